What follows belongs to an exercise in optimizing a design on an open flow for small area; a production flow would make more cautious choices.
RTL that was checked went through simulation tests only; none was proved equivalent to the original.
Runs are listed by start time; runs that overlapped did not see each other's results, and the first one shown may already differ from the original design.
The series may have gaps, and a smaller design here may also do less where the tests do not look.
The RTL of runs 1 and 8 was laid out without a check of its function.
Power figures rest on the tool's default switching activity, not on a simulated workload.

$ cat design/flow/run.sh
#!/bin/bash
# synth_recipe.tcl (not shown) runs the flow's synth.tcl, then flattens the netlist and writes it again
# the make line also repeats each setting of config.mk as NAME=value (left out here)
make -C /OpenROAD-flow-scripts/flow DESIGN_CONFIG=/design/flow/config.mk WORK_HOME=/design/flow/orfs CLKGATE_MAP_FILE= SYNTH_SCRIPT=/design/flow/synth_recipe.tcl finish
$ cat design/flow/config.mk
export PLATFORM = sky130hd
export DESIGN_NAME = Calculadora_Top
export DESIGN_NICKNAME = Calculadora_Top
export VERILOG_FILES = /design/flow/design.v
export SDC_FILE = /design/flow/constraint.sdc
export NUM_CORES = 4
export LEC_CHECK = 0
export CAP_MARGIN = 20
export CORE_MARGIN = 2
export CORE_UTILIZATION = 40
export SLEW_MARGIN = 20
$ cat design/flow/constraint.sdc
create_clock -name core_clock -period 15.0 [get_ports {clock}]
set_input_delay 3.0000 -clock core_clock [delete_from_list [all_inputs] [get_ports {clock}]]
set_output_delay 3.0000 -clock core_clock [all_outputs]
set_load 0.01 [all_outputs]
$ cat design/flow/design.v
module display(
    input logic [3:0] data,
    output logic a, b, c, d, e, f, g, dp
);
    always_comb begin
        case (data)
            4'd0: {a, b, c, d, e, f, g, dp} = 8'b1111110_0;
            4'd1: {a, b, c, d, e, f, g, dp} = 8'b0110000_0;
            4'd2: {a, b, c, d, e, f, g, dp} = 8'b1101101_0;
            4'd3: {a, b, c, d, e, f, g, dp} = 8'b1111001_0;
            4'd4: {a, b, c, d, e, f, g, dp} = 8'b0110011_0;
            4'd5: {a, b, c, d, e, f, g, dp} = 8'b1011011_0;
            4'd6: {a, b, c, d, e, f, g, dp} = 8'b1011111_0;
            4'd7: {a, b, c, d, e, f, g, dp} = 8'b1110000_0;
            4'd8: {a, b, c, d, e, f, g, dp} = 8'b1111111_0;
            4'd9: {a, b, c, d, e, f, g, dp} = 8'b1110011_0;
            default: {a, b, c, d, e, f, g, dp} = 8'b0000000_0;
        endcase
    end
endmodule
module Display_Ctrl(
  input logic clock,        
  input logic reset,        
  input logic [3:0] dig,    
  input logic [3:0] pos,    
  output logic [7:0] a,
  output logic [7:0] b,
  output logic [7:0] c,
  output logic [7:0] d,
  output logic [7:0] e,
  output logic [7:0] f,
  output logic [7:0] g,
  output logic [7:0] dp
);
  logic [7:0][3:0] data;
  display d0 (.data(data[0]),.a(a[0]), .b(b[0]), .c(c[0]), .d(d[0]), .e(e[0]), .f(f[0]), .g(g[0]), .dp(dp[0]));
  display d1 (.data(data[1]),.a(a[1]), .b(b[1]), .c(c[1]), .d(d[1]), .e(e[1]), .f(f[1]), .g(g[1]), .dp(dp[1]));
  display d2 (.data(data[2]),.a(a[2]), .b(b[2]), .c(c[2]), .d(d[2]), .e(e[2]), .f(f[2]), .g(g[2]), .dp(dp[2]));
  display d3 (.data(data[3]),.a(a[3]), .b(b[3]), .c(c[3]), .d(d[3]), .e(e[3]), .f(f[3]), .g(g[3]), .dp(dp[3]));
  display d4 (.data(data[4]),.a(a[4]), .b(b[4]), .c(c[4]), .d(d[4]), .e(e[4]), .f(f[4]), .g(g[4]), .dp(dp[4]));
  display d5 (.data(data[5]),.a(a[5]), .b(b[5]), .c(c[5]), .d(d[5]), .e(e[5]), .f(f[5]), .g(g[5]), .dp(dp[5]));
  display d6 (.data(data[6]),.a(a[6]), .b(b[6]), .c(c[6]), .d(d[6]), .e(e[6]), .f(f[6]), .g(g[6]), .dp(dp[6]));
  display d7 (.data(data[7]),.a(a[7]), .b(b[7]), .c(c[7]), .d(d[7]), .e(e[7]), .f(f[7]), .g(g[7]), .dp(dp[7]));
  always @(posedge clock) begin
    if (reset) begin
      for (int i = 0; i < 8; i++) begin
        data[i] <= 4'b0;
      end
    end else begin
      if (pos < 8 && dig < 10) begin
        data[pos[2:0]] <= dig;
      end
    end
  end
endmodule
module Calculadora(
    input logic [3:0] cmd,   
    input logic reset,
    input logic clock,
    output logic [1:0] status,  
    output logic [3:0] pos,      
    output logic [3:0] dig       
);
    typedef enum logic [1:0] {ERRO, PRONTA, OCUPADA} statetype;
    statetype estados;
    reg [31:0] reg1, reg2, saida, contador;
    reg [3:0] op;
    reg set_op, flag;
    reg [31:0] resultado, temp;
    reg [3:0] dig_count;
    reg exibir_resultado;
    assign status = estados[1:0];
    always @(posedge clock) begin
        if (reset) begin
            estados         <= PRONTA;
            op              <= 4'b1010;
            dig             <= 0;
            pos             <= 0;
            set_op          <= 0;
            flag            <= 0;
            reg1            <= 32'd0;
            reg2            <= 32'd0;
            saida           <= 32'b0;
            contador        <= 32'd0;
            resultado       <= 0;
            temp            <= 0;
            dig_count       <= 0;
            exibir_resultado <= 0;
        end else begin
            case (estados)
                PRONTA: begin
                    if (exibir_resultado) begin
                        if (dig_count < 8) begin
                            dig <= temp % 10;
                            pos <= dig_count;
                            temp <= temp / 10;
                            dig_count <= dig_count + 1;
                        end else begin
                            exibir_resultado <= 0;
                        end
                    end else if (cmd < 10 && !set_op) begin
                        reg1 <= (reg1 * 10) + cmd;
                        dig  <= cmd;
                        if (flag) pos <= pos + 1;
                        flag <= 1;
                    end else if (cmd < 10 && set_op) begin
                        reg2 <= (reg2 * 10) + cmd;
                        dig  <= cmd;
                        if (flag) pos <= pos + 1;
                        flag <= 1;
                    end else if (cmd >= 10 && cmd != 4'b1110 && cmd != 4'b1111) begin
                        op     <= cmd;
                        set_op <= 1;
                    end else if (cmd == 4'b1110) begin
                        case (op)
                            4'b1010: begin   
                                resultado <= reg1 + reg2;
                                temp <= reg1 + reg2;
                                dig_count <= 0;
                                exibir_resultado <= 1;
                            end
                            4'b1011: begin   
                                resultado <= reg1 - reg2;
                                temp <= reg1 - reg2;
                                dig_count <= 0;
                                exibir_resultado <= 1;
                            end
                            4'b1100: begin   
                                if (reg1 == 0 || reg2 == 0) begin
                                    resultado <= 0;
                                    temp <= 0;
                                    dig_count <= 0;
                                    exibir_resultado <= 1;
                                end else begin
                                    saida <= 0;
                                    contador <= 0;
                                    estados <= OCUPADA;
                                end
                            end
                            default: estados <= ERRO;
                        endcase
                    end else if (cmd == 4'b1111) begin
                        if (set_op) begin
                            reg2 <= reg2 / 10;
                            pos  <= pos - 1;
                        end else begin
                            reg1 <= reg1 / 10;
                            pos  <= pos - 1;
                        end
                    end
                    if ((!set_op && reg1 > 32'd99999999) || (set_op && reg2 > 32'd99999999))
                        estados <= ERRO;
                end
                ERRO: begin
                    if (cmd == 4'b1111) begin
                        estados  <= PRONTA;
                        reg1     <= 0;
                        reg2     <= 0;
                        saida    <= 0;
                        op       <= 0;
                        set_op   <= 0;
                        contador <= 0;
                        dig      <= 0;
                        pos      <= 0;
                        exibir_resultado <= 0;
                    end
                end
                OCUPADA: begin
                    if (contador < reg2) begin
                        saida    <= saida + reg1;
                        contador <= contador + 1;
                    end else begin
                        contador <= 0;
                        if (saida > 32'd99999999)
                            estados <= ERRO;
                        else begin
                            estados <= PRONTA;
                            resultado <= saida;
                            temp <= saida;
                            dig_count <= 0;
                            exibir_resultado <= 1;
                        end
                    end
                end
            endcase
        end
    end
endmodule
module Calculadora_Top(
    input logic [3:0] cmd,
    input logic reset, clock,
    output logic [7:0] d0, d1, d2, d3, d4, d5, d6, d7    
);
    logic [3:0] dig, pos;   
    logic [1:0] status;      
    logic [7:0] a, b, c, d, e, f, g, dp;   
    Calculadora calculo (
        .clock(clock),
        .reset(reset),
        .cmd(cmd),
        .dig(dig),
        .pos(pos),
        .status(status)
    );
    Display_Ctrl controlador(
        .clock(clock),
        .reset(reset),
        .dig(dig),
        .pos(pos),
        .a(a),
        .b(b),
        .c(c),
        .d(d),
        .e(e),
        .f(f),
        .g(g),
        .dp(dp)
    );
    assign d0 = {a[0], b[0], c[0], d[0], e[0], f[0], g[0], dp[0]};
    assign d1 = {a[1], b[1], c[1], d[1], e[1], f[1], g[1], dp[1]};
    assign d2 = {a[2], b[2], c[2], d[2], e[2], f[2], g[2], dp[2]};
    assign d3 = {a[3], b[3], c[3], d[3], e[3], f[3], g[3], dp[3]};
    assign d4 = {a[4], b[4], c[4], d[4], e[4], f[4], g[4], dp[4]};
    assign d5 = {a[5], b[5], c[5], d[5], e[5], f[5], g[5], dp[5]};
    assign d6 = {a[6], b[6], c[6], d[6], e[6], f[6], g[6], dp[6]};
    assign d7 = {a[7], b[7], c[7], d[7], e[7], f[7], g[7], dp[7]};
endmodule
==> results.json, run 1 <==
{
  "cts_max_path_buffers": 3,
  "cts_buffers": 36,
  "synth_simple_gate_area_frac": 0.2371,
  "grt.total_usage": 0.2266,
  "grt_pass1_vias": 33490,
  "start_util": 0.4020,
  "antenna_violating_nets_post_route": 0,
  "nNetsFinal": 4996,
  "cts.sinks": 269,
  "yosysUniqueCellTypes": 150,
  "final-hold-violation-count": 0,
  "clk_pin_slew_ns": 0.06,
  "slew_headroom": 0.2594,
  "cts_setup_buffers": 0,
  "slew_viol_final": 0,
  "worst_pin_slew_ns": 1.109,
  "max-cap-violations": 0,
  "fin_setup_tns_ns": 0,
  "num_vias": 36870,
  "cts_resized": 0,
  "ctsHoldBuffers": 0,
  "vias_per_cell": 6.229,
  "synthCells": 4976,
  "ios": 70,
  "portBuffers": 61,
  "min_period_ns": 13.58,
  "synth_xor_area_frac": 0.07051,
  "wire_per_inst_um": 18.63,
  "dieHeight_um": 304.3,
  "worstHoldPathType": "reg2reg",
  "grt_max_degree": 81,
  "dieArea_um2": 92600,
  "synth_compound_area_frac": 0.3429,
  "seq_area_frac_synth": 0.1493,
  "synth_fa_ha_area_frac": 0.09864,
  "drc": 0,
  "synth_seq_cells": 269,
  "start_kind": "register",
  "synth_edf_count": 0,
  "critPathRequiredTime_ns": 15.40,
  "gp_congestion": 0.9198,
  "antenna_found_initial": 1,
  "core_area_um2": 89740,
  "diodes": 0,
  "crit_family": "compound AO/OA/AOI/OAI gates",
  "ys.warnings.count": 3,
  "die_width_um": 304.3,
  "rsz0062_at_grt": "no",
  "drt_wl_total_um": 110300,
  "clk_latency_ns": 0.56,
  "criticalPathCategory": "reg2reg",
  "setup_violations": 0,
  "finalClockSkew_ns": 0.01912,
  "synth_ff_type": "dfxtp_1",
  "drtPass1Iterations": 9,
  "run_status": "finished clean",
  "rows": 110,
  "htree_levels": 2,
  "cpPeakStageDelay_ns": 0.96,
  "synth_mux_area_frac": 0.02345,
  "grt_pass1_wl_um": 178900,
  "finalCritPeriodShare": 0.9051,
  "syn_to_final_growth_pct": 4.953,
  "fillers": 9257,
  "crit_path_end_kind": "register",
  "drt_iter0_drc": 4143,
  "root_buffer": "clkbuf_16",
  "synth_top_family_by_area": "compound AO/OA/AOI/OAI gates",
  "critPathBufInv": 0,
  "maxClockFrequency_mhz": 73.65,
  "synthArstFlopShare": 0,
  "cts_tree": "yes",
  "netlist_area_um2": 36070,
  "arrival_ns": 13.98,
  "drive_gt1_frac": 0.06706,
  "syn_avg_cell_area_um2": 7.250,
  "cp_max_fo": 24,
  "overflow": 0,
  "dp_hpwl_um": 79560,
  "crit_slowest_cell": "dfxtp_1"
}
[per-stage QoR]
stage	hold slack (ns)	setup slack, ns	std cells	utilization	area [µm²]
4_1_cts	0.4724	1.727	5918	0.4219	37860
5_1_grt	0.4886	0.4651	5918	0.4219	37860
6_report	0.4727	1.423	5918	0.4219	37860
3_3_place_gp	0.4476	1.915	5852	0.4079	36610
3_5_place_dp	0.4643	1.740	5852	0.4079	36610
2_1_floorplan	0.4403	4.583	4983	-	36100
[synthesized netlist by cell type, types with 47 or more instances]
| cell type | count | share of area |
|---|---|---|
| nand4_1 | 58 | 0.010 |
| nor2_1 | 557 | 0.058 |
| clkbuf_1 | 257 | 0.027 |
| nor3_1 | 171 | 0.024 |
| nor2b_1 | 52 | 0.0090 |
| o21ai_0 | 241 | 0.033 |
| o31ai_1 | 53 | 0.011 |
| and3_1 | 60 | 0.010 |
| a31oi_1 | 57 | 0.0099 |
| buf_2 | 65 | 0.0090 |
| a21oi_1 | 358 | 0.050 |
| nand2_1 | 359 | 0.037 |
| nand2b_1 | 47 | 0.0082 |
| a22oi_1 | 92 | 0.019 |
| ha_1 | 270 | 0.094 |
| mux2i_1 | 61 | 0.017 |
| inv_1 | 169 | 0.018 |
| o211ai_1 | 55 | 0.011 |
| dfxtp_1 | 269 | 0.15 |
| a211oi_1 | 51 | 0.011 |
| a21o_1 | 97 | 0.020 |
| nand3_1 | 169 | 0.023 |
| xnor2_1 | 192 | 0.047 |
| o21bai_1 | 66 | 0.014 |
| buf_4 | 79 | 0.016 |
| xor2_1 | 94 | 0.023 |
[worst paths after layout]
path	from	endpoint	slack, ns	cells past startpoint
setup reg to reg	calculo.reg1[27]$_SDFFE_PP0P_	calculo.reg1[0]$_SDFFE_PP0P_	1.42	37
hold reg to reg	controlador.data[0]$_SDFFE_PP0P_	controlador.data[0]$_SDFFE_PP0P_	0.47	2
hold / removal	controlador.data[0]$_SDFFE_PP0P_	controlador.data[0]$_SDFFE_PP0P_	0.47	2
setup / recovery	calculo.reg1[27]$_SDFFE_PP0P_	calculo.reg1[0]$_SDFFE_PP0P_	1.42	37
[layout make-up]
cell class,count,area [µm²],area share
Sequential cell,269,5385,0.1422
Clock inverter,17,274.0,0.007237
Multi-Input combinational cell,4085,27950,0.7381
Tap cell,1176,1471,0.03886
Timing Repair Buffer,118,1040,0.02746
Clock buffer,49,979.7,0.02588
Inverter,204,765.7,0.02022
[state kept, by name (all words and copies together) (netlist names), 2 cells and up]
register and flops:
calculo.saida 32, calculo.pos 4, calculo.dig 4, d3 7
calculo.temp 32, d1 7, d4 7, d2 7
calculo.dig_count 4, controlador.data 32, calculo.reg2 32, calculo.estados 2
calculo.contador 32, calculo.op 4, calculo.reg1 32, d6 7
d0 7, d7 7, d5 7
[cell usage in the layout, fill, tap and decap left out, drive strengths merged, types with 36 or more instances in the layout]
master,count
nand2b,48
a21oi,366
clkdlybuf4s50,60
xnor2,193
ha,270
mux2i,62
buf,58
nor2,569
nor2b,53
and3,60
o21ai,284
o21bai,66
a221oi,49
a222oi,43
o31ai,55
a211oi,57
nor3,180
o2111ai,43
a21o,97
nand2,361
dfxtp,269
clkbuf,49
o211ai,57
nor4,43
a22oi,95
nand4,59
nand3,174
a31oi,61
inv,181
and2,36
xor2,94
[logic make-up after synthesis]
group           after synthesis
compound gates             1684
xor+xnor                    288
fa+ha+maj                   282
buf+inv                     629
flops                       269
mux                          80
other cells                   1
simple gates               1743
[tightest hold or removal path: stages (launching register included)]
cell,delay [ns]
dfxtp_1,0.30
nand2_1,0.07
a21oi_1,0.06
[metal layers]
layer | wire length (µm) | share of wire | track usage | vias to the layer above
met2 | 49740 | 0.45 | 0.3671 | 1228
met3 | 6321 | 0.057 | 0.02437 | 170
met1 | 51670 | 0.47 | 0.3194 | 17380
li1 | - | - | - | 18080
met5 | 13 | 0.00012 | 0 | -
met4 | 2525 | 0.023 | 0.05722 | 2
Power of run 1 is left out: the tool's default activity adds up to more than one toggle a clock period on the data nets, which glitch-free logic cannot reach.
==> inputs of run 2 (changes only) <==
==> design/flow/design.v (replaced) <==
module display(
    input  logic [3:0] data,
    output logic a, b, c, d, e, f, g, dp
);
    wire cb = data[3], cd = data[2], cf = data[1], cx = data[0];
    assign b  = cb;
    assign d  = cd;
    assign f  = cf;
    assign a  = cd | !cx;
    assign c  = !(cd & !cf & cx);
    assign e  = cd & (cx | (cb & cf));
    assign g  = !((!cd & !cf) | (cb & cd & cf & cx));
    assign dp = 1'b0;
endmodule
module Display_Ctrl(
  input  logic clock,
  input  logic reset,
  input  logic [3:0] dig,    
  input  logic [3:0] pos,    
  output logic [7:0] a,
  output logic [7:0] b,
  output logic [7:0] c,
  output logic [7:0] d,
  output logic [7:0] e,
  output logic [7:0] f,
  output logic [7:0] g,
  output logic [7:0] dp
);
  logic [7:0][3:0] data;
  genvar k;
  generate
    for (k = 0; k < 8; k++) begin : disp
      display u (.data(data[k]), .a(a[k]), .b(b[k]), .c(c[k]), .d(d[k]), .e(e[k]), .f(f[k]), .g(g[k]), .dp(dp[k]));
    end
  endgenerate
  always_ff @(posedge clock) begin
    if (reset) begin
      for (int i = 0; i < 8; i++) data[i] <= 4'b1111;    
    end else if (!pos[3]) begin
      data[pos[2:0]] <= dig;
    end
  end
endmodule
module Calculadora(
    input  logic [3:0] cmd,
    input  logic       reset,
    input  logic       clock,
    output logic [3:0] dig,
    output logic [3:0] pos
);
    localparam logic [1:0] OP_ADD = 2'b10, OP_SUB = 2'b11, OP_MUL = 2'b00, OP_BAD = 2'b01;
    logic        err, busy, exib, set_op, flag, ovf, neg;
    logic [1:0]  op, cy;
    logic [3:0]  dcnt;
    logic [31:0] r1, r2, cnt, acc;
    logic [5:0]  acc_hi;
    function automatic logic [4:0] bcd_add(input logic [3:0] a, input logic [3:0] b, input logic c);
        logic [4:0] t;
        t = a + b + c;
        if (t >= 10) bcd_add = {1'b1, 4'(t - 10)};
        else         bcd_add = {1'b0, t[3:0]};
    endfunction
    function automatic logic [3:0] enc(input logic [3:0] v);
        case (v)
            4'd0: enc = 4'b1111;
            4'd1: enc = 4'b1001;
            4'd2: enc = 4'b1101;
            4'd3: enc = 4'b1100;
            4'd4: enc = 4'b1011;
            4'd5: enc = 4'b0110;
            4'd6: enc = 4'b0111;
            4'd7: enc = 4'b1000;
            4'd8: enc = 4'b1110;
            default: enc = 4'b1010;
        endcase
    endfunction
    wire rdy    = !err && !busy;
    wire act    = rdy && !exib;
    wire is_dig = !cmd[3] || (cmd[2:1] == 2'b00);
    wire is_opr = cmd[3] && (cmd[2] ^ cmd[1]);
    wire is_eq  = (cmd == 4'd14);
    wire is_bs  = (cmd == 4'd15);
    wire recov  = err && is_bs;
    wire clr    = reset || recov;
    wire disp   = rdy && exib && !dcnt[3];
    wire fin    = rdy && exib && dcnt[3];
    wire r1z = (r1 == 32'd0);
    wire cz  = (cnt == 32'd0);             
    wire eq_go   = act && is_eq;
    wire eq_show = eq_go && (op[1] || (op == OP_MUL && (r1z || cz)));
    wire eq_busy = eq_go && op == OP_MUL && !r1z && !cz;
    wire done    = busy && cz;
    wire [31:0] ed = set_op ? r2 : r1;
    wire big = (ed[31:28] != 4'd0);
    logic [31:0] r1_n, r2_n;
    always_comb begin
        r1_n = r1;
        r2_n = r2;
        if (clr) begin
            r1_n = 32'd0;
            r2_n = 32'd0;
        end else if (act && is_dig) begin
            if (set_op) r2_n = {r2[27:0], cmd};
            else        r1_n = {r1[27:0], cmd};
        end else if (act && is_bs) begin
            if (set_op) r2_n = {4'd0, r2[31:4]};
            else        r1_n = {4'd0, r1[31:4]};
        end else if (disp) begin
            r1_n = {r1[3:0], r1[31:4]};
            r2_n = {r2[3:0], r2[31:4]};
        end
    end
    logic [31:0] sum, sumw;
    logic [8:0]  c1, c2;
    logic [5:0]  hi_s;
    logic        wrap;
    localparam logic [31:0] T_LO = 32'h94967296;    
    localparam logic [31:0] T_NEG = 32'h05032704;   
    always_comb begin
        c1[0] = 1'b0;
        for (int i = 0; i < 8; i++)
            {c1[i+1], sum[4*i +: 4]} = bcd_add(acc[4*i +: 4], r1[4*i +: 4], c1[i]);
        hi_s = acc_hi + 6'(c1[8]);
        wrap = (hi_s > 6'd42) || (hi_s == 6'd42 && sum >= T_LO);
        c2[0] = 1'b0;
        for (int i = 0; i < 8; i++)
            {c2[i+1], sumw[4*i +: 4]} = bcd_add(sum[4*i +: 4], wrap ? T_NEG[4*i +: 4] : 4'd0, c2[i]);
    end
    logic [3:0] kd, bq, rd;
    logic [4:0] s5;
    always_comb begin
        case (dcnt[2:0])           
            3'd0: kd = 4'd6;
            3'd1: kd = 4'd9;
            3'd2: kd = 4'd2;
            3'd3: kd = 4'd7;
            3'd4: kd = 4'd6;
            3'd5: kd = 4'd9;
            3'd6: kd = 4'd4;
            default: kd = 4'd9;
        endcase
        if (!(op[0] && neg)) kd = 4'd0;
        bq = op[0] ? 4'd9 - r2[3:0] : r2[3:0];
        s5 = r1[3:0] + bq + kd + cy;
        if (op == OP_MUL) rd = acc[3:0];
        else if (s5 >= 20) rd = 4'(s5 - 20);
        else if (s5 >= 10) rd = 4'(s5 - 10);
        else rd = s5[3:0];
    end
    always_ff @(posedge clock) begin
        r1 <= r1_n;
        r2 <= r2_n;
        cnt <= (busy && !reset) ? cnt_dec(cnt) : r2_n;
        if (reset || err) begin
            acc <= 32'd0;
            acc_hi <= 6'd0;
        end else if (busy && !cz) begin
            acc <= sumw;
            acc_hi <= wrap ? 6'd0 : hi_s;
        end else if (disp) begin
            acc <= {4'd0, acc[31:4]};
        end
        if (reset) begin
            err <= 1'b0; busy <= 1'b0; exib <= 1'b0; set_op <= 1'b0; flag <= 1'b0;
            ovf <= 1'b0; op <= OP_ADD; dig <= enc(4'd0); pos <= 4'd0;
        end else begin
            ovf <= act && is_dig && big;
            if (recov) begin
                err <= 1'b0; exib <= 1'b0; set_op <= 1'b0; op <= OP_BAD;
                dig <= enc(4'd0); pos <= 4'd0;
            end else if (done) begin
                busy <= 1'b0;
                if (acc_hi != 6'd0) err <= 1'b1;
                else begin
                    exib <= 1'b1; dcnt <= 4'd0;
                end
            end else if (disp) begin
                dig <= enc(rd);
                pos <= {1'b0, dcnt[2:0]};
                dcnt <= dcnt + 4'd1;
                if (s5 >= 20) cy <= 2'd2;
                else if (s5 >= 10) cy <= 2'd1;
                else cy <= 2'd0;
            end else if (fin) begin
                exib <= 1'b0;
            end else if (act) begin
                if (is_dig) begin
                    dig <= enc(cmd);
                    if (flag) pos <= pos + 4'd1;
                    flag <= 1'b1;
                end else if (is_opr) begin
                    op <= cmd[1:0];
                    set_op <= 1'b1;
                end else if (is_bs) begin
                    pos <= pos - 4'd1;
                end
                if (eq_show) begin
                    exib <= 1'b1; dcnt <= 4'd0;
                    cy <= {1'b0, op[0]};
                    neg <= (r1 < r2);
                end
                if (eq_busy) busy <= 1'b1;
                if (eq_go && op == OP_BAD) err <= 1'b1;
            end
            if (rdy && ovf) begin
                err <= 1'b1;
                busy <= 1'b0;
            end
        end
    end
    function automatic logic [31:0] cnt_dec(input logic [31:0] v);
        logic b;
        b = 1'b1;
        for (int i = 0; i < 8; i++) begin
            if (b) begin
                if (v[4*i +: 4] == 4'd0) cnt_dec[4*i +: 4] = 4'd9;
                else begin
                    cnt_dec[4*i +: 4] = v[4*i +: 4] - 4'd1;
                    b = 1'b0;
                end
            end else cnt_dec[4*i +: 4] = v[4*i +: 4];
        end
    endfunction
endmodule
module Calculadora_Top(
    input logic [3:0] cmd,
    input logic reset, clock,
    output logic [7:0] d0, d1, d2, d3, d4, d5, d6, d7
);
    logic [3:0] dig, pos;
    logic [7:0] a, b, c, d, e, f, g, dp;
    Calculadora calculo (.clock(clock), .reset(reset), .cmd(cmd), .dig(dig), .pos(pos));
    Display_Ctrl controlador (.clock(clock), .reset(reset), .dig(dig), .pos(pos),
        .a(a), .b(b), .c(c), .d(d), .e(e), .f(f), .g(g), .dp(dp));
    assign d0 = {a[0], b[0], c[0], d[0], e[0], f[0], g[0], dp[0]};
    assign d1 = {a[1], b[1], c[1], d[1], e[1], f[1], g[1], dp[1]};
    assign d2 = {a[2], b[2], c[2], d[2], e[2], f[2], g[2], dp[2]};
    assign d3 = {a[3], b[3], c[3], d[3], e[3], f[3], g[3], dp[3]};
    assign d4 = {a[4], b[4], c[4], d[4], e[4], f[4], g[4], dp[4]};
    assign d5 = {a[5], b[5], c[5], d[5], e[5], f[5], g[5], dp[5]};
    assign d6 = {a[6], b[6], c[6], d[6], e[6], f[6], g[6], dp[6]};
    assign d7 = {a[7], b[7], c[7], d[7], e[7], f[7], g[7], dp[7]};
endmodule
==> run 2 against run 1 <==
The layout now fails its checks (negative setup slack). Maximum frequency decreased by 44%. Global-route usage decreased by 1.0 points. Die area decreased by 58%. Core utilization increased by 9.8 points. Critical endpoint is now calculo.acc[29]$_SDFFE_PP0P_.
==> results.json, run 2 <==
{
  "start_kind": "register",
  "yosysMostFrequentCell": "nor2_1",
  "die_width_um": 196.5,
  "reg2reg_from": "calculo.r1[0]$_SDFFE_PN0P_",
  "layout_commonest_cell": "buf_4",
  "ios": 70,
  "syn_avg_cell_area_um2": 7.992,
  "setup_slack_ns": -9.141,
  "placed_area_um2": 17690,
  "final-hold-violation-count": 0,
  "cp-startpoint": "calculo.r1[0]$_SDFFE_PN0P_",
  "total_power_mw": 2.256,
  "slew_viol_final": 0,
  "drt_iter0_drc": 1022,
  "mostFrequentLayoutCells": "263 x buf_4, 203 x nor2_1, 163 x nand2_1",
  "max-cap-violations": 0,
  "vdd_drop_max_v": 0.00009290,
  "htree_levels": 4,
  "rows": 70,
  "finalClockSkew_ns": 0.01872,
  "arrival_ns": 24.51,
  "synth_seq_cells": 189,
  "crit_slowest_cell": "fa_2",
  "core_area_um2": 36520,
  "cts_buffers": 17,
  "wire_per_inst_um": 16.74,
  "cpPeakStageDelay_ns": 0.61,
  "worst_pin_slew_ns": 1.039,
  "critPathCapture": "calculo.acc[29]$_SDFFE_PP0P_",
  "cts_tree": "yes",
  "run_status": "failed layout checks",
  "diodes": 0,
  "grt_pass1_wl_um": 67680,
  "reg2reg_to": "calculo.acc[29]$_SDFFE_PP0P_",
  "critPathRequiredTime_ns": 15.37,
  "antenna_found_initial": 0,
  "num_vias": 13960,
  "portBuffers": 61,
  "grt_max_degree": 65,
  "slew_headroom": 0.3073,
  "critPathMostFrequentCell": "ha_4",
  "p_leak_nw": 7.815,
  "drive_gt1_frac": 0.2394,
  "drt_wl_total_um": 42720,
  "synthCells": 1855,
  "clk_latency_ns": 0.45,
  "cp_max_fo": 4,
  "ys.warnings.count": 2,
  "worstHoldPathType": "reg2reg",
  "synthTopCellsByArea": "dfxtp_1 21%, ha_1 10%, edfxtp_1 7.1%",
  "grt.total_usage": 0.2163,
  "ys_top_cells_by_count": "211 x nor2_1, 165 x nand2_1, 154 x dfxtp_1",
  "ctsHoldBuffers": 0,
  "regToRegSetupSlack_ns": -9.14,
  "seq_area_frac_synth": 0.2788,
  "min_period_ns": 24.14,
  "cts.sinks": 189,
  "yosysUniqueCellTypes": 82,
  "synth_top_cell_by_area": "dfxtp_1",
  "root_buffer": "clkbuf_16",
  "drtPass1Iterations": 5,
  "r2r_cells": 131,
  "criticalPathCategory": "reg2reg",
  "synth_ff_type": "dfxtp_1",
  "cts_max_path_buffers": 2,
  "start_util": 0.4059,
  "dp_hpwl_um": 31480,
  "nNetsFinal": 2228,
  "dieArea_um2": 38620,
  "clk_pin_slew_ns": 0.08,
  "vias_per_cell": 5.471,
  "gp_congestion": 0.8881,
  "grt_pass1_vias": 13210,
  "netlist_area_um2": 14830,
  "crit_path_end_kind": "register",
  "antenna_violating_nets_post_route": 0,
  "design_area_um2": 18980,
  "dieHeight_um": 196.5,
  "synth_top_area_frac": 0.2080,
  "synthArstFlopShare": 0,
  "violations": "negative setup slack",
  "setup_violations": 31,
  "dpl_worst_slack_ns": -9.185,
  "overflow": 0,
  "pwr_density_cell_nw_per_um2": 118.9,
  "fillers": 3423,
  "finalCritPeriodShare": 1.609,
  "synth_edf_count": 35,
  "syn_to_final_growth_pct": 28.04,
  "rsz0062_at_grt": "yes",
  "maxClockFrequency_mhz": 41.42,
  "drc": 0
}
-- run 2: logic make-up (layout without fill, tap and decap cells) --
group,count (synthesis),after routing,synth area share
other,1,8,0.0002529
adder cells (fa/ha/maj),151,151,0.1421
flip-flops,189,189,0.2788
AO/OA/AOI/OAI,480,480,0.2187
AND/OR/NAND/NOR,657,657,0.2117
multiplexers,41,41,0.02827
buffers and inverters,286,508,0.09064
XOR/XNOR,50,50,0.02954
-- run 2: metrics by stage --
stage	setup TNS, ns	cells	util	hold WS (ns)
2_1_floorplan	-167.56	1862	-	0.4412
3_3_place_gp	-143.89	2486	0.4843	0.4499
3_5_place_dp	-161.17	2486	0.4843	0.4748
6_report	-164.71	2552	0.5197	0.4888
5_1_grt	-197.83	2552	0.5197	0.5216
4_1_cts	-158.18	2520	0.5011	0.4843
-- run 2: worst min path at each step --
stage / from / to / slack, ns / cells past startpoint
after floorplan: calculo.flag$_SDFFE_PP0P_ / calculo.flag$_SDFFE_PP0P_ / 0.44 / 2
after global placement: calculo.flag$_SDFFE_PP0P_ / calculo.flag$_SDFFE_PP0P_ / 0.45 / 2
after detailed placement: calculo.acc[24]$_SDFFE_PP0P_ / calculo.acc[24]$_SDFFE_PP0P_ / 0.47 / 2
after CTS: calculo.acc[24]$_SDFFE_PP0P_ / calculo.acc[24]$_SDFFE_PP0P_ / 0.48 / 2
after global routing: calculo.flag$_SDFFE_PP0P_ / calculo.flag$_SDFFE_PP0P_ / 0.52 / 2
final: calculo.acc[24]$_SDFFE_PP0P_ / calculo.acc[24]$_SDFFE_PP0P_ / 0.49 / 2
-- run 2: critical path: cells and delay by family, from the launching register on --
kind	cells	cell delay, ns
AOI/OAI and AO/OA	32	4.58
buffers and inverters	23	1.41
xor gates and xnor gates	12	2.31
and+or+nand+nor	16	2.00
adders and majority gates	47	13.15
muxes	1	0.17
DFF	1	0.36
-- run 2: repair_timing --
item / CTS / global route
gates resized for setup: 4 / 85
pin swaps: 7 / 99
setup endpoints to repair: 31 / 37
buffers inserted: 2 / 32
-- run 2: metal layers --
layer	GRT usage	vias to the layer above	routed length, µm
met2	0.3775	264	20900
met3	0.02413	36	1396
met1	0.2875	6679	19880
met5	0	-	0
li1	-	6982	-
met4	0.04882	0	549
-- run 2: final cells by class --
cell class | instances | area [µm²] | share of cell area
clock buffer | 19 | 434.2 | 0.02287
clock inverter | 13 | 150.1 | 0.007910
inverter | 141 | 534.3 | 0.02815
multi-input combinational | 1387 | 10430 | 0.5495
sequential | 189 | 4138 | 0.2180
tap | 468 | 585.6 | 0.03085
timing repair buffer | 335 | 2709 | 0.1427
-- run 2: power breakdown --
group / switching [mW] / leakage [nW] / internal [mW]
logic: 0.590 / 5.87 / 0.570
clock network: 0.230 / 0.285 / 0.237
registers: 0.0624 / 1.66 / 0.566
==> inputs of run 3 (changes only) <==
--- a/design/flow/design.v
+++ b/design/flow/design.v
@@ -51,4 +51,6 @@
     localparam logic [1:0] OP_ADD = 2'b10, OP_SUB = 2'b11, OP_MUL = 2'b00, OP_BAD = 2'b01;
-    logic        err, busy, exib, set_op, flag, ovf, neg;
-    logic [1:0]  op, cy;
+    localparam logic [31:0] T_LO  = 32'h94967296;    
+    localparam logic [31:0] T_NEG = 32'h05032704;    
+    logic        err, busy, exib, set_op, flag, ovf;
+    logic [1:0]  op;
     logic [3:0]  dcnt;
@@ -56,7 +58,30 @@
     logic [5:0]  acc_hi;
-    function automatic logic [4:0] bcd_add(input logic [3:0] a, input logic [3:0] b, input logic c);
-        logic [4:0] t;
-        t = a + b + c;
-        if (t >= 10) bcd_add = {1'b1, 4'(t - 10)};
-        else         bcd_add = {1'b0, t[3:0]};
+    function automatic logic [32:0] bcd_add8(input logic [31:0] a, input logic [31:0] b, input logic cin);
+        logic [4:0] t [8];
+        logic [8:0] c;
+        logic [4:0] v;
+        logic k;
+        for (int i = 0; i < 8; i++) begin
+            k = 1'b0;
+            for (int j = 0; j < 4; j++) begin
+                t[i][j] = a[4*i+j] ^ b[4*i+j] ^ k;
+                k = (a[4*i+j] & b[4*i+j]) | (k & (a[4*i+j] ^ b[4*i+j]));
+            end
+            t[i][4] = k;
+        end
+        c[0] = cin;
+        for (int i = 0; i < 8; i++)
+            c[i+1] = t[i][4] | (t[i][3] & (t[i][2] | t[i][1])) |
+                     (t[i][3] & !t[i][2] & !t[i][1] & t[i][0] & c[i]);
+        for (int i = 0; i < 8; i++) begin
+            v[0] = t[i][0] ^ c[i];
+            k    = t[i][0] & c[i];
+            v[1] = t[i][1] ^ k;
+            k    = t[i][1] & k;
+            v[2] = t[i][2] ^ k;
+            k    = t[i][2] & k;
+            v[3] = t[i][3] ^ k;
+            bcd_add8[4*i +: 4] = {v[3] ^ (c[i+1] & (v[2] | v[1])), v[2] ^ (c[i+1] & !v[1]), v[1] ^ c[i+1], v[0]};
+        end
+        bcd_add8[32] = c[8];
     endfunction
@@ -76,2 +101,25 @@
     endfunction
+    function automatic logic [31:0] cnt_dec(input logic [31:0] v);
+        logic b, z;
+        logic [3:0] d;
+        b = 1'b1;
+        for (int i = 0; i < 8; i++) begin
+            d = v[4*i +: 4];
+            z = (d == 4'd0);
+            if (b) cnt_dec[4*i +: 4] = {d[3] ^ (!d[0] & !d[1] & !d[2]),
+                                        !z & (d[2] ^ (!d[0] & !d[1])),
+                                        !z & (d[1] ^ !d[0]),
+                                        !d[0]};
+            else   cnt_dec[4*i +: 4] = d;
+            b = b & z;
+        end
+    endfunction
+    function automatic logic [5:0] inc6(input logic [5:0] v, input logic c);
+        logic k;
+        k = c;
+        for (int i = 0; i < 6; i++) begin
+            inc6[i] = v[i] ^ k;
+            k = k & v[i];
+        end
+    endfunction
     wire rdy    = !err && !busy;
@@ -89,4 +137,5 @@
     wire eq_go   = act && is_eq;
-    wire eq_show = eq_go && (op[1] || (op == OP_MUL && (r1z || cz)));
-    wire eq_busy = eq_go && op == OP_MUL && !r1z && !cz;
+    wire eq_mul  = eq_go && op == OP_MUL;
+    wire eq_show = eq_go && (op[1] || r1z || cz);
+    wire eq_busy = eq_mul && !r1z && !cz;
     wire done    = busy && cz;
@@ -107,43 +156,23 @@
             else        r1_n = {4'd0, r1[31:4]};
-        end else if (disp) begin
-            r1_n = {r1[3:0], r1[31:4]};
-            r2_n = {r2[3:0], r2[31:4]};
-        end
-    end
-    logic [31:0] sum, sumw;
-    logic [8:0]  c1, c2;
+        end
+    end
+    wire cpl = !busy && op[0];
+    logic [31:0] a_in, sum, sumw, kc;
+    logic        co1, co2;
     logic [5:0]  hi_s;
-    logic        wrap;
-    localparam logic [31:0] T_LO = 32'h94967296;    
-    localparam logic [31:0] T_NEG = 32'h05032704;   
+    logic        wrap, ge, sneg;
     always_comb begin
-        c1[0] = 1'b0;
-        for (int i = 0; i < 8; i++)
-            {c1[i+1], sum[4*i +: 4]} = bcd_add(acc[4*i +: 4], r1[4*i +: 4], c1[i]);
-        hi_s = acc_hi + 6'(c1[8]);
-        wrap = (hi_s > 6'd42) || (hi_s == 6'd42 && sum >= T_LO);
-        c2[0] = 1'b0;
-        for (int i = 0; i < 8; i++)
-            {c2[i+1], sumw[4*i +: 4]} = bcd_add(sum[4*i +: 4], wrap ? T_NEG[4*i +: 4] : 4'd0, c2[i]);
-    end
-    logic [3:0] kd, bq, rd;
-    logic [4:0] s5;
-    always_comb begin
-        case (dcnt[2:0])           
-            3'd0: kd = 4'd6;
-            3'd1: kd = 4'd9;
-            3'd2: kd = 4'd2;
-            3'd3: kd = 4'd7;
-            3'd4: kd = 4'd6;
-            3'd5: kd = 4'd9;
-            3'd6: kd = 4'd4;
-            default: kd = 4'd9;
-        endcase
-        if (!(op[0] && neg)) kd = 4'd0;
-        bq = op[0] ? 4'd9 - r2[3:0] : r2[3:0];
-        s5 = r1[3:0] + bq + kd + cy;
-        if (op == OP_MUL) rd = acc[3:0];
-        else if (s5 >= 20) rd = 4'(s5 - 20);
-        else if (s5 >= 10) rd = 4'(s5 - 10);
-        else rd = s5[3:0];
+        for (int i = 0; i < 8; i++) begin
+            logic [3:0] d;
+            d = acc[4*i +: 4];
+            a_in[4*i +: 4] = cpl ? {!(d[3] | d[2] | d[1]), d[2] ^ d[1], d[1], !d[0]} : d;
+        end
+        {co1, sum} = bcd_add8(a_in, r1, cpl);
+        hi_s = inc6(acc_hi, co1);
+        ge = (sum >= T_LO);
+        wrap = busy && ((hi_s == 6'd43) || (hi_s == 6'd42 && ge));
+        sneg = cpl && !co1;                           
+        for (int i = 0; i < 32; i++)
+            kc[i] = (wrap && T_NEG[i]) || (sneg && T_LO[i]);
+        {co2, sumw} = bcd_add8(sum, kc, 1'b0);
     end
@@ -153,10 +182,17 @@
         cnt <= (busy && !reset) ? cnt_dec(cnt) : r2_n;
-        if (reset || err) begin
+        if (busy) begin
+            if (!cz) begin
+                acc <= sumw;
+                acc_hi <= wrap ? 6'd0 : hi_s;
+            end
+        end else begin
+            acc_hi <= 6'd0;
+            if (disp)               acc <= {4'd0, acc[31:4]};
+            else if (eq_mul)        acc <= 32'd0;
+            else if (eq_go && op[1]) acc <= sumw;
+            else                    acc <= r2_n;
+        end
+        if (reset) begin
             acc <= 32'd0;
             acc_hi <= 6'd0;
-        end else if (busy && !cz) begin
-            acc <= sumw;
-            acc_hi <= wrap ? 6'd0 : hi_s;
-        end else if (disp) begin
-            acc <= {4'd0, acc[31:4]};
         end
@@ -177,8 +213,5 @@
             end else if (disp) begin
-                dig <= enc(rd);
+                dig <= enc(acc[3:0]);
                 pos <= {1'b0, dcnt[2:0]};
                 dcnt <= dcnt + 4'd1;
-                if (s5 >= 20) cy <= 2'd2;
-                else if (s5 >= 10) cy <= 2'd1;
-                else cy <= 2'd0;
             end else if (fin) begin
@@ -198,4 +231,2 @@
                     exib <= 1'b1; dcnt <= 4'd0;
-                    cy <= {1'b0, op[0]};
-                    neg <= (r1 < r2);
                 end
@@ -210,15 +241,2 @@
     end
-    function automatic logic [31:0] cnt_dec(input logic [31:0] v);
-        logic b;
-        b = 1'b1;
-        for (int i = 0; i < 8; i++) begin
-            if (b) begin
-                if (v[4*i +: 4] == 4'd0) cnt_dec[4*i +: 4] = 4'd9;
-                else begin
-                    cnt_dec[4*i +: 4] = v[4*i +: 4] - 4'd1;
-                    b = 1'b0;
-                end
-            end else cnt_dec[4*i +: 4] = v[4*i +: 4];
-        end
-    endfunction
 endmodule
==> run 3 against run 2 <==
The run now finishes clean. Worst hold slack lost 0.0035 ns. Setup slack improved by 13 ns. Non-clock buffer count shrank 260. Sequential share of layout area up 6.4 points. Cell count down 21%. Power is 10% lower. Clock-buffer cell count down 1. Register-to-register slack gained 13 ns. Cell area fell by 23%. Global-route usage shrank 1.7 points.
==> results.json, run 3 <==
{
  "run_status": "finished clean",
  "synth_edf_count": 32,
  "seqPwrFrac": 0.305,
  "start_kind": "register",
  "antenna_found_initial": 0,
  "power_frac_comb": 0.467,
  "vdd_drop_max_v": 0.0001356,
  "sw_frac_of_total": 0.4169,
  "regToRegSetupSlack_ns": 3.98,
  "pwr_density_cell_nw_per_um2": 138.8,
  "synth_ff_type": "dfxtp_1",
  "grt_pass1_wl_um": 56750,
  "diodes": 0,
  "multi_input_area_um2": 8133,
  "finalClockSkew_ns": 0.01693,
  "criticalPathCategory": "reg2reg",
  "ys.warnings.count": 4,
  "overflow": 0,
  "yosysUniqueCellTypes": 83,
  "nNetsFinal": 1715,
  "finalCritPeriodShare": 0.7348,
  "clk_latency_ns": 0.45,
  "antenna_violating_nets_post_route": 0,
  "p_sw_mw": 0.8466,
  "synthCells": 1590,
  "synth_seq_cells": 190,
  "critPathMostFrequentCell": "ha_1",
  "drc": 0,
  "gp_congestion": 0.8683,
  "netlist_area_um2": 13500,
  "final-hold-violation-count": 0,
  "clkPwrFrac": 0.229,
  "start_util": 0.4046,
  "dieArea_um2": 35240,
  "yosysMostFrequentCell": "nor2_1",
  "grt.total_usage": 0.1995,
  "rsz0062_at_grt": "no",
  "drtPass1Iterations": 6,
  "cts_buffers": 17,
  "crit_slowest_cell": "nand2_1",
  "synth_top_cell_by_area": "dfxtp_1",
  "cp_max_fo": 18,
  "grt_pass1_vias": 10600,
  "core_area_um2": 33360,
  "setup_violations": 0,
  "seq_area_frac_synth": 0.3055,
  "ys_top_cells_by_count": "184 x nor2_1, 158 x dfxtp_1, 136 x inv_1",
  "cts_max_path_buffers": 2,
  "power.internal_mw": 1.184,
  "slew_headroom": 0.2995,
  "fillers": 3343,
  "arrival_ns": 11.32,
  "grt_max_degree": 75,
  "min_period_ns": 11.02,
  "ios": 70,
  "portBuffers": 61,
  "clk_pin_slew_ns": 0.09,
  "synthTopCellsByArea": "dfxtp_1 23%, ha_1 11%, edfxtp_1 7.1%",
  "layout_commonest_cell": "nor2_1",
  "slew_viol_final": 0,
  "worstHoldPathType": "reg2reg",
  "drive_gt1_frac": 0.05099,
  "syn_to_final_growth_pct": 8.396,
  "p_leak_nw": 6.148,
  "synth_top_area_frac": 0.2343,
  "vias_per_cell": 5.567,
  "cpPeakStageDelay_ns": 0.74,
  "syn_avg_cell_area_um2": 8.491,
  "dieHeight_um": 187.7,
  "cts_setup_buffers": 0,
  "root_buffer": "clkbuf_16",
  "rows": 67,
  "synthArstFlopShare": 0,
  "drt_wl_total_um": 35360,
  "num_vias": 11230,
  "cts_resized": 0,
  "total_power_mw": 2.031,
  "die_width_um": 187.7,
  "wire_per_inst_um": 17.53,
  "fin_setup_tns_ns": 0,
  "worst_pin_slew_ns": 1.048,
  "max-cap-violations": 0,
  "htree_levels": 4,
  "cts_tree": "yes",
  "maxClockFrequency_mhz": 90.73,
  "regArea_um2": 4124,
  "mostFrequentLayoutCells": "183 x nor2_1, 158 x dfxtp_1, 136 x inv_1",
  "ctsHoldBuffers": 0,
  "dp_hpwl_um": 26890,
  "drt_iter0_drc": 815,
  "crit_path_end_kind": "register",
  "cts.sinks": 190,
  "critPathRequiredTime_ns": 15.30
}
==> run 3: changes by cell type after synthesis, sizes merged, moves of 21 or more <==
| cell | change |
|---|---|
| nand2b | -21 |
| a21o | -29 |
| a21oi | -34 |
| nand2 | -58 |
| nand3 | -33 |
| o22ai | +31 |
| nor2 | -26 |
==> run 3: power by group through the flow <==
stage	Sequential [mW]	Clock (mW)	Combinational [mW]
2_1_floorplan	0.606	0	0.720
3_3_place_gp	0.629	0	0.932
3_5_place_dp	0.629	0	0.940
4_1_cts	0.617	0.474	0.951
5_1_grt	0.625	0.492	1.07
6_report	0.619	0.464	0.948
==> run 3: final cells by class <==
type | instances | share of cell area
Sequential cell | 190 | 0.2818
Clock buffer | 18 | 0.02933
Tap cell | 448 | 0.03830
Clock inverter | 14 | 0.01111
Multi-Input combinational cell | 1135 | 0.5557
Timing Repair Buffer | 75 | 0.04856
Inverter | 137 | 0.03514
==> run 3: kinds of logic after synthesis <==
| family | count (synthesis) | synth area share |
|---|---|---|
| XOR/XNOR | 71 | 0.04717 |
| other | 1 | 0.0002778 |
| AO/OA/AOI/OAI | 395 | 0.1991 |
| adder cells (fa/ha/maj) | 153 | 0.1618 |
| buffers and inverters | 272 | 0.09509 |
| AND/OR/NAND/NOR | 490 | 0.1777 |
| multiplexers | 18 | 0.01344 |
| flip-flops | 190 | 0.3055 |
==> run 3: worst paths after layout <==
path / startpoint / endpoint / cells after the start
worst min-delay path: calculo.acc_hi[1]$_SDFFE_PP0P_ / calculo.acc_hi[1]$_SDFFE_PP0P_ / 2
worst max register to register: calculo.busy$_SDFFE_PP0P_ / calculo.acc[31]$_SDFFE_PP0N_ / 41
worst max-delay path: calculo.busy$_SDFFE_PP0P_ / calculo.acc[31]$_SDFFE_PP0N_ / 41
worst min register to register: calculo.acc_hi[1]$_SDFFE_PP0P_ / calculo.acc_hi[1]$_SDFFE_PP0P_ / 2
==> run 3: metrics by stage <==
stage / hold WS [ns] / instance area (µm²) / util / setup slack, ns / cells
floorplan: 0.4371 / 13530 / - / 4.657 / 1597
global placement: 0.4600 / 14040 / 0.4209 / 4.354 / 1985
detailed placement: 0.4743 / 14040 / 0.4209 / 4.035 / 1985
CTS: 0.4894 / 14630 / 0.4386 / 3.981 / 2017
global route: 0.5038 / 14630 / 0.4386 / 3.157 / 2017
finish: 0.4853 / 14630 / 0.4386 / 3.978 / 2017
==> run 3: metal layers <==
metal	up-vias	routed length, µm	track usage
met2	261	16990	0.3382
met5	-	0	0
li1	5552	-	-
met4	0	623	0.05179
met3	42	1343	0.02564
met1	5373	16390	0.2681
==> run 3: worst max-delay path: cells and delay by family (launching register included) <==
family                   cells  cell delay (ns)
AO/OA/AOI/OAI               17             3.88
XOR/XNOR                     1             0.09
adder cells (fa/ha/maj)     11             3.29
buffers and inverters        3             0.88
flip-flops                   1             0.59
AND/OR/NAND/NOR              9             2.12
==> inputs of run 4 (changes only) <==
--- a/design/flow/config.mk
+++ b/design/flow/config.mk
@@ -9,3 +9,4 @@
 export CORE_MARGIN = 2
-export CORE_UTILIZATION = 40
+export CORE_UTILIZATION = 60
+export CTS_BUF_LIST = sky130_fd_sc_hd__clkbuf_8
 export SLEW_MARGIN = 20
==> run 4 against run 3 <==
Global-route usage is 9.9 points higher. First-iteration DRC count increased by 13%. Still clean on timing, DRC and antenna. Flip-flop and latch count is the same. Wire length is 0.92% lower. Die area is 33% lower. Critical path depth increased by 1. Via count is 1.4% higher. Clock skew is essentially flat. Core utilization is 21 points higher. Critical path type unchanged. Clock power down 29%.
==> results.json, run 4 <==
{
  "synthTopCellsByArea": "dfxtp_1 23%, ha_1 11%, edfxtp_1 7.1%",
  "num_vias": 11380,
  "met3_length_um": 2023,
  "critPathBufInv": 4,
  "synth_top_area_frac": 0.2343,
  "syn_avg_cell_area_um2": 8.491,
  "vdd_drop_max_v": 0.0001172,
  "rows": 54,
  "ios": 70,
  "crit_path_end_kind": "register",
  "cts_setup_buffers": 0,
  "cpPeakStageDelay_ns": 0.75,
  "dieArea_um2": 23720,
  "worstHoldPathType": "reg2reg",
  "power.internal_mw": 1.077,
  "synth_ff_type": "dfxtp_1",
  "nNetsFinal": 1714,
  "overflow": 0,
  "crit_family": "compound AO/OA/AOI/OAI gates",
  "mostFrequentLayoutCells": "183 x nor2_1, 158 x dfxtp_1, 136 x inv_1",
  "grt.total_usage": 0.2980,
  "grt_pass1_vias": 10700,
  "grt_max_degree": 74,
  "wl_met2_um": 16840,
  "multi_input_area_um2": 8133,
  "drt-met1-wl_um": 15570,
  "worst_pin_slew_ns": 1.061,
  "netlist_area_um2": 13500,
  "portBuffers": 61,
  "finalCritPeriodShare": 0.7604,
  "fin_setup_tns_ns": 0,
  "final-hold-violation-count": 0,
  "layout_commonest_cell": "nor2_1",
  "die_width_um": 154,
  "design_area_um2": 14200,
  "maxClockFrequency_mhz": 87.67,
  "htree_levels": 4,
  "finalClockSkew_ns": 0.01711,
  "run_status": "finished clean",
  "cts_resized": 0,
  "seqPwrFrac": 0.327,
  "yosysMostFrequentCell": "nor2_1",
  "slew_viol_final": 0,
  "grt_pass1_wl_um": 56620,
  "drtPass1Iterations": 5,
  "placed_area_um2": 13820,
  "clk_latency_ns": 0.49,
  "dieHeight_um": 154,
  "regToRegSetupSlack_ns": 3.59,
  "critPathRequiredTime_ns": 15.35,
  "arrival_ns": 11.75,
  "cts_max_path_buffers": 2,
  "cp_max_fo": 31,
  "start_kind": "register",
  "drt_iter0_drc": 919,
  "p_sw_mw": 0.8200,
  "cts_buffers": 17,
  "slew_headroom": 0.2829,
  "drt_wl_total_um": 35030,
  "dp_hpwl_um": 26760,
  "whs_ns": 0.4845,
  "synth_edf_count": 32,
  "drive_gt1_frac": 0.04974,
  "antenna_found_initial": 1,
  "pwr_density_cell_nw_per_um2": 133.6,
  "min_period_ns": 11.41,
  "sw_frac_of_total": 0.4323,
  "yosysUniqueCellTypes": 83,
  "routed.top_layer": "met4",
  "seq_area_frac_synth": 0.3055,
  "ctsHoldBuffers": 0,
  "fillers": 1874,
  "wire_per_inst_um": 18.95,
  "synthArstFlopShare": 0,
  "criticalPathCategory": "reg2reg",
  "start_util": 0.6148,
  "synth_seq_cells": 190,
  "vias_per_cell": 6.156,
  "rsz0062_at_grt": "no",
  "p_leak_nw": 6.039,
  "core_area_um2": 21960,
  "ys_top_cells_by_count": "184 x nor2_1, 158 x dfxtp_1, 136 x inv_1",
  "drc": 0,
  "antenna_violating_nets_post_route": 0,
  "root_buffer": "clkbuf_8",
  "syn_to_final_growth_pct": 5.162,
  "clkPwrFrac": 0.173,
  "max-cap-violations": 0,
  "power_frac_comb": 0.500,
  "synthCells": 1590,
  "crit_slowest_cell": "nand2_1",
  "setup_violations": 0,
  "regArea_um2": 4124,
  "gp_congestion": 0.9228,
  "cts_tree": "yes",
  "ys.warnings.count": 4,
  "clk_pin_slew_ns": 0.10,
  "cts.sinks": 190,
  "critPathMostFrequentCell": "ha_1",
  "synth_top_cell_by_area": "dfxtp_1"
}
[run 4: cell counts after synthesis]
Identical to the previous run, type by type.
[run 4: area by class of cell]
class | instances | share of cell area
timing repair buffer | 74 | 0.04953
clock buffer | 17 | 0.01648
sequential | 190 | 0.2905
multi-input combinational | 1135 | 0.5728
antenna | 1 | 0.0001763
inverter | 137 | 0.03622
tap | 280 | 0.02468
clock inverter | 15 | 0.009606
[run 4: power by group through the flow]
stage | logic [mW] | clock network (mW) | registers, mW
final | 0.948 | 0.328 | 0.620
after detailed placement | 0.939 | 0 | 0.630
after global placement | 0.924 | 0 | 0.629
after global routing | 1.07 | 0.351 | 0.626
after floorplan | 0.720 | 0 | 0.606
after CTS | 0.946 | 0.330 | 0.619
[run 4: logic make-up after synthesis]
logic type                 share of synthesized area
other                                      0.0002778
buffers and inverters                        0.09509
adders and majority gates                     0.1618
muxes                                        0.01344
and+or+nand+nor                               0.1777
AOI/OAI and AO/OA                             0.1991
xor gates and xnor gates                     0.04717
DFF                                           0.3055
[run 4: final timing paths]
path / startpoint / to / cells after the start
max: calculo.busy$_SDFFE_PP0P_ / calculo.acc[31]$_SDFFE_PP0N_ / 42
min: calculo.acc_hi[1]$_SDFFE_PP0P_ / calculo.acc_hi[1]$_SDFFE_PP0P_ / 2
max reg2reg: calculo.busy$_SDFFE_PP0P_ / calculo.acc[31]$_SDFFE_PP0N_ / 42
min reg2reg: calculo.acc_hi[1]$_SDFFE_PP0P_ / calculo.acc_hi[1]$_SDFFE_PP0P_ / 2
[run 4: tightest hold or removal path, cell delays in order, from the launching register on]
cell     delay [ns]
dfxtp_1        0.34
nand2_1        0.06
a21oi_1        0.05
[run 4: stage by stage]
stage | total power, mW | setup slack [ns] | cells | utilization
6_report | 1.897 | 3.594 | 1849 | 0.6466
5_1_grt | 2.044 | 2.824 | 1848 | 0.6464
4_1_cts | 1.895 | 3.723 | 1848 | 0.6464
3_5_place_dp | 1.569 | 3.786 | 1816 | 0.6296
3_3_place_gp | 1.553 | 4.097 | 1816 | 0.6296
2_1_floorplan | 1.326 | 4.657 | 1597 | -
[run 4: per-layer routing]
| metal | up-vias | track usage |
|---|---|---|
| met2 | 351 | 0.5025 |
| met3 | 40 | 0.04425 |
| met5 | - | 0 |
| met4 | 0 | 0.07477 |
| li1 | 5554 | - |
| met1 | 5438 | 0.4029 |
==> inputs of run 5 (changes only) <==
==> design/flow/flow/run.sh (new file) <==
#!/bin/bash
# Standard synthesis, then an area-oriented re-mapping of its combinational
# cells (flip-flops and full adders untouched, so the registers are exactly the
# standard synthesis's), then the standard ORFS layout steps.
set -euo pipefail
HERE=$(pwd)
LIB=$FLOW_HOME/platforms/sky130hd/lib/sky130_fd_sc_hd__tt_025C_1v80.lib
R=$HERE/orfs/results/sky130hd/Calculadora_Top/base
YOSYS=$(command -v yosys || echo /OpenROAD-flow-scripts/tools/install/yosys/bin/yosys)
PY=$(command -v python3 || command -v python)

bash standard.sh synth > synth.log 2>&1
cp $R/1_2_yosys.v $R/1_2_yosys_std.v

$YOSYS -q -p "read_liberty -ignore_miss_func $LIB; write_verilog -noattr cells_all.v" > cells.log 2>&1
$PY flow/comb_models.py cells_all.v comb_models.v > models.log 2>&1
sed -e "s#@LIB@#$LIB#g; s#@IN@#$R/1_2_yosys_std.v#; s#@OUT@#$R/1_2_yosys.v#; s#@TOP@#$FLOW_TOP#; s#@DIR@#$HERE/flow#" flow/remap.ys > remap_run.ys
$YOSYS -s remap_run.ys > remap.log 2>&1

rm -f $R/1_synth.odb $R/1_synth.sdc
bash standard.sh finish BUFFER_PORTS_ARGS="-buffer_cell sky130_fd_sc_hd__buf_1" > finish.log 2>&1
==> design/flow/flow/area.abc (new file) <==
&get -n
&st
&syn2
&syn2
&dch -f
&nf -R 1000
&put
&get -n
&st
&dch -f
&nf -R 1000
&put
==> design/flow/flow/comb_models.py (new file) <==
#!/usr/bin/env python3
# Keep the combinational cell models (no flip-flops, latches, full adders,
# tie cells or special cells) from a write_verilog of the liberty file.
import re, sys
t = open(sys.argv[1]).read()
out = []
for body, name in re.findall(r'(module (\S+)\(.*?endmodule)', t, re.S):
    if 'always' in body or 'reg ' in body:
        continue
    if re.search(r'__(fa|fah|conb|tap|fill|decap|diode|lpflow|probe|macro)', name):
        continue
    out.append(body)
open(sys.argv[2], 'w').write('\n'.join(out) + '\n')
print(len(out), 'combinational cell models')
==> design/flow/flow/remap.ys (new file) <==
# Re-map the combinational logic of the standard synthesis for area.
# Flip-flops and full adders stay as the standard synthesis made them.
read_liberty -lib @LIB@
read_verilog -noblackbox @IN@
hierarchy -top @TOP@
techmap -map comb_models.v
techmap
opt -purge
abc -script @DIR@/area.abc -liberty @LIB@ -dont_use sky130_fd_sc_hd__probe_p_8 -dont_use sky130_fd_sc_hd__probec_p_8 -dont_use sky130_fd_sc_hd__lpflow_*
opt_clean -purge
hilomap -singleton -hicell sky130_fd_sc_hd__conb_1 HI -locell sky130_fd_sc_hd__conb_1 LO
splitnets
opt_clean -purge
tee -o remap_stat.txt stat -liberty @LIB@
write_verilog -noattr -noexpr -nohex -nodec @OUT@
==> design/flow/standard.sh (new file) <==
#!/bin/bash
# synth_recipe.tcl (not shown) runs the flow's synth.tcl, then flattens the netlist and writes it again
# the make line also repeats each setting of config.mk as NAME=value (left out here)
make -C /OpenROAD-flow-scripts/flow DESIGN_CONFIG=/design/flow/config.mk WORK_HOME=/design/flow/orfs CLKGATE_MAP_FILE= SYNTH_SCRIPT=/design/flow/synth_recipe.tcl "${@:-finish}"
removed: design/flow/run.sh
==> run 5 against run 4 <==
First-iteration DRC count increased by 14%. Clock-buffer cell count unchanged. Area after synthesis shrank 14%. Cell area fell by 9.7%. Critical endpoint is now calculo.acc[29]$_SDFFE_PP0N_. Largest cell class unchanged.
==> results.json, run 5 <==
{
  "rows": 50,
  "crit_slowest_cell": "fa_1",
  "core_area_um2": 18890,
  "finalClockSkew_ns": 0.01616,
  "syn_avg_cell_area_um2": 7.612,
  "worstHoldPathType": "reg2reg",
  "clk_pin_slew_ns": 0.10,
  "gp_congestion": 0.9568,
  "reg2reg_from": "calculo.op[0]$_SDFFE_PP0P_",
  "drtPass1Iterations": 5,
  "antenna_violating_nets_post_route": 0,
  "slew_viol_final": 0,
  "grt_use_met2": 0.4960,
  "run_status": "finished clean",
  "overflow": 0,
  "total_power_mw": 1.734,
  "start_kind": "register",
  "ios": 70,
  "grtUsageMet1": 0.4707,
  "finalCritPeriodShare": 0.9093,
  "ctsHoldBuffers": 0,
  "portBuffers": 61,
  "root_buffer": "clkbuf_8",
  "rsz0062_at_grt": "no",
  "grt.total_usage": 0.3221,
  "min_period_ns": 13.64,
  "pwr_density_cell_nw_per_um2": 135.3,
  "drc": 0,
  "vdd_drop_max_v": 0.00007532,
  "htree_levels": 4,
  "drive_gt1_frac": 0.03630,
  "critPathMostFrequentCell": "o21ai_0",
  "dieArea_um2": 20550,
  "grt_pass1_vias": 10220,
  "wire_per_inst_um": 17.27,
  "dieHeight_um": 143.4,
  "netlist_area_um2": 11650,
  "cp_max_fo": 17,
  "antenna_found_initial": 0,
  "slew_headroom": 0.3113,
  "r2r_cells": 56,
  "drt_wl_total_um": 33040,
  "synthCells": 1531,
  "die_width_um": 143.4,
  "layout_commonest_cell": "nand2_1",
  "reg2reg_to": "calculo.acc[29]$_SDFFE_PP0N_",
  "whs_ns": 0.4626,
  "maxClockFrequency_mhz": 73.32,
  "max-cap-violations": 0,
  "critPathRequiredTime_ns": 15.35,
  "arrival_ns": 13.99,
  "num_vias": 11570,
  "setup_violations": 0,
  "drt_iter0_drc": 1051,
  "cpPeakStageDelay_ns": 0.63,
  "start_util": 0.6168,
  "mostFrequentLayoutCells": "239 x nand2_1, 204 x nor2_1, 173 x a21oi_1",
  "min-delay-start": "controlador.data[4]$_SDFFE_PP1N_",
  "cts.sinks": 190,
  "fin_setup_tns_ns": 0,
  "criticalPathCategory": "reg2reg",
  "dp_hpwl_um": 24450,
  "grtUsageMet3": 0.04765,
  "hold_end": "controlador.data[4]$_SDFFE_PP1N_",
  "regToRegSetupSlack_ns": 1.36,
  "crit_path_end_kind": "register",
  "hold-path-cell-count": 2,
  "final-hold-violation-count": 0,
  "cts_setup_buffers": 0,
  "ys.warnings.count": 4,
  "worst_pin_slew_ns": 1.031,
  "top_usage_layer": "met2",
  "cts_max_path_buffers": 2,
  "clk_latency_ns": 0.50,
  "syn_to_final_growth_pct": 9.952,
  "p_leak_nw": 4.790,
  "cts_buffers": 17,
  "cts_resized": 0,
  "cts_tree": "yes",
  "nNetsFinal": 1683,
  "grt_max_degree": 61,
  "diodes": 0,
  "vias_per_cell": 6.050,
  "grt_pass1_wl_um": 52520
}
-- run 5: cell type report --
| cell class | count | area (µm²) |
|---|---|---|
| multi-input combinational | 1280 | 7328 |
| fill | 1730 | 6080 |
| sequential | 190 | 4124 |
| timing repair buffer | 84 | 402.9 |
| tap | 260 | 325.3 |
| inverter | 68 | 255.2 |
| clock buffer | 17 | 234.0 |
| clock inverter | 14 | 143.9 |
-- run 5: critical path, delay by kind of cell, from the launching register on --
kind	cells	cell delay, ns
AO/OA/AOI/OAI	21	4.51
XOR/XNOR	1	0.15
adder cells (fa/ha/maj)	5	2.40
buffers and inverters	4	0.91
flip-flops	1	0.42
AND/OR/NAND/NOR	25	5.07
-- run 5: report_power, final --
group | total (mW) | internal [mW] | leakage [nW] | switching [mW]
logic | 0.762 | 0.297 | 2.92 | 0.465
registers | 0.626 | 0.565 | 1.67 | 0.0611
clock network | 0.345 | 0.148 | 0.204 | 0.197
-- run 5: per-stage QoR --
step | instance area [µm²] | setup WS [ns] | instances | util
floorplan | 11680 | 1.853 | 1538 | -
global placement | 12420 | 1.898 | 1882 | 0.6574
detailed placement | 12420 | 1.156 | 1882 | 0.6574
CTS | 12800 | 1.073 | 1913 | 0.6774
global route | 12810 | 0.02660 | 1913 | 0.6782
finish | 12810 | 1.361 | 1913 | 0.6782
-- run 5: routing by layer --
metal | vias to the layer above | part of all wire
met5 | - | 0
met3 | 60 | 0.075
met2 | 502 | 0.44
li1 | 5679 | -
met4 | 0 | 0.023
met1 | 5332 | 0.46
-- run 5: how the worst max path moves through the flow --
| stage | from | to | slack [ns] | cells after the start |
|---|---|---|---|---|
| detailed placement | calculo.op[0]$_SDFFE_PP0P_ | calculo.acc[29]$_SDFFE_PP0N_ | 1.16 | 56 |
| floorplan | calculo.busy$_SDFFE_PP0P_ | calculo.acc[29]$_SDFFE_PP0N_ | 1.85 | 53 |
| global route | calculo.op[0]$_SDFFE_PP0P_ | calculo.acc[30]$_SDFFE_PP0N_ | 0.03 | 56 |
| CTS | calculo.op[0]$_SDFFE_PP0P_ | calculo.acc[29]$_SDFFE_PP0N_ | 1.07 | 56 |
| global placement | calculo.op[0]$_SDFFE_PP0P_ | calculo.acc[29]$_SDFFE_PP0N_ | 1.90 | 56 |
| finish | calculo.op[0]$_SDFFE_PP0P_ | calculo.acc[29]$_SDFFE_PP0N_ | 1.36 | 56 |
==> inputs of run 6 (changes only) <==
--- a/design/flow/design.v
+++ b/design/flow/design.v
@@ -56,3 +56,6 @@
     logic [3:0]  dcnt;
-    logic [31:0] r1, r2, cnt, acc;
+    logic [31:0] r1, r2, acc;
+    logic [3:0]  cu;                
+    logic [27:0] ch;                
+    logic        pend, pb;          
     logic [5:0]  acc_hi;
@@ -101,16 +104,6 @@
     endfunction
-    function automatic logic [31:0] cnt_dec(input logic [31:0] v);
-        logic b, z;
-        logic [3:0] d;
-        b = 1'b1;
-        for (int i = 0; i < 8; i++) begin
-            d = v[4*i +: 4];
-            z = (d == 4'd0);
-            if (b) cnt_dec[4*i +: 4] = {d[3] ^ (!d[0] & !d[1] & !d[2]),
-                                        !z & (d[2] ^ (!d[0] & !d[1])),
-                                        !z & (d[1] ^ !d[0]),
-                                        !d[0]};
-            else   cnt_dec[4*i +: 4] = d;
-            b = b & z;
-        end
+    function automatic logic [3:0] dec_d(input logic [3:0] d);
+        logic z;
+        z = (d == 4'd0);
+        dec_d = {d[3] ^ (!d[0] & !d[1] & !d[2]), !z & (d[2] ^ (!d[0] & !d[1])), !z & (d[1] ^ !d[0]), !d[0]};
     endfunction
@@ -135,3 +128,3 @@
     wire r1z = (r1 == 32'd0);
-    wire cz  = (cnt == 32'd0);             
+    wire cz  = (cu == 4'd0) && (ch == 28'd0);   
     wire eq_go   = act && is_eq;
@@ -141,2 +134,4 @@
     wire done    = busy && cz;
+    wire ph0 = (dcnt[2:0] == 3'd0);
+    wire bin = ph0 ? (pend || (cu == 4'd0)) : pb;
     wire [31:0] ed = set_op ? r2 : r1;
@@ -181,3 +176,18 @@
         r2 <= r2_n;
-        cnt <= (busy && !reset) ? cnt_dec(cnt) : r2_n;
+        if (busy && !reset) begin
+            cu <= dec_d(cu);
+            ch <= {bin ? dec_d(ch[3:0]) : ch[3:0], ch[27:4]};
+            if (ph0) begin
+                pend <= 1'b0;
+                pb <= bin && (ch[3:0] == 4'd0);
+            end else begin
+                pend <= pend || (cu == 4'd0);
+                pb <= pb && (ch[3:0] == 4'd0);
+            end
+        end else begin
+            cu <= r2_n[3:0];
+            ch <= r2_n[31:4];
+            pend <= 1'b0;
+            pb <= 1'b0;
+        end
         if (busy) begin
@@ -212,2 +222,4 @@
                 end
+            end else if (busy) begin
+                dcnt <= (dcnt[2:0] == 3'd6) ? 4'd0 : dcnt + 4'd1;
             end else if (disp) begin
@@ -232,3 +244,5 @@
                 end
-                if (eq_busy) busy <= 1'b1;
+                if (eq_busy) begin
+                    busy <= 1'b1; dcnt <= 4'd0;
+                end
                 if (eq_go && op == OP_BAD) err <= 1'b1;
==> run 6 against run 5 <==
Critical path type unchanged. Via count fell by 0.53%. Global-route usage rose by 1.2 points. Clock power rose by 6%. Area after synthesis fell by 1.0%. Worst hold slack got worse by 0.0084 ns. First-iteration DRC count fell by 6.8%. Critical endpoint unchanged.
==> results.json, run 6 <==
{
  "run_status": "finished clean",
  "wire_per_inst_um": 17.94,
  "antenna_found_initial": 0,
  "final-hold-violation-count": 0,
  "vdd_drop_max_v": 0.00009119,
  "arrival_ns": 13.95,
  "ctsHoldBuffers": 0,
  "clk_latency_ns": 0.49,
  "dieHeight_um": 142.7,
  "grt_pass1_wl_um": 53850,
  "grt_pass1_vias": 10160,
  "die_width_um": 142.7,
  "antenna_violating_nets_post_route": 0,
  "placed_area_um2": 12220,
  "layout_commonest_cell": "nand2_1",
  "whs_ns": 0.4542,
  "root_buffer": "clkbuf_8",
  "p_leak_nw": 4.692,
  "r2r_cells": 50,
  "drt_wl_total_um": 33590,
  "fin_util": 0.6743,
  "worst_pin_slew_ns": 0.9277,
  "finalCritPeriodShare": 0.9063,
  "synthCells": 1522,
  "critPathCapture": "calculo.acc[29]$_SDFFE_PP0N_",
  "cts_resized": 0,
  "drtPass1Iterations": 5,
  "crit_path_end_kind": "register",
  "portBuffers": 61,
  "start_kind": "register",
  "drive_gt1_frac": 0.03297,
  "worstHoldPathType": "reg2reg",
  "mostFrequentLayoutCells": "258 x nand2_1, 188 x dfxtp_1, 178 x a21oi_1",
  "ios": 70,
  "overflow": 0,
  "finalClockSkew_ns": 0.02008,
  "cts_max_path_buffers": 2,
  "diodes": 0,
  "power.internal_mw": 0.9667,
  "nNetsFinal": 1667,
  "cp_max_fo": 19,
  "slew_headroom": 0.3734,
  "gp_congestion": 0.9567,
  "max-cap-violations": 0,
  "regToRegSetupSlack_ns": 1.40,
  "start_util": 0.6147,
  "cts_buffers": 17,
  "p_sw_mw": 0.7660,
  "maxClockFrequency_mhz": 73.56,
  "sw_frac_of_total": 0.4421,
  "critPathRequiredTime_ns": 15.36,
  "core_area_um2": 18770,
  "pwr_density_cell_nw_per_um2": 136.9,
  "clk_pin_slew_ns": 0.12,
  "cts_tree": "yes",
  "netlist_area_um2": 11540,
  "syn_to_final_growth_pct": 9.695,
  "dieArea_um2": 20350,
  "design_area_um2": 12660,
  "htree_levels": 4,
  "crit_slowest_cell": "fa_1",
  "reg2reg_from": "calculo.busy$_SDFFE_PP0N_",
  "vias_per_cell": 6.150,
  "min_period_ns": 13.60,
  "slew_viol_final": 0,
  "drc": 0,
  "grt_max_degree": 62,
  "rows": 50,
  "reg2reg_to": "calculo.acc[29]$_SDFFE_PP0N_",
  "dp_hpwl_um": 25250,
  "seqPwrFrac": 0.359,
  "cts_setup_buffers": 0,
  "total_power_mw": 1.733,
  "criticalPathCategory": "reg2reg",
  "cts.sinks": 192,
  "power_frac_comb": 0.430,
  "clkPwrFrac": 0.210,
  "cp-startpoint": "calculo.busy$_SDFFE_PP0N_",
  "grt.total_usage": 0.3339,
  "ys.warnings.count": 4,
  "drt_iter0_drc": 980,
  "rsz0062_at_grt": "no",
  "cpPeakStageDelay_ns": 0.58,
  "setup_violations": 0,
  "fin_setup_tns_ns": 0,
  "syn_avg_cell_area_um2": 7.580,
  "num_vias": 11510
}
-- run 6: cell types whose count changed in the layout (fill, tap and decap cells not counted), sizes merged, moves of 9 or more --
| cell | previous run | this run |
|---|---|---|
| o21ai | 126 | 138 |
| clkinv | 71 | 80 |
| nand3 | 29 | 20 |
| nor3 | 81 | 36 |
| o221ai | 1 | 18 |
| a221oi | 23 | 11 |
| edfxtp | 32 | 4 |
| dfxtp | 158 | 188 |
| nand2 | 241 | 258 |
| nor2 | 207 | 173 |
| nor4 | 18 | 38 |
| o22ai | 45 | 20 |
-- run 6: critical path: cells and delay by family, from the launching register on --
| kind | cells | cell delay (ns) |
|---|---|---|
| AO/OA/AOI/OAI | 13 | 3.85 |
| XOR/XNOR | 3 | 0.53 |
| adder cells (fa/ha/maj) | 4 | 1.93 |
| buffers and inverters | 3 | 0.76 |
| flip-flops | 1 | 0.35 |
| AND/OR/NAND/NOR | 27 | 6.05 |
-- run 6: final cells by class --
class,count,area [µm²]
Clock buffer,17,234.0
Clock inverter,15,197.7
Inverter,74,277.8
Fill cell,1670,6112
Sequential cell,192,3884
Multi-Input combinational cell,1263,7420
Timing Repair Buffer,77,350.3
Tap cell,234,292.8
-- run 6: worst min-delay path by stage --
stage | startpoint | to | slack (ns) | cells past startpoint
final | calculo.ch[14]$_DFF_P_ | calculo.ch[10]$_DFF_P_ | 0.45 | 2
after global routing | register | calculo.dig[0]$_SDFFE_PP1P_ | 0.47 | 2
after CTS | calculo.ch[10]$_DFF_P_ | calculo.ch[6]$_DFF_P_ | 0.46 | 2
after detailed placement | register | calculo.dig[2]$_SDFFE_PP1P_ | 0.44 | 2
after floorplan | register | calculo.dig[1]$_SDFFE_PP1P_ | 0.41 | 2
after global placement | register | calculo.dig[2]$_SDFFE_PP1P_ | 0.42 | 2
-- run 6: power groups by stage --
stage / Sequential, mW / Clock [mW] / Combinational (mW)
floorplan: 0.613 / 0 / 0.558
global placement: 0.632 / 0 / 0.713
detailed placement: 0.633 / 0 / 0.726
CTS: 0.621 / 0.367 / 0.730
global route: 0.629 / 0.388 / 0.824
finish: 0.623 / 0.364 / 0.746
-- run 6: per-layer routing --
metal,track usage,up-vias,part of all wire
met5,0,-,0
met4,0.1126,0,0.029
met3,0.04326,56,0.075
met2,0.5142,480,0.45
met1,0.4850,5354,0.45
li1,-,5622,-
-- run 6: per-stage QoR --
| step | cells | setup WS (ns) |
|---|---|---|
| final | 1872 | 1.405 |
| after global routing | 1872 | 0.02817 |
| after CTS | 1872 | 1.510 |
| after detailed placement | 1840 | 1.620 |
| after global placement | 1840 | 2.247 |
| after floorplan | 1529 | 2.327 |
==> inputs of run 7 (changes only) <==
--- a/design/flow/flow/run.sh
+++ b/design/flow/flow/run.sh
@@ -3,3 +3,4 @@
 # cells (flip-flops and full adders untouched, so the registers are exactly the
-# standard synthesis's), then the standard ORFS layout steps.
+# standard synthesis's), proven equal to the standard netlist, then the
+# standard ORFS layout steps. Every tool's output goes to a log file here.
 set -euo pipefail
@@ -9,2 +10,3 @@
 YOSYS=$(command -v yosys || echo /OpenROAD-flow-scripts/tools/install/yosys/bin/yosys)
+STA=$(command -v sta || echo /OpenROAD-flow-scripts/tools/install/OpenROAD/bin/sta)
 PY=$(command -v python3 || command -v python)
@@ -16,4 +18,27 @@
 $PY flow/comb_models.py cells_all.v comb_models.v > models.log 2>&1
-sed -e "s#@LIB@#$LIB#g; s#@IN@#$R/1_2_yosys_std.v#; s#@OUT@#$R/1_2_yosys.v#; s#@TOP@#$FLOW_TOP#; s#@DIR@#$HERE/flow#" flow/remap.ys > remap_run.ys
-$YOSYS -s remap_run.ys > remap.log 2>&1
+
+# candidates: a plain area script and deep synthesis with a few seeds
+remap() {  # name abc-script
+  sed -e "s#@SEED@#${3:-1}#" $2 > abc_$1.script
+  sed -e "s#@LIB@#$LIB#g; s#@IN@#$R/1_2_yosys_std.v#; s#@OUT@#net_$1.v#; s#@TOP@#$FLOW_TOP#; s#@ABC@#$HERE/abc_$1.script#; s#@STAT@#stat_$1.txt#" flow/remap.ys > remap_$1.ys
+  $YOSYS -s remap_$1.ys > remap_$1.log 2>&1 || return 0
+  sed -e "s#@STD@#$R/1_2_yosys_std.v#; s#@NEW@#net_$1.v#; s#@TOP@#$FLOW_TOP#" flow/equiv.ys > equiv_$1.ys
+  if $YOSYS -s equiv_$1.ys > equiv_$1.log 2>&1; then
+    sed -e "s#@LIB@#$LIB#; s#@NET@#net_$1.v#; s#@TOP@#$FLOW_TOP#; s#@SDC@#$FLOW_SDC#" flow/sta.tcl > sta_$1.tcl
+    $STA -no_init -exit sta_$1.tcl > sta_$1.log 2>&1 || true
+    echo "$1 $(awk "/Chip area/{print \$NF}" stat_$1.txt) $(awk "/worst slack/{print \$NF}" sta_$1.log)" >> candidates.txt
+  fi
+}
+: > candidates.txt
+remap std flow/area_std.abc &
+remap d7 flow/area_deep.abc 7 &
+remap d1 flow/area_deep.abc 1 &
+remap d13 flow/area_deep.abc 13 &
+wait
+# smallest area among proven candidates with unplaced slack >= -0.6 ns, else the
+# plain script's, else the standard netlist
+BEST=$(awk '$3 != "" && $3 >= -0.6 {print $2, $1}' candidates.txt | sort -n | head -1 | awk '{print $2}')
+[ -z "$BEST" ] && BEST=$(awk '$1 == "std" {print $1}' candidates.txt)
+echo "chosen: ${BEST:-standard}" >> candidates.txt
+if [ -n "$BEST" ]; then cp net_$BEST.v $R/1_2_yosys.v; fi
 
==> design/flow/flow/area_deep.abc (new file) <==
&get -n
&st
&deepsyn -T 60 -S @SEED@
&dch -f
&nf -R 1000
&put
&get -n
&st
&dch -f
&nf -R 1000
&put
==> design/flow/flow/area_std.abc (new file) <==
&get -n
&st
&syn2
&syn2
&dch -f
&nf -R 1000
&put
&get -n
&st
&dch -f
&nf -R 1000
&put
==> design/flow/flow/equiv.ys (new file) <==
# Prove the re-mapped netlist equal to the standard synthesis (same registers).
read_verilog cells_all.v
read_verilog -noblackbox @STD@
rename @TOP@ std_top
read_verilog -noblackbox @NEW@
rename @TOP@ new_top
hierarchy -check
flatten std_top new_top
proc
opt_clean
equiv_make std_top new_top eq
hierarchy -top eq
equiv_simple -seq 2
equiv_status -assert
==> design/flow/flow/remap.ys (replaced) <==
# Re-map the combinational logic of the standard synthesis for area.
# Flip-flops and full adders stay exactly as the standard synthesis made them.
read_liberty -lib @LIB@
read_verilog -noblackbox @IN@
hierarchy -top @TOP@
techmap -map comb_models.v
techmap
opt -purge
abc -script @ABC@ -liberty @LIB@ -dont_use sky130_fd_sc_hd__probe_p_8 -dont_use sky130_fd_sc_hd__probec_p_8 -dont_use sky130_fd_sc_hd__lpflow_*
opt_clean -purge
hilomap -singleton -hicell sky130_fd_sc_hd__conb_1 HI -locell sky130_fd_sc_hd__conb_1 LO
splitnets
opt_clean -purge
tee -o @STAT@ stat -liberty @LIB@
write_verilog -noattr -noexpr -nohex -nodec @OUT@
==> design/flow/flow/sta.tcl (new file) <==
read_liberty @LIB@
read_verilog @NET@
link_design @TOP@
read_sdc @SDC@
report_worst_slack -max
--- a/design/flow/config.mk
+++ b/design/flow/config.mk
@@ -11,2 +11,3 @@
 export CTS_BUF_LIST = sky130_fd_sc_hd__clkbuf_8
+export CTS_CLUSTER_SIZE = 12
 export SLEW_MARGIN = 20
removed: design/flow/flow/area.abc
==> run 7 against run 6 <==
Sequential power down 9.6%. Still clean on timing, DRC and antenna. Cell count fell by 13%. Critical path depth grew 26. Power shrank 32%.
==> results.json, run 7 <==
{
  "cp_max_fo": 10,
  "worst_pin_slew_ns": 1.019,
  "drtPass1Iterations": 8,
  "slew_viol_final": 0,
  "fin_setup_tns_ns": 0,
  "final-hold-violation-count": 0,
  "ctsHoldBuffers": 0,
  "crit_slowest_cell": "fa_1",
  "dieArea_um2": 18520,
  "cts_buffers": 17,
  "start_util": 0.6096,
  "nNetsFinal": 1441,
  "pwr_density_cell_nw_per_um2": 101.6,
  "netlist_area_um2": 10470,
  "rows": 48,
  "run_status": "finished clean",
  "clk_pin_slew_ns": 0.11,
  "grt_pass1_wl_um": 47230,
  "worstHoldPathType": "reg2reg",
  "gp_congestion": 0.9518,
  "overflow": 0,
  "start_kind": "register",
  "power_frac_comb": 0.227,
  "seqPwrFrac": 0.477,
  "drt_wl_total_um": 30260,
  "portBuffers": 61,
  "sw_frac_of_total": 0.3439,
  "finalCritPeriodShare": 0.9190,
  "cts_setup_buffers": 0,
  "ios": 70,
  "grt.total_usage": 0.3310,
  "layout_commonest_cell": "dfxtp_1",
  "die_width_um": 136.1,
  "vias_per_cell": 6.164,
  "dp_hpwl_um": 23080,
  "syn_avg_cell_area_um2": 8.111,
  "cpPeakStageDelay_ns": 0.56,
  "cts.sinks": 192,
  "diodes": 0,
  "drive_gt1_frac": 0.04603,
  "vdd_drop_max_v": 0.00005735,
  "antenna_found_initial": 0,
  "antenna_violating_nets_post_route": 0,
  "criticalPathCategory": "reg2reg",
  "crit_path_end_kind": "register",
  "drt_iter0_drc": 1175,
  "grt_max_degree": 34,
  "cts_tree": "yes",
  "synthCells": 1291,
  "htree_levels": 4,
  "finalClockSkew_ns": 0.01255,
  "drc": 0,
  "total_power_mw": 1.181,
  "setup_violations": 0,
  "min_period_ns": 13.79,
  "ys.warnings.count": 4,
  "power.internal_mw": 0.7750,
  "critPathRequiredTime_ns": 15.37,
  "arrival_ns": 14.16,
  "max-cap-violations": 0,
  "p_sw_mw": 0.4062,
  "clkPwrFrac": 0.296,
  "critPathMostFrequentCell": "nor2_1",
  "maxClockFrequency_mhz": 72.54,
  "mostFrequentLayoutCells": "188 x dfxtp_1, 155 x nor2_1, 119 x nand2_1",
  "syn_to_final_growth_pct": 11.06,
  "clk_latency_ns": 0.48,
  "num_vias": 10090,
  "dieHeight_um": 136.1,
  "cts_max_path_buffers": 2,
  "whs_ns": 0.4639,
  "p_leak_nw": 4.147,
  "slew_headroom": 0.3182,
  "grt_pass1_vias": 8775,
  "root_buffer": "clkbuf_8",
  "wire_per_inst_um": 18.48,
  "core_area_um2": 17180
}
-- run 7: cell types whose count changed in the layout (fill, tap and decap cells not counted), moves of 15 or more --
cell,change
a21oi_1,-68
a222oi_1,+24
a22o_1,+27
clkinv_1,+33
nand2_1,-139
nor2_1,-15
o21ai_0,-43
o22ai_1,+27
-- run 7: worst max-delay path, delay by kind of cell (launching register included) --
kind | cells | cell delay [ns]
flops | 1 | 0.41
mux | 1 | 0.29
fa+ha+maj | 4 | 1.91
buf+inv | 4 | 0.65
simple gates | 41 | 5.74
xor+xnor | 1 | 0.21
compound gates | 25 | 4.48
-- run 7: power groups by stage --
stage / registers, mW / clock network, mW / logic (mW)
after floorplan: 0.565 / 0 / 0.195
final: 0.563 / 0.350 / 0.268
after global routing: 0.566 / 0.375 / 0.298
after global placement: 0.573 / 0 / 0.256
after CTS: 0.562 / 0.352 / 0.259
after detailed placement: 0.574 / 0 / 0.258
-- run 7: routing by layer --
metal | up-vias | share of wire | GRT usage
met5 | - | 0 | 0
met4 | 0 | 0.024 | 0.1001
met3 | 57 | 0.082 | 0.05556
met2 | 425 | 0.45 | 0.5201
met1 | 4752 | 0.44 | 0.4681
li1 | 4857 | - | -
-- run 7: worst paths after layout --
check                              from                            to  slack [ns]  depth (start not counted)
max reg2reg  calculo.op[0]$_SDFFE_PP0P_  calculo.acc[31]$_SDFFE_PP0N_        1.21                         76
min              calculo.ch[25]$_DFF_P_        calculo.ch[21]$_DFF_P_        0.46                          2
min reg2reg      calculo.ch[25]$_DFF_P_        calculo.ch[21]$_DFF_P_        0.46                          2
max          calculo.op[0]$_SDFFE_PP0P_  calculo.acc[31]$_SDFFE_PP0N_        1.21                         76
-- run 7: repair_timing --
action,in CTS,in global routing
setup endpoints to repair,0,11
gates resized for setup,0,16
hold endpoints to repair,0,0
-- run 7: area by class of cell --
type | instances | area (µm²)
Fill cell | 1539 | 5547
Multi-Input combinational cell | 999 | 6266
Tap cell | 225 | 281.5
Clock buffer | 17 | 234.0
Clock inverter | 15 | 176.4
Inverter | 107 | 401.6
Sequential cell | 192 | 3884
Timing Repair Buffer | 82 | 386.6
-- run 7: through the flow --
stage               area [µm²]    util  setup WS [ns]  cells
CTS                      11590  0.6748         0.3639   1637
finish                   11630  0.6771          1.215   1637
detailed placement       11180  0.6509         0.4584   1605
global route             11630  0.6771       -0.03902   1637
global placement         11180  0.6509          1.084   1605
floorplan                10500       -         0.1730   1298
==> inputs of run 8 (changes only) <==
--- a/design/flow/design.v
+++ b/design/flow/design.v
@@ -109,2 +109,9 @@
     endfunction
+    function automatic logic [31:0] nines(input logic [31:0] v);
+        for (int i = 0; i < 8; i++) begin
+            logic [3:0] d;
+            d = v[4*i +: 4];
+            nines[4*i +: 4] = {!(d[3] | d[2] | d[1]), d[2] ^ d[1], d[1], !d[0]};
+        end
+    endfunction
     function automatic logic [5:0] inc6(input logic [5:0] v, input logic c);
@@ -138,2 +145,9 @@
     wire big = (ed[31:28] != 4'd0);
+    logic [1:0] op_n;
+    always_comb begin
+        op_n = op;
+        if (reset)                    op_n = OP_ADD;
+        else if (recov)               op_n = OP_BAD;
+        else if (act && is_opr)       op_n = cmd[1:0];
+    end
     logic [31:0] r1_n, r2_n;
@@ -154,3 +168,3 @@
     wire cpl = !busy && op[0];
-    logic [31:0] a_in, sum, sumw, kc;
+    logic [31:0] sum, sumw, kc;
     logic        co1, co2;
@@ -159,8 +173,3 @@
     always_comb begin
-        for (int i = 0; i < 8; i++) begin
-            logic [3:0] d;
-            d = acc[4*i +: 4];
-            a_in[4*i +: 4] = cpl ? {!(d[3] | d[2] | d[1]), d[2] ^ d[1], d[1], !d[0]} : d;
-        end
-        {co1, sum} = bcd_add8(a_in, r1, cpl);
+        {co1, sum} = bcd_add8(acc, r1, cpl);
         hi_s = inc6(acc_hi, co1);
@@ -202,3 +211,3 @@
             else if (eq_go && op[1]) acc <= sumw;
-            else                    acc <= r2_n;
+            else                    acc <= op_n[0] ? nines(r2_n) : r2_n;
         end
==> run 8 against run 7 <==
Core utilization rose by 0.73 points. Non-clock buffer count is 5 higher. Global-route usage rose by 0.58 points. Synthesized cell count is 2.3% higher. Critical path type unchanged. Clock skew is 0.0098 ns higher. Still clean. Flip-flop and latch count unchanged. Maximum frequency is 1.1% higher.
==> results.json, run 8 <==
{
  "core_area_um2": 17240,
  "final-hold-violation-count": 0,
  "dpl.cell_count": 1637,
  "sw_frac_of_total": 0.3308,
  "power.internal_mw": 0.8132,
  "mostFrequentLayoutCells": "220 x nor2_1, 188 x dfxtp_1, 123 x nand2_1",
  "cpPeakStageDelay_ns": 0.56,
  "diodes": 0,
  "critPathRequiredTime_ns": 15.36,
  "crit_slowest_cell": "fa_1",
  "grt_max_degree": 45,
  "run_status": "finished clean",
  "start_kind": "register",
  "cp_max_fo": 6,
  "p_sw_mw": 0.4019,
  "drive_gt1_frac": 0.05252,
  "nNetsFinal": 1476,
  "overflow": 0,
  "setup_slack_ns": 1.370,
  "worst_pin_slew_ns": 1.040,
  "antenna_violating_nets_post_route": 0,
  "vdd_drop_max_v": 0.00006187,
  "finalCritPeriodShare": 0.9086,
  "power_frac_comb": 0.211,
  "antenna_found_initial": 0,
  "wire_per_inst_um": 18.47,
  "dpl_worst_slack_ns": -0.2135,
  "slew_viol_final": 0,
  "max-cap-violations": 0,
  "ys.warnings.count": 4,
  "drt_wl_total_um": 30880,
  "layout_commonest_cell": "nor2_1",
  "dp_hpwl_um": 23310,
  "drc": 0,
  "seqPwrFrac": 0.470,
  "final_cells": 1672,
  "criticalPathCategory": "reg2reg",
  "cts_buffers": 17,
  "clk_pin_slew_ns": 0.10,
  "drtPass1Iterations": 6,
  "synthCells": 1321,
  "pwr_density_cell_nw_per_um2": 103.0,
  "setup_violations": 0,
  "fillers": 1517,
  "grt_pass1_wl_um": 48180,
  "ios": 70,
  "rows": 48,
  "slew_headroom": 0.3043,
  "netlist_area_um2": 10510,
  "cts.sinks": 192,
  "cts_max_path_buffers": 2,
  "vias_per_cell": 6.173,
  "arrival_ns": 13.99,
  "die_width_um": 136.4,
  "multi_input_area_um2": 6397,
  "syn_avg_cell_area_um2": 7.957,
  "clkPwrFrac": 0.318,
  "dieArea_um2": 18590,
  "syn_to_final_growth_pct": 12.22,
  "ctsHoldBuffers": 0,
  "clk_latency_ns": 0.48,
  "htree_levels": 4,
  "cts_tree": "yes",
  "worstHoldPathType": "reg2reg",
  "portBuffers": 61,
  "maxClockFrequency_mhz": 73.37,
  "crit_path_end_kind": "register",
  "start_util": 0.6098,
  "regArea_um2": 3884,
  "grt_pass1_vias": 9084,
  "finalClockSkew_ns": 0.02236,
  "drt_iter0_drc": 969,
  "root_buffer": "clkbuf_8",
  "dieHeight_um": 136.4,
  "grt.total_usage": 0.3368,
  "min_period_ns": 13.63,
  "p_leak_nw": 4.359,
  "num_vias": 10320,
  "critPathBufInv": 4,
  "crit_family": "simple AND/OR/NAND/NOR gates",
  "gp_congestion": 0.9250
}
[run 8: area by class of cell]
class | count | share of cell area
inverters | 90 | 0.02864
clock inverters | 14 | 0.01888
multi-input cells | 1046 | 0.5423
well taps | 225 | 0.02387
flip-flops and latches | 192 | 0.3292
clock buffers | 18 | 0.02100
repair buffers | 87 | 0.03606
[run 8: worst reg2reg max path: cells and delay by family, from the launching register on]
kind / cells / cell delay (ns)
flip-flops: 1 / 0.37
XOR/XNOR: 2 / 0.32
AND/OR/NAND/NOR: 38 / 6.07
AO/OA/AOI/OAI: 26 / 4.38
multiplexers: 1 / 0.34
adder cells (fa/ha/maj): 4 / 1.66
buffers and inverters: 4 / 0.37
[run 8: per-layer routing]
metal  wire length, µm  vias up  track usage
met3              2303       64      0.05891
li1                  -     4986            -
met1             13550     4829       0.4642
met2             14010      442       0.5243
met5                 0        -            0
met4              1008        0       0.1372
[run 8: worst paths after layout]
| kind | start | slack [ns] | cells past startpoint | endpoint |
|---|---|---|---|---|
| setup / recovery | calculo.r1[0]$_SDFFE_PN0P_ | 1.37 | 75 | calculo.acc[31]$_SDFFE_PP0N_ |
| hold / removal | register | 0.48 | 2 | calculo.dig[0]$_SDFFE_PN1P_ |
| setup reg to reg | calculo.r1[0]$_SDFFE_PN0P_ | 1.37 | 75 | calculo.acc[31]$_SDFFE_PP0N_ |
| hold reg to reg | register | 0.48 | 2 | calculo.dig[0]$_SDFFE_PN1P_ |
[run 8: what timing repair did]
item,CTS,global route
pin swaps,0,4
gates resized for setup,3,21
setup buffers,0,3
hold endpoints to repair,0,0
endpoints found under the setup margin,3,9
[run 8: per-stage QoR]
step,instance area (µm²),setup TNS (ns),hold WS (ns),total power [mW],util
6_report,11800,0,0.4786,1.215,0.6844
5_1_grt,11800,-0.006375,0.4999,1.267,0.6844
4_1_cts,11720,0,0.4771,1.209,0.6797
3_5_place_dp,11240,-0.5128,0.4491,0.8284,0.6520
3_3_place_gp,11240,0,0.4536,0.8253,0.6520
2_1_floorplan,10540,0,0.4221,0.7577,-
[run 8: power by group through the flow]
stage	clock network, mW	logic (mW)	registers, mW
finish	0.387	0.257	0.572
global route	0.406	0.286	0.575
CTS	0.391	0.248	0.571
detailed placement	0	0.246	0.582
global placement	0	0.243	0.582
floorplan	0	0.186	0.572
==> inputs of run 9 (changes only) <==
--- a/design/flow/design.v
+++ b/design/flow/design.v
@@ -109,9 +109,2 @@
     endfunction
-    function automatic logic [31:0] nines(input logic [31:0] v);
-        for (int i = 0; i < 8; i++) begin
-            logic [3:0] d;
-            d = v[4*i +: 4];
-            nines[4*i +: 4] = {!(d[3] | d[2] | d[1]), d[2] ^ d[1], d[1], !d[0]};
-        end
-    endfunction
     function automatic logic [5:0] inc6(input logic [5:0] v, input logic c);
@@ -145,9 +138,2 @@
     wire big = (ed[31:28] != 4'd0);
-    logic [1:0] op_n;
-    always_comb begin
-        op_n = op;
-        if (reset)                    op_n = OP_ADD;
-        else if (recov)               op_n = OP_BAD;
-        else if (act && is_opr)       op_n = cmd[1:0];
-    end
     logic [31:0] r1_n, r2_n;
@@ -168,3 +154,3 @@
     wire cpl = !busy && op[0];
-    logic [31:0] sum, sumw, kc;
+    logic [31:0] a_in, sum, sumw, kc;
     logic        co1, co2;
@@ -173,3 +159,8 @@
     always_comb begin
-        {co1, sum} = bcd_add8(acc, r1, cpl);
+        for (int i = 0; i < 8; i++) begin
+            logic [3:0] d;
+            d = acc[4*i +: 4];
+            a_in[4*i +: 4] = cpl ? {!(d[3] | d[2] | d[1]), d[2] ^ d[1], d[1], !d[0]} : d;
+        end
+        {co1, sum} = bcd_add8(a_in, r1, cpl);
         hi_s = inc6(acc_hi, co1);
@@ -211,3 +202,3 @@
             else if (eq_go && op[1]) acc <= sumw;
-            else                    acc <= op_n[0] ? nines(r2_n) : r2_n;
+            else                    acc <= r2_n;
         end
--- a/design/flow/flow/run.sh
+++ b/design/flow/flow/run.sh
@@ -45,2 +45,6 @@
 rm -f $R/1_synth.odb $R/1_synth.sdc
-bash standard.sh finish BUFFER_PORTS_ARGS="-buffer_cell sky130_fd_sc_hd__buf_1" > finish.log 2>&1
+# port buffers: the smallest buffer; clock tree: clkbuf_8 clusters of at most
+# 12 sinks, without CTS's dummy balancing loads
+bash standard.sh finish BUFFER_PORTS_ARGS="-buffer_cell sky130_fd_sc_hd__buf_1" \
+  "CTS_ARGS=-sink_clustering_enable -repair_clock_nets -dont_use_dummy_load -buf_list sky130_fd_sc_hd__clkbuf_8 -sink_clustering_size 12" \
+  > finish.log 2>&1
==> run 9 against run 8 <==
Clock-buffer cell count down 1. Combinational power is 4% higher. Largest power group unchanged. Critical path type unchanged. Synthesized cell count decreased by 2.3%. Cell area decreased by 2.9%. Highest routed layer unchanged. Sequential share of layout area grew 0.99 points.
==> results.json, run 9 <==
{
  "min-delay-start": "calculo.ch[25]$_DFF_P_",
  "drt_iter0_drc": 1090,
  "cpPeakStageDelay_ns": 0.57,
  "setup_violations": 0,
  "cts_setup_buffers": 0,
  "critPathMostFrequentCell": "nor2_1",
  "drc": 0,
  "drtPass1Iterations": 8,
  "grt.total_usage": 0.3294,
  "root_buffer": "clkbuf_8",
  "dpl_worst_slack_ns": 0.4584,
  "start_util": 0.6096,
  "dpl.cell_count": 1605,
  "grt_pass1_vias": 8761,
  "criticalPathCategory": "reg2reg",
  "crit_path_end_kind": "register",
  "maxClockFrequency_mhz": 72.67,
  "grt_pass1_wl_um": 47130,
  "synthCells": 1291,
  "cts.sinks": 192,
  "vdd_drop_max_v": 0.00005916,
  "reg2reg_from": "calculo.op[0]$_SDFFE_PP0P_",
  "cts_tree": "yes",
  "placed_area_um2": 11180,
  "ys.warnings.count": 4,
  "ios": 70,
  "cts_max_path_buffers": 2,
  "grt_use_met2": 0.5184,
  "netlist_area_um2": 10470,
  "finalCritPeriodShare": 0.9174,
  "arrival_ns": 14.11,
  "mostFrequentLayoutCells": "188 x dfxtp_1, 155 x nor2_1, 119 x nand2_1",
  "grtUsageMet1": 0.4629,
  "dieHeight_um": 136.1,
  "rows": 48,
  "run_status": "finished clean",
  "cts_buffers": 17,
  "critPathRequiredTime_ns": 15.35,
  "max-cap-violations": 0,
  "overflow": 0,
  "antenna_found_initial": 0,
  "vias_per_cell": 6.147,
  "worst_pin_slew_ns": 1.029,
  "start_kind": "register",
  "clk_latency_ns": 0.49,
  "final_cells": 1622,
  "portBuffers": 61,
  "slew_viol_final": 0,
  "drt_wl_total_um": 30010,
  "p_leak_nw": 4.060,
  "grtUsageMet3": 0.06488,
  "regToRegSetupSlack_ns": 1.24,
  "final-hold-violation-count": 0,
  "finalClockSkew_ns": 0.03739,
  "syn_to_final_growth_pct": 9.380,
  "min_period_ns": 13.76,
  "layout_commonest_cell": "dfxtp_1",
  "htree_levels": 4,
  "worstHoldPathType": "reg2reg",
  "setup_slack_ns": 1.239,
  "die_width_um": 136.1,
  "cp_max_fo": 10,
  "wire_per_inst_um": 18.50,
  "num_vias": 9971,
  "r2r_cells": 76,
  "crit_slowest_cell": "fa_1",
  "hold-path-cell-count": 2,
  "core_area_um2": 17180,
  "syn_avg_cell_area_um2": 8.111,
  "diodes": 0,
  "design_area_um2": 11450,
  "pwr_density_cell_nw_per_um2": 95.50,
  "top_usage_layer": "met2",
  "fin_setup_tns_ns": 0,
  "dp_hpwl_um": 23080,
  "slew_headroom": 0.3112,
  "fin_util": 0.6668,
  "clk_pin_slew_ns": 0.11,
  "antenna_violating_nets_post_route": 0,
  "hold_end": "calculo.ch[21]$_DFF_P_",
  "drive_gt1_frac": 0.03579,
  "grt_max_degree": 34,
  "gp_congestion": 0.9518,
  "nNetsFinal": 1441,
  "reg2reg_to": "calculo.acc[31]$_SDFFE_PP0N_",
  "dieArea_um2": 18520
}
-- run 9: changes by cell type in the layout (fill, tap and decap cells not counted), sizes merged, moves of 10 or more --
cell	delta
xor2	+10
a21oi	+20
a22o	+15
nor2	-67
o21ai	+19
-- run 9: stage by stage --
| stage | hold slack [ns] | power [mW] |
|---|---|---|
| finish | 0.4402 | 1.094 |
| global placement | 0.4363 | 0.8289 |
| detailed placement | 0.4429 | 0.8317 |
| floorplan | 0.4196 | 0.7606 |
| CTS | 0.4394 | 1.085 |
| global route | 0.4826 | 1.150 |
-- run 9: final cells by class --
cell class	count	area, µm²
flip-flops and latches	192	3884
repair buffers	82	386.6
clock buffers	17	234.0
well taps	225	281.5
inverters	107	401.6
multi-input cells	999	6266
fillers	1564	5723
-- run 9: timing repair --
action	CTS	global route
endpoints found under the hold margin	0	0
setup endpoints to repair	0	11
hold buffers	0	0
gates resized for setup	0	16
-- run 9: power breakdown --
| group | leakage (nW) | internal [mW] | switching (mW) |
|---|---|---|---|
| Sequential | 1.57 | 0.536 | 0.0272 |
| Combinational | 2.37 | 0.0984 | 0.169 |
| Clock | 0.122 | 0.100 | 0.163 |
| Total | 4.06 | 0.735 | 0.359 |
-- run 9: worst max-delay path by stage --
| stage | startpoint | endpoint | slack [ns] | cells past startpoint |
|---|---|---|---|---|
| 2_1_floorplan | calculo.busy$_SDFFE_PP0N_ | calculo.acc[31]$_SDFFE_PP0N_ | 0.17 | 73 |
| 5_1_grt | calculo.op[0]$_SDFFE_PP0P_ | calculo.acc[31]$_SDFFE_PP0N_ | -0.03 | 76 |
| 3_5_place_dp | calculo.op[0]$_SDFFE_PP0P_ | calculo.acc[31]$_SDFFE_PP0N_ | 0.46 | 76 |
| 3_3_place_gp | calculo.op[0]$_SDFFE_PP0P_ | calculo.acc[31]$_SDFFE_PP0N_ | 1.08 | 76 |
| 6_report | calculo.op[0]$_SDFFE_PP0P_ | calculo.acc[31]$_SDFFE_PP0N_ | 1.24 | 76 |
| 4_1_cts | calculo.op[0]$_SDFFE_PP0P_ | calculo.acc[31]$_SDFFE_PP0N_ | 0.37 | 76 |
-- run 9: critical path: cells and delay by family, from the launching register on --
family,cells,cell delay (ns)
AO/OA/AOI/OAI,25,4.44
XOR/XNOR,1,0.21
AND/OR/NAND/NOR,41,5.69
buffers and inverters,4,0.65
multiplexers,1,0.29
flip-flops,1,0.39
adder cells (fa/ha/maj),4,1.93
-- run 9: layer usage --
layer | routed length [µm] | vias up
li1 | - | 4844
met1 | 13570 | 4701
met2 | 13720 | 381
met3 | 2137 | 45
met4 | 591 | 0
met5 | 0 | -
==> inputs of run 10 (changes only) <==
--- a/design/flow/config.mk
+++ b/design/flow/config.mk
@@ -9,5 +9,3 @@
 export CORE_MARGIN = 2
-export CORE_UTILIZATION = 60
-export CTS_BUF_LIST = sky130_fd_sc_hd__clkbuf_8
-export CTS_CLUSTER_SIZE = 12
+export CORE_UTILIZATION = 75
 export SLEW_MARGIN = 20
==> run 10 against run 9 <==
Clock power barely moved. Largest cell class unchanged. Non-clock buffer count fell by 3. Core utilization rose by 16 points. Highest routed layer unchanged. Combinational power rose by 3%. Critical endpoint unchanged. Clock-buffer cell count did not move.
==> results.json, run 10 <==
{
  "run_status": "finished clean",
  "power.internal_mw": 0.7346,
  "critPathRequiredTime_ns": 15.37,
  "start_util": 0.7603,
  "dp_hpwl_um": 22260,
  "power_frac_comb": 0.251,
  "layout_commonest_cell": "dfxtp_1",
  "max-cap-violations": 0,
  "p_sw_mw": 0.3644,
  "antenna_found_initial": 0,
  "seqPwrFrac": 0.512,
  "diodes": 0,
  "fin_setup_tns_ns": 0,
  "start_kind": "register",
  "ys.warnings.count": 4,
  "grt_pass1_vias": 9209,
  "htree_levels": 4,
  "finalClockSkew_ns": 0.03946,
  "worst_pin_slew_ns": 0.9980,
  "dpl_worst_slack_ns": -0.2753,
  "worstHoldPathType": "reg2reg",
  "grt_max_degree": 34,
  "cts_tree": "yes",
  "cp_max_fo": 10,
  "root_buffer": "clkbuf_8",
  "grt.total_usage": 0.4069,
  "ios": 70,
  "synthCells": 1291,
  "arrival_ns": 14.27,
  "multi_input_area_um2": 6294,
  "crit_path_end_kind": "register",
  "mostFrequentLayoutCells": "188 x dfxtp_1, 152 x nor2_1, 119 x nand2_1",
  "num_vias": 10390,
  "dieArea_um2": 14920,
  "pwr_density_cell_nw_per_um2": 96.39,
  "drt_iter0_drc": 1224,
  "slew_viol_final": 0,
  "rows": 43,
  "p_leak_nw": 4.059,
  "critPathBufInv": 3,
  "clk_latency_ns": 0.49,
  "syn_to_final_growth_pct": 8.890,
  "die_width_um": 122.2,
  "cpPeakStageDelay_ns": 0.57,
  "criticalPathCategory": "reg2reg",
  "min_period_ns": 13.90,
  "syn_avg_cell_area_um2": 8.111,
  "nNetsFinal": 1438,
  "final-hold-violation-count": 0,
  "vias_per_cell": 6.602,
  "antenna_violating_nets_post_route": 0,
  "netlist_area_um2": 10470,
  "cts_max_path_buffers": 2,
  "drc": 0,
  "sw_frac_of_total": 0.3316,
  "crit_slowest_cell": "fa_1",
  "finalCritPeriodShare": 0.9268,
  "regArea_um2": 3884,
  "core_area_um2": 13770,
  "drtPass1Iterations": 10,
  "clkPwrFrac": 0.238,
  "total_power_mw": 1.099,
  "dieHeight_um": 122.2,
  "clk_pin_slew_ns": 0.09,
  "crit_family": "simple AND/OR/NAND/NOR gates",
  "slew_headroom": 0.3285,
  "drt_wl_total_um": 30020,
  "cts_buffers": 17,
  "gp_congestion": 1.004,
  "vdd_drop_max_v": 0.00007560,
  "grt_pass1_wl_um": 47060,
  "cts.sinks": 192,
  "maxClockFrequency_mhz": 71.94,
  "setup_slack_ns": 1.099,
  "portBuffers": 61,
  "wire_per_inst_um": 19.07,
  "critPathMostFrequentCell": "nor2_1",
  "drive_gt1_frac": 0.03945,
  "fillers": 967,
  "setup_violations": 0,
  "ctsHoldBuffers": 0,
  "overflow": 0
}
-- run 10: final cells by class --
class,instances,area share
Multi-Input combinational cell,999,0.5520
Inverter,107,0.03522
Timing Repair Buffer,79,0.03193
Tap cell,180,0.01975
Sequential cell,192,0.3406
Clock buffer,17,0.02052
-- run 10: worst paths after layout --
check                                   from                            to  slack (ns)  cells after the start
hold / removal        calculo.ovf$_SDFF_PP0_     calculo.busy$_SDFFE_PP0N_        0.45                      1
hold reg to reg       calculo.ovf$_SDFF_PP0_     calculo.busy$_SDFFE_PP0N_        0.45                      1
setup reg to reg  calculo.op[0]$_SDFFE_PP0P_  calculo.acc[31]$_SDFFE_PP0N_        1.10                     75
setup / recovery  calculo.op[0]$_SDFFE_PP0P_  calculo.acc[31]$_SDFFE_PP0N_        1.10                     75
-- run 10: worst register-to-register path: cells and delay by family (launching register included) --
family | cells | cell delay [ns]
fa+ha+maj | 4 | 1.99
compound gates | 25 | 4.46
buf+inv | 3 | 0.56
flops | 1 | 0.40
xor+xnor | 1 | 0.22
simple gates | 41 | 5.85
mux | 1 | 0.29
-- run 10: power by group through the flow --
stage / Combinational [mW] / Sequential [mW] / Clock (mW)
final: 0.275 / 0.563 / 0.261
after global routing: 0.302 / 0.565 / 0.274
after CTS: 0.260 / 0.561 / 0.257
after detailed placement: 0.257 / 0.573 / 0
after global placement: 0.249 / 0.572 / 0
after floorplan: 0.195 / 0.565 / 0
-- run 10: layer usage --
layer  routed length (µm)  GRT usage  vias to the layer above
met5                    0          0                        -
met4                 1168     0.1645                        0
met3                 3159    0.09316                      109
met2                13830     0.6463                      638
met1                11860     0.5396                     4796
li1                     -          -                     4848
-- run 10: metrics by stage --
step / utilization / cells / cell area [µm²] / hold slack, ns
floorplan: - / 1298 / 10500 / 0.4196
global placement: 0.8053 / 1556 / 11090 / 0.4397
detailed placement: 0.8053 / 1556 / 11090 / 0.4498
CTS: 0.8229 / 1573 / 11330 / 0.4518
global route: 0.8279 / 1574 / 11400 / 0.4804
finish: 0.8279 / 1574 / 11400 / 0.4527
-- run 10: repair_timing --
item	4_1_cts	5_1_grt
pin swaps	0	1
gates resized for setup	4	23
endpoints found under the setup margin	3	11
buffers inserted	0	1
hold endpoints to repair	0	0
==> inputs of run 11 (changes only) <==
--- a/design/flow/flow/run.sh
+++ b/design/flow/flow/run.sh
@@ -45,6 +45,6 @@
 rm -f $R/1_synth.odb $R/1_synth.sdc
-# port buffers: the smallest buffer; clock tree: clkbuf_8 clusters of at most
-# 12 sinks, without CTS's dummy balancing loads
+# port buffers: the smallest buffer; clock tree: clkbuf_16 clusters of at most
+# 24 sinks, without CTS's dummy balancing loads
 bash standard.sh finish BUFFER_PORTS_ARGS="-buffer_cell sky130_fd_sc_hd__buf_1" \
-  "CTS_ARGS=-sink_clustering_enable -repair_clock_nets -dont_use_dummy_load -buf_list sky130_fd_sc_hd__clkbuf_8 -sink_clustering_size 12" \
+  "CTS_ARGS=-sink_clustering_enable -repair_clock_nets -dont_use_dummy_load -buf_list sky130_fd_sc_hd__clkbuf_16 -sink_clustering_size 24" \
   > finish.log 2>&1
--- a/design/flow/config.mk
+++ b/design/flow/config.mk
@@ -9,3 +9,5 @@
 export CORE_MARGIN = 2
-export CORE_UTILIZATION = 75
+export CORE_UTILIZATION = 60
+export CTS_BUF_LIST = sky130_fd_sc_hd__clkbuf_8
+export CTS_CLUSTER_SIZE = 12
 export SLEW_MARGIN = 20
==> run 11 against run 10 <==
Flip-flop and latch count stayed put. Cell count is 3.0% higher. Clock-buffer cell count stayed put. Register-to-register slack better by 0.10 ns. First-iteration DRC count is 3.6% lower. Power is 9.5% higher. Critical path depth is 1 higher. Worst hold slack worse by 0.0082 ns. Global-route usage is 7.5 points lower. Non-clock buffer count is 3 higher. Setup slack better by 0.10 ns. Maximum frequency is 0.74% higher. Largest power group unchanged. Highest routed layer unchanged.
==> results.json, run 11 <==
{
  "diodes": 0,
  "die_width_um": 136.1,
  "clk_latency_ns": 0.44,
  "syn_to_final_growth_pct": 11.21,
  "clk_pin_slew_ns": 0.08,
  "cts.sinks": 192,
  "total_power_mw": 1.204,
  "run_status": "finished clean",
  "wire_per_inst_um": 18.68,
  "layout_commonest_cell": "dfxtp_1",
  "final_cells": 1622,
  "drtPass1Iterations": 7,
  "slew_headroom": 0.3017,
  "start_util": 0.6096,
  "cts_tree": "yes",
  "hold-path-cell-count": 2,
  "antenna_violating_nets_post_route": 0,
  "portBuffers": 61,
  "final-hold-violation-count": 0,
  "ys.warnings.count": 4,
  "whs_ns": 0.4445,
  "cts_resized": 0,
  "cts_buffers": 17,
  "drc": 0,
  "overflow": 0,
  "p_leak_nw": 4.147,
  "arrival_ns": 14.11,
  "dp_hpwl_um": 23080,
  "grt_pass1_vias": 8785,
  "crit_slowest_cell": "fa_1",
  "synthCells": 1291,
  "drt_iter0_drc": 1180,
  "nNetsFinal": 1441,
  "netlist_area_um2": 10470,
  "vdd_drop_max_v": 0.00008397,
  "dpl.cell_count": 1605,
  "core_area_um2": 17180,
  "pwr_density_cell_nw_per_um2": 103.4,
  "ctsHoldBuffers": 0,
  "worst_pin_slew_ns": 1.044,
  "ios": 70,
  "grt_pass1_wl_um": 47320,
  "crit_path_end_kind": "register",
  "rows": 48,
  "vias_per_cell": 6.215,
  "grt.total_usage": 0.3320,
  "fin_util": 0.6780,
  "drive_gt1_frac": 0.03579,
  "max-cap-violations": 0,
  "finalCritPeriodShare": 0.9199,
  "slew_viol_final": 0,
  "finalClockSkew_ns": 0.02273,
  "setup_slack_ns": 1.201,
  "syn_avg_cell_area_um2": 8.111,
  "dieHeight_um": 136.1,
  "cts_max_path_buffers": 2,
  "mostFrequentLayoutCells": "188 x dfxtp_1, 155 x nor2_1, 119 x nand2_1",
  "dieArea_um2": 18520,
  "num_vias": 10080,
  "dpl_worst_slack_ns": 0.4584,
  "grt_max_degree": 34,
  "cpPeakStageDelay_ns": 0.57,
  "r2r_cells": 76,
  "antenna_found_initial": 0,
  "drt_wl_total_um": 30300,
  "worstHoldPathType": "reg2reg",
  "criticalPathCategory": "reg2reg",
  "min_period_ns": 13.80,
  "cts_setup_buffers": 0,
  "cp_max_fo": 10,
  "fin_setup_tns_ns": 0,
  "critPathRequiredTime_ns": 15.31,
  "htree_levels": 4,
  "gp_congestion": 0.9518,
  "critPathMostFrequentCell": "nor2_1",
  "placed_area_um2": 11180,
  "start_kind": "register",
  "root_buffer": "clkbuf_16",
  "maxClockFrequency_mhz": 72.47,
  "setup_violations": 0,
  "design_area_um2": 11640
}
==> run 11: final cells by class <==
type                    instances  area [µm²]
clock buffers                  17       425.4
inverters                     107       401.6
fillers                      1546        5532
well taps                     225       281.5
repair buffers                 82       386.6
flip-flops and latches        192        3884
multi-input cells             999        6266
==> run 11: critical path, delay by kind of cell (launching register included) <==
family	cells	cell delay [ns]
mux	1	0.29
flops	1	0.39
simple gates	41	5.73
fa+ha+maj	4	1.92
buf+inv	4	0.65
xor+xnor	1	0.21
compound gates	25	4.49
==> run 11: metal layers <==
metal | up-vias | track usage | part of all wire
met1 | 4771 | 0.4645 | 0.44
met2 | 421 | 0.5243 | 0.46
met5 | - | 0 | 0
met4 | 0 | 0.09838 | 0.021
met3 | 43 | 0.06152 | 0.084
li1 | 4846 | - | -
==> run 11: report_power, final <==
group          internal [mW]  switching (mW)  total, mW
combinational         0.0984           0.170      0.268
sequential             0.536          0.0273      0.564
clock                  0.197           0.174      0.372
total                  0.832           0.372       1.20
==> run 11: path summary, 6_finish.rpt <==
path	from	endpoint	slack, ns
worst max-delay path	calculo.op[0]$_SDFFE_PP0P_	calculo.acc[31]$_SDFFE_PP0N_	1.20
worst min register to register	calculo.ch[25]$_DFF_P_	calculo.ch[21]$_DFF_P_	0.44
worst min-delay path	calculo.ch[25]$_DFF_P_	calculo.ch[21]$_DFF_P_	0.44
worst max register to register	calculo.op[0]$_SDFFE_PP0P_	calculo.acc[31]$_SDFFE_PP0N_	1.20
==> inputs of run 12 (changes only) <==
--- a/design/flow/flow/run.sh
+++ b/design/flow/flow/run.sh
@@ -19,5 +19,5 @@
 
-# candidates: a plain area script and deep synthesis with a few seeds
-remap() {  # name abc-script
-  sed -e "s#@SEED@#${3:-1}#" $2 > abc_$1.script
+# candidates: a plain area script, and deep synthesis (one or two rounds)
+remap() {  # name abc-script [seed [second seed]]
+  sed -e "s#@SEED@#${3:-1}#; s#@SEED2@#${4:-1}#" $2 > abc_$1.script
   sed -e "s#@LIB@#$LIB#g; s#@IN@#$R/1_2_yosys_std.v#; s#@OUT@#net_$1.v#; s#@TOP@#$FLOW_TOP#; s#@ABC@#$HERE/abc_$1.script#; s#@STAT@#stat_$1.txt#" flow/remap.ys > remap_$1.ys
@@ -34,4 +34,4 @@
 remap d7 flow/area_deep.abc 7 &
-remap d1 flow/area_deep.abc 1 &
-remap d13 flow/area_deep.abc 13 &
+remap c7_16 flow/area_deep2.abc 7 16 &
+remap c7_3 flow/area_deep2.abc 7 3 &
 wait
@@ -45,6 +45,6 @@
 rm -f $R/1_synth.odb $R/1_synth.sdc
-# port buffers: the smallest buffer; clock tree: clkbuf_16 clusters of at most
-# 24 sinks, without CTS's dummy balancing loads
+# port buffers: the smallest buffer; clock tree: clkbuf_8 clusters of at most
+# 12 sinks, without CTS's dummy balancing loads
 bash standard.sh finish BUFFER_PORTS_ARGS="-buffer_cell sky130_fd_sc_hd__buf_1" \
-  "CTS_ARGS=-sink_clustering_enable -repair_clock_nets -dont_use_dummy_load -buf_list sky130_fd_sc_hd__clkbuf_16 -sink_clustering_size 24" \
+  "CTS_ARGS=-sink_clustering_enable -repair_clock_nets -dont_use_dummy_load -buf_list sky130_fd_sc_hd__clkbuf_8 -sink_clustering_size 12" \
   > finish.log 2>&1
==> design/flow/flow/area_deep2.abc (new file) <==
&get -n
&st
&deepsyn -T 60 -S @SEED@
&deepsyn -T 60 -S @SEED2@
&dch -f
&nf -R 1000
&put
&get -n
&st
&dch -f
&nf -R 1000
&put
==> run 12 against run 11 <==
Die area shrank 0.50%. Clock power shrank 29%. Power shrank 4.9%. Via count grew 1.6%. Worst hold slack gained 0.019 ns. First-iteration DRC count is essentially flat. Combinational power grew 18%. Synthesized cell count shrank 0.15%. Critical path type unchanged. Critical endpoint is now calculo.acc[30]$_SDFFE_PP0N_. Highest routed layer unchanged.
==> results.json, run 12 <==
{
  "crit_slowest_cell": "fa_1",
  "dieHeight_um": 135.8,
  "netlist_area_um2": 10420,
  "pwr_density_cell_nw_per_um2": 99.77,
  "whs_ns": 0.4634,
  "worstHoldPathType": "reg2reg",
  "core_area_um2": 17120,
  "arrival_ns": 14.03,
  "cts_max_path_buffers": 2,
  "fin_util": 0.6704,
  "portBuffers": 61,
  "p_leak_nw": 4.121,
  "clk_pin_slew_ns": 0.12,
  "finalCritPeriodShare": 0.9118,
  "drtPass1Iterations": 7,
  "drc": 0,
  "grt_use_met2": 0.5553,
  "grt_max_degree": 33,
  "total_power_mw": 1.145,
  "setup_violations": 0,
  "critPathRequiredTime_ns": 15.35,
  "setup_slack_ns": 1.323,
  "diodes": 0,
  "ys.warnings.count": 4,
  "drt_wl_total_um": 32550,
  "clk_latency_ns": 0.49,
  "synthCells": 1289,
  "critPathCapture": "calculo.acc[30]$_SDFFE_PP0N_",
  "worst_pin_slew_ns": 1.066,
  "rows": 48,
  "grt_pass1_wl_um": 50200,
  "vdd_drop_max_v": 0.00005796,
  "dp_hpwl_um": 24590,
  "num_vias": 10250,
  "final-hold-violation-count": 0,
  "antenna_violating_nets_post_route": 0,
  "antenna_found_initial": 0,
  "min_period_ns": 13.68,
  "grt_pass1_vias": 9081,
  "max-cap-violations": 0,
  "dpl.cell_count": 1614,
  "root_buffer": "clkbuf_8",
  "drt_iter0_drc": 1179,
  "placed_area_um2": 11210,
  "cpPeakStageDelay_ns": 0.53,
  "maxClockFrequency_mhz": 73.11,
  "overflow": 0,
  "ctsHoldBuffers": 0,
  "cp-startpoint": "calculo.op[0]$_SDFFE_PP0P_",
  "vias_per_cell": 6.278,
  "r2r_cells": 74,
  "top_usage_layer": "met2",
  "slew_headroom": 0.2879,
  "final_cells": 1632,
  "finalClockSkew_ns": 0.05054,
  "cp_max_fo": 7,
  "fin_setup_tns_ns": 0,
  "gp_congestion": 1.025,
  "regToRegSetupSlack_ns": 1.32,
  "syn_avg_cell_area_um2": 8.082,
  "slew_viol_final": 0,
  "dpl_worst_slack_ns": 0.05038,
  "nNetsFinal": 1451,
  "htree_levels": 4,
  "reg2reg_to": "calculo.acc[30]$_SDFFE_PP0N_",
  "wire_per_inst_um": 19.94,
  "die_width_um": 135.8,
  "cts_buffers": 17,
  "start_util": 0.6086,
  "crit_path_end_kind": "register",
  "grtUsageMet3": 0.07969,
  "start_kind": "register",
  "cts.sinks": 192,
  "dieArea_um2": 18430,
  "ios": 70,
  "mostFrequentLayoutCells": "188 x dfxtp_1, 153 x nor2_1, 133 x nand2_1",
  "grtUsageMet1": 0.4696,
  "syn_to_final_growth_pct": 10.15,
  "drive_gt1_frac": 0.04335,
  "design_area_um2": 11470,
  "run_status": "finished clean",
  "reg2reg_from": "calculo.op[0]$_SDFFE_PP0P_",
  "cts_tree": "yes",
  "criticalPathCategory": "reg2reg",
  "layout_commonest_cell": "dfxtp_1",
  "grt.total_usage": 0.3570,
  "rsz0062_at_grt": "no"
}
## run 12: cell count changes in the layout (fill, tap and decap cells not counted), moves of 4 or more
cell,before,now
clkbuf_8,0,17
a31oi_1,10,14
nand2_1,119,133
buf_4,21,33
a21oi_1,110,96
o21ai_1,5,9
a22o_1,28,22
o211ai_1,4,10
nor2b_1,13,5
clkbuf_16,17,0
and2_0,15,9
nor3_1,47,39
## run 12: how the worst min path moves through the flow
stage / from / to / slack, ns / cells past startpoint
4_1_cts: calculo.ch[22]$_DFF_P_ / calculo.ch[18]$_DFF_P_ / 0.46 / 2
5_1_grt: calculo.ch[17]$_DFF_P_ / calculo.ch[13]$_DFF_P_ / 0.50 / 1
2_1_floorplan: calculo.ovf$_SDFF_PP0_ / calculo.busy$_SDFFE_PP0N_ / 0.42 / 1
3_3_place_gp: calculo.ch[14]$_DFF_P_ / calculo.ch[10]$_DFF_P_ / 0.44 / 2
6_report: calculo.ch[22]$_DFF_P_ / calculo.ch[18]$_DFF_P_ / 0.46 / 2
3_5_place_dp: calculo.ch[8]$_DFF_P_ / calculo.ch[4]$_DFF_P_ / 0.45 / 2
## run 12: final cells by class
cell class              instances  area, µm²
repair buffers                 94      476.7
flip-flops and latches        192       3884
multi-input cells             994       6186
well taps                     225      281.5
clock buffers                  17      234.0
inverters                     110      412.9
fillers                      1520       5642
## run 12: timing repair
action,CTS,global route
gates resized for setup,1,18
setup endpoints to repair,1,10
buffers inserted,0,1
## run 12: power breakdown
| part | switching [mW] | total [mW] | internal [mW] |
|---|---|---|---|
| registers | 0.0267 | 0.563 | 0.536 |
| logic | 0.203 | 0.317 | 0.114 |
| clock network | 0.165 | 0.265 | 0.101 |
| total | 0.394 | 1.14 | 0.751 |
## run 12: critical path: cells and delay by family, from the launching register on
family / cells / cell delay (ns)
and+or+nand+nor: 39 / 5.40
AOI/OAI and AO/OA: 24 / 4.52
muxes: 1 / 0.32
buffers and inverters: 4 / 0.53
xor gates and xnor gates: 2 / 0.47
adders and majority gates: 4 / 1.94
DFF: 1 / 0.40
## run 12: layer usage
metal / share of wire / vias up
li1: - / 4867
met1: 0.41 / 4809
met2: 0.45 / 478
met3: 0.087 / 92
met4: 0.049 / 0
met5: 0 / -
==> inputs of run 13 (changes only) <==
--- a/design/flow/design.v
+++ b/design/flow/design.v
@@ -53,3 +53,3 @@
     localparam logic [31:0] T_NEG = 32'h05032704;    
-    logic        err, busy, exib, set_op, flag, ovf;
+    logic        err, busy, exib, set_op, flag, ovf, sn, sc;
     logic [1:0]  op;
@@ -108,2 +108,14 @@
         dec_d = {d[3] ^ (!d[0] & !d[1] & !d[2]), !z & (d[2] ^ (!d[0] & !d[1])), !z & (d[1] ^ !d[0]), !d[0]};
+    endfunction
+    function automatic logic [4:0] bcd_add1(input logic [3:0] a, input logic [3:0] b, input logic c);
+        logic [4:0] t;
+        logic k, co;
+        k = c;
+        for (int j = 0; j < 4; j++) begin
+            t[j] = a[j] ^ b[j] ^ k;
+            k = (a[j] & b[j]) | (k & (a[j] ^ b[j]));
+        end
+        t[4] = k;
+        co = t[4] | (t[3] & (t[2] | t[1]));
+        bcd_add1 = {co, t[3] ^ (co & (t[2] | t[1])), t[2] ^ (co & !t[1]), t[1] ^ co, t[0]};
     endfunction
@@ -170,4 +182,20 @@
         for (int i = 0; i < 32; i++)
-            kc[i] = (wrap && T_NEG[i]) || (sneg && T_LO[i]);
+            kc[i] = wrap && T_NEG[i];
         {co2, sumw} = bcd_add8(sum, kc, 1'b0);
+    end
+    logic [3:0] kd, sd;
+    logic       sc_n;
+    always_comb begin
+        case (dcnt[2:0])
+            3'd0: kd = 4'd6;
+            3'd1: kd = 4'd9;
+            3'd2: kd = 4'd2;
+            3'd3: kd = 4'd7;
+            3'd4: kd = 4'd6;
+            3'd5: kd = 4'd9;
+            3'd6: kd = 4'd4;
+            default: kd = 4'd9;
+        endcase
+        if (!sn) kd = 4'd0;
+        {sc_n, sd} = bcd_add1(acc[3:0], kd, sc);
     end
@@ -221,2 +249,3 @@
                     exib <= 1'b1; dcnt <= 4'd0;
+                    sn <= 1'b0; sc <= 1'b0;
                 end
@@ -225,3 +254,4 @@
             end else if (disp) begin
-                dig <= enc(acc[3:0]);
+                dig <= enc(sd);
+                sc <= sc_n;
                 pos <= {1'b0, dcnt[2:0]};
@@ -243,2 +273,3 @@
                     exib <= 1'b1; dcnt <= 4'd0;
+                    sn <= sneg; sc <= 1'b0;
                 end
==> run 13 against run 12 <==
Power fell by 7.4%. First-iteration DRC count fell by 8.7%. Core utilization is 0.91 points lower. Sequential share of layout area increased by 0.17 points. Non-clock buffer count decreased by 20. Critical path depth shrank 12. Cell area is 1.0% lower. Clock-buffer cell count stayed put. Via count rose by 0.44%. Largest cell class unchanged. Highest routed layer unchanged.
==> results.json, run 13 <==
{
  "overflow": 0,
  "drt_wl_total_um": 30040,
  "dpl.cell_count": 1618,
  "maxClockFrequency_mhz": 74.19,
  "final-hold-violation-count": 0,
  "clk_latency_ns": 0.49,
  "syn_avg_cell_area_um2": 7.974,
  "total_power_mw": 1.060,
  "multi_input_area_um2": 6270,
  "nNetsFinal": 1451,
  "start_kind": "register",
  "crit_path_end_kind": "register",
  "r2r_cells": 62,
  "final_cells": 1635,
  "cts_setup_buffers": 0,
  "grt_pass1_wl_um": 47750,
  "grt_pass1_vias": 9135,
  "syn_to_final_growth_pct": 8.576,
  "wire_per_inst_um": 18.37,
  "hold-path-cell-count": 1,
  "grt_max_degree": 36,
  "mostFrequentLayoutCells": "184 x dfxtp_1, 166 x nor2_1, 125 x nand2_1",
  "clk_pin_slew_ns": 0.10,
  "fin_setup_tns_ns": 0,
  "cp_max_fo": 16,
  "fillers": 1606,
  "worstHoldPathType": "reg2reg",
  "worst_pin_slew_ns": 1.072,
  "grt.total_usage": 0.3298,
  "layout_commonest_cell": "dfxtp_1",
  "drive_gt1_frac": 0.02553,
  "drc": 0,
  "htree_levels": 4,
  "dieArea_um2": 18510,
  "start_util": 0.6090,
  "regArea_um2": 3864,
  "rsz0062_at_grt": "no",
  "dp_hpwl_um": 22650,
  "ctsHoldBuffers": 0,
  "whs_ns": 0.4500,
  "drtPass1Iterations": 8,
  "drt_iter0_drc": 1076,
  "crit_slowest_cell": "nor2b_1",
  "netlist_area_um2": 10460,
  "finalClockSkew_ns": 0.06017,
  "die_width_um": 136.0,
  "ios": 70,
  "p_leak_nw": 4.149,
  "critPathMostFrequentCell": "nor2_1",
  "portBuffers": 61,
  "core_area_um2": 17180,
  "cts_buffers": 17,
  "diodes": 0,
  "antenna_found_initial": 0,
  "num_vias": 10290,
  "synthCells": 1312,
  "cts_tree": "yes",
  "cts_resized": 0,
  "min_period_ns": 13.48,
  "antenna_violating_nets_post_route": 0,
  "cts_max_path_buffers": 2,
  "slew_headroom": 0.2834,
  "placed_area_um2": 11120,
  "slew_viol_final": 0,
  "vdd_drop_max_v": 0.00006033,
  "ys.warnings.count": 4,
  "vias_per_cell": 6.294,
  "max-cap-violations": 0,
  "run_status": "finished clean",
  "finalCritPeriodShare": 0.8986,
  "arrival_ns": 13.82,
  "cpPeakStageDelay_ns": 0.73,
  "design_area_um2": 11360,
  "cts.sinks": 190,
  "setup_violations": 0,
  "criticalPathCategory": "reg2reg",
  "dieHeight_um": 136.0,
  "rows": 48,
  "root_buffer": "clkbuf_8",
  "pwr_density_cell_nw_per_um2": 93.34,
  "critPathRequiredTime_ns": 15.34,
  "gp_congestion": 0.9285
}
-- run 13: worst max-delay path: cells and delay by family (launching register included) --
kind / cells / cell delay [ns]
adder cells (fa/ha/maj): 3 / 1.14
AO/OA/AOI/OAI: 27 / 5.75
buffers and inverters: 6 / 0.82
XOR/XNOR: 1 / 0.29
AND/OR/NAND/NOR: 25 / 4.94
flip-flops: 1 / 0.41
-- run 13: worst paths after layout --
path	startpoint	end	slack (ns)
setup / recovery	calculo.op[0]$_SDFFE_PP0P_	calculo.acc[30]$_SDFFE_PP0N_	1.52
hold / removal	calculo.ch[21]$_DFF_P_	calculo.ch[17]$_DFF_P_	0.45
setup reg to reg	calculo.op[0]$_SDFFE_PP0P_	calculo.acc[30]$_SDFFE_PP0N_	1.52
hold reg to reg	calculo.ch[21]$_DFF_P_	calculo.ch[17]$_DFF_P_	0.45
-- run 13: power breakdown --
| part | switching, mW | total (mW) | internal, mW |
|---|---|---|---|
| sequential | 0.0264 | 0.558 | 0.532 |
| clock | 0.156 | 0.256 | 0.100 |
| combinational | 0.158 | 0.246 | 0.0878 |
-- run 13: area by class of cell --
class,instances,area share
multi-input combinational,1027,0.5520
sequential,190,0.3402
inverter,102,0.03371
timing repair buffer,74,0.02875
tap,225,0.02479
clock buffer,17,0.02060
-- run 13: layer usage --
layer  wire, µm  GRT usage
met1      13110     0.4455
met2      13900     0.5285
met3       2310    0.06637
met4        720     0.1117
met5          0          0
-- run 13: per-stage QoR --
stage                     worst slack, ns    util
after floorplan                     1.634       -
after CTS                           1.671  0.6611
after global placement              2.144  0.6471
after global routing              0.09944  0.6613
after detailed placement            1.730  0.6474
final                               1.520  0.6613
==> inputs of run 14 (changes only) <==
--- a/design/flow/flow/run.sh
+++ b/design/flow/flow/run.sh
@@ -46,5 +46,5 @@
 # port buffers: the smallest buffer; clock tree: clkbuf_8 clusters of at most
-# 12 sinks, without CTS's dummy balancing loads
+# 10 sinks, without CTS's dummy balancing loads
 bash standard.sh finish BUFFER_PORTS_ARGS="-buffer_cell sky130_fd_sc_hd__buf_1" \
-  "CTS_ARGS=-sink_clustering_enable -repair_clock_nets -dont_use_dummy_load -buf_list sky130_fd_sc_hd__clkbuf_8 -sink_clustering_size 12" \
+  "CTS_ARGS=-sink_clustering_enable -repair_clock_nets -dont_use_dummy_load -buf_list sky130_fd_sc_hd__clkbuf_8 -sink_clustering_size 10" \
   > finish.log 2>&1
==> run 14 against run 13 <==
Still clean. Setup slack worse by 0.17 ns. Cell area is 0.35% higher. Core utilization is 0.23 points higher. Sequential power is 1% higher. Worst hold slack better by 0.022 ns. Global-route usage is 0.85 points higher. Clock-buffer cell count stayed put. Cell count is 1.0% lower. Critical endpoint unchanged. Largest power group unchanged. Highest routed layer unchanged.
==> results.json, run 14 <==
{
  "run_status": "finished clean",
  "rsz0062_at_grt": "no",
  "setup_violations": 0,
  "setup_slack_ns": 1.355,
  "drtPass1Iterations": 8,
  "seqPwrFrac": 0.513,
  "worstHoldPathType": "reg2reg",
  "grt_max_degree": 33,
  "whs_ns": 0.4717,
  "r2r_cells": 69,
  "rows": 48,
  "min_period_ns": 13.64,
  "drive_gt1_frac": 0.03159,
  "ys.warnings.count": 4,
  "netlist_area_um2": 10450,
  "slew_headroom": 0.2793,
  "p_sw_mw": 0.3678,
  "wire_per_inst_um": 19.12,
  "syn_avg_cell_area_um2": 8.109,
  "p_leak_nw": 4.102,
  "antenna_violating_nets_post_route": 0,
  "power.internal_mw": 0.7352,
  "synthCells": 1289,
  "cts_max_path_buffers": 2,
  "mostFrequentLayoutCells": "184 x dfxtp_1, 164 x nor2_1, 121 x nand2_1",
  "criticalPathCategory": "reg2reg",
  "grt.total_usage": 0.3383,
  "critPathRequiredTime_ns": 15.38,
  "clk_latency_ns": 0.50,
  "cpPeakStageDelay_ns": 0.60,
  "htree_levels": 4,
  "clk_pin_slew_ns": 0.12,
  "start_util": 0.6085,
  "dieHeight_um": 136.0,
  "grt_pass1_vias": 9230,
  "nNetsFinal": 1434,
  "max-cap-violations": 0,
  "hold-path-cell-count": 2,
  "num_vias": 10230,
  "portBuffers": 61,
  "final_cells": 1618,
  "cts.sinks": 190,
  "vias_per_cell": 6.320,
  "fin_setup_tns_ns": 0,
  "maxClockFrequency_mhz": 73.29,
  "start_kind": "register",
  "cts_tree": "yes",
  "critPathMostFrequentCell": "nor2_1",
  "placed_area_um2": 11160,
  "crit_path_end_kind": "register",
  "syn_to_final_growth_pct": 9.049,
  "crit_slowest_cell": "fa_1",
  "dp_hpwl_um": 23180,
  "gp_congestion": 0.9689,
  "arrival_ns": 14.03,
  "pwr_density_cell_nw_per_um2": 96.77,
  "sw_frac_of_total": 0.3335,
  "cp_max_fo": 20,
  "core_area_um2": 17180,
  "drt_wl_total_um": 30940,
  "power_frac_comb": 0.248,
  "ios": 70,
  "diodes": 0,
  "overflow": 0,
  "final-hold-violation-count": 0,
  "antenna_found_initial": 0,
  "slew_viol_final": 0,
  "finalCritPeriodShare": 0.9097,
  "cts_buffers": 17,
  "dpl_worst_slack_ns": 1.005,
  "clkPwrFrac": 0.239,
  "dpl.cell_count": 1601,
  "layout_commonest_cell": "dfxtp_1",
  "dieArea_um2": 18490,
  "drt_iter0_drc": 999,
  "drc": 0,
  "die_width_um": 136.0,
  "grt_pass1_wl_um": 48200,
  "root_buffer": "clkbuf_8",
  "worst_pin_slew_ns": 1.078,
  "design_area_um2": 11400,
  "vdd_drop_max_v": 0.00006386,
  "finalClockSkew_ns": 0.04962
}
-- run 14: cell count changes in the layout (fill, tap and decap cells not counted), moves of 6 or more --
cell       before  now
nor3_1         71   52
o21ai_0       104   87
o221ai_1        8   17
o22ai_1        47   38
and2_0         20   12
a21o_1         12    5
o2bb2ai_1       0    6
-- run 14: layout make-up --
cell class | count | area, µm²
fillers | 1552 | 5778
repair buffers | 80 | 375.4
flip-flops and latches | 190 | 3864
multi-input cells | 1002 | 6254
well taps | 225 | 281.5
clock buffers | 17 | 234.0
inverters | 104 | 390.4
-- run 14: power groups by stage --
stage	logic (mW)	clock network, mW	registers [mW]
finish	0.273	0.264	0.566
CTS	0.268	0.266	0.565
global placement	0.264	0	0.575
floorplan	0.200	0	0.567
global route	0.303	0.285	0.569
detailed placement	0.266	0	0.576
-- run 14: timing repair --
item	CTS	global route
setup endpoints to repair	0	3
buffers inserted	0	0
resized for setup	0	5
hold buffers	0	0
-- run 14: worst max-delay path: cells and delay by family (launching register included) --
kind                     cells  cell delay, ns
AO/OA/AOI/OAI               27            5.90
XOR/XNOR                     1            0.13
adder cells (fa/ha/maj)      3            1.19
buffers and inverters        6            0.72
flip-flops                   1            0.30
multiplexers                 1            0.13
AND/OR/NAND/NOR             31            5.13
-- run 14: metrics by stage --
| stage | util | power, mW |
|---|---|---|
| floorplan | - | 0.7669 |
| detailed placement | 0.6495 | 0.8427 |
| finish | 0.6636 | 1.103 |
| global route | 0.6636 | 1.157 |
| global placement | 0.6488 | 0.8390 |
| CTS | 0.6631 | 1.098 |
-- run 14: final timing paths --
check	startpoint	to	slack, ns
worst max-delay path	calculo.busy$_SDFFE_PP0N_	calculo.acc[30]$_SDFFE_PP0N_	1.36
worst min-delay path	calculo.ch[11]$_DFF_P_	calculo.ch[7]$_DFF_P_	0.47
worst min register to register	calculo.ch[11]$_DFF_P_	calculo.ch[7]$_DFF_P_	0.47
worst max register to register	calculo.busy$_SDFFE_PP0N_	calculo.acc[30]$_SDFFE_PP0N_	1.36
-- run 14: layer usage --
metal	GRT usage	share of wire	up-vias
met3	0.06861	0.089	68
met5	0	0	-
met4	0.1105	0.027	0
li1	-	-	4880
met2	0.5513	0.46	446
met1	0.4518	0.42	4831

afterwards: timing with drivers on the ports:
In the flow no input, the clock included, has a driving cell. The finished layouts below were timed again as built, in two steps. Step 1 assumes that a clkbuf_16 drives the clock port and a buf_2 every other input. Step 2 also shifts input and output timing later by t, the mid clock arrival at the registers, as if the neighbouring blocks saw the same clock. Slacks: no drivers / after step 1 / after step 2; pairs: no drivers / after step 1.
run	shift t [ns]	slack for setup (ns)	worst setup path after step 2	worst slew at a driven data input, ns
run 1	0.617	1.423 / 1.423 / 1.423	register to register	0.04
run 2	0.495	-9.141 / -9.141 / -9.141	register to register	0.04
run 3	0.489	3.978 / 3.978 / 3.978	register to register	0.04
run 4	0.528	3.594 / 3.594 / 3.594	register to register	0.04
run 5	0.534	1.361 / 1.361 / 1.361	register to register	0.03
run 6	0.525	1.405 / 1.405 / 1.405	register to register	0.04
run 7	0.511	1.215 / 1.215 / 1.215	register to register	0.03
run 8	0.518	1.370 / 1.370 / 1.370	register to register	0.05
run 9	0.509	1.239 / 1.239 / 1.239	register to register	0.03
run 10	0.511	1.099 / 1.099 / 1.099	register to register	0.04
run 11	0.476	1.201 / 1.201 / 1.201	register to register	0.03
run 12	0.504	1.323 / 1.323 / 1.323	register to register	0.04
run 13	0.502	1.520 / 1.520 / 1.520	register to register	0.05
run 14	0.513	1.355 / 1.355 / 1.355	register to register	0.03
